This is an optimization exercise on Yosys and OpenROAD, whose aim is a short achievable clock period and few clock cycles per item, not a production implementation. At most, simulation tests tie the RTL to the original design; equivalence was not proved. Runs are listed by start time; runs that overlapped did not see each other's results, and the first one shown may already differ from the original design. Not every run is shown, and edits may drop behaviour that the tests do not exercise. Function not checked in runs 1 and 3: the RTL went through the layout flow alone. Power figures rest on the tool's default switching activity, not on a simulated workload.

`design/flow/config.mk`:
```
export PLATFORM = sky130hd
export DESIGN_NAME = snax_alu_shell_wrapper
export DESIGN_NICKNAME = snax_alu_shell_wrapper
export VERILOG_FILES = /design/flow/design.v
export SDC_FILE = /design/flow/constraint.sdc
export NUM_CORES = 4
export LEC_CHECK = 0
export CAP_MARGIN = 20
export CORE_MARGIN = 2
export CORE_UTILIZATION = 40
export SLEW_MARGIN = 20
```
`design/flow/design.v`:
```
module snax_alu_csr #(
  parameter int unsigned RegRWCount   = 3,
  parameter int unsigned RegROCount   = 2,
  parameter int unsigned RegDataWidth = 32
)(
  input  logic                                    clk_i,
  input  logic                                    rst_ni,
  input  logic [RegRWCount-1:0][RegDataWidth-1:0] csr_reg_set_i,
  input  logic                                    csr_reg_set_valid_i,
  output logic                                    csr_reg_set_ready_o,
  output logic [RegROCount-1:0][RegDataWidth-1:0] csr_reg_ro_set_o,
  input  logic                                    acc_output_success_i,
  output logic                                    acc_ready_o,
  output logic               [1:0]                csr_alu_config_o
);
  logic [RegRWCount-1:0][RegDataWidth-1:0] csr_reg_rw_set;
  logic [RegDataWidth-1:0] csr_reg_rw_len;
  logic                    csr_reg_set_req_success;
  logic                    reg_ro_busy;
  logic [RegDataWidth-1:0] reg_ro_perf_counter;
  logic [RegDataWidth-1:0] len_counter;
  logic                    len_counter_finish;
  assign csr_reg_set_ready_o = 1'b1;
  assign csr_reg_set_req_success = csr_reg_set_valid_i && csr_reg_set_ready_o;
  always_ff @ (posedge clk_i or negedge rst_ni) begin
    if(!rst_ni) begin
      for( int i = 0; i < RegRWCount; i++) begin
        csr_reg_rw_set[i] <= {RegDataWidth{1'b0}};
      end
    end else begin
      if(csr_reg_set_req_success) begin
        csr_reg_rw_set <= csr_reg_set_i;
      end else begin
        csr_reg_rw_set <= csr_reg_rw_set;
      end
    end
  end
  assign csr_alu_config_o = csr_reg_rw_set[0][1:0];
  assign csr_reg_rw_len = csr_reg_rw_set[1];
  assign acc_ready_o = reg_ro_busy;
  assign len_counter_finish = (len_counter == (csr_reg_rw_len - 1));
  always_ff @(posedge clk_i or negedge rst_ni) begin
    if(!rst_ni) begin
      len_counter         <= {RegDataWidth{1'b0}};
      reg_ro_busy         <= 1'b0;
      reg_ro_perf_counter <= {RegDataWidth{1'b0}};
    end else begin
      if (len_counter_finish && acc_output_success_i) begin
        reg_ro_busy <= 1'b0;
      end else if (csr_reg_set_req_success) begin
        reg_ro_busy <= 1'b1;
      end else begin
        reg_ro_busy <= reg_ro_busy;
      end
      if (csr_reg_set_req_success) begin
        reg_ro_perf_counter <= 1;
      end else if (reg_ro_busy && !len_counter_finish) begin
        reg_ro_perf_counter <= reg_ro_perf_counter + 1;
      end else begin
        reg_ro_perf_counter <= reg_ro_perf_counter;
      end
      if (len_counter_finish && acc_output_success_i) begin
        len_counter <= {RegDataWidth{1'b0}};
      end else if (acc_output_success_i) begin
        len_counter <= len_counter + 1;
      end else begin
        len_counter <= len_counter;
      end
    end
  end
  assign csr_reg_ro_set_o[0] = {{(RegDataWidth-1){1'b0}},reg_ro_busy};
  assign csr_reg_ro_set_o[1] = reg_ro_perf_counter;
endmodule
module snax_alu_pe #(
  parameter int unsigned DataWidth = 64
)(
  input  logic                   clk_i,
  input  logic                   rst_ni,
  input  logic [  DataWidth-1:0] a_i,
  input  logic                   a_valid_i,
  output logic                   a_ready_o,
  input  logic [  DataWidth-1:0] b_i,
  input  logic                   b_valid_i,
  output logic                   b_ready_o,
  output logic [2*DataWidth-1:0] c_o,
  output logic                   c_valid_o,
  input  logic                   c_ready_i,
  input  logic                   acc_ready_i,
  input  logic [            1:0] alu_config_i
);
  localparam int unsigned CsrAddrAdd = 0;
  localparam int unsigned CsrAddrSub = 1;
  localparam int unsigned CsrAddrMul = 2;
  localparam int unsigned CsrAddrXor = 3;
  logic [2*DataWidth-1:0] result_wide;
  logic input_success;
  logic result_success;
  logic result_valid;
  assign input_success  = (a_valid_i && a_ready_o) && (b_valid_i && b_ready_o);
  always_comb begin
    case(alu_config_i)
      default: result_wide = a_i + b_i;
      CsrAddrSub: result_wide = a_i - b_i;
      CsrAddrMul: result_wide = a_i * b_i;
      CsrAddrXor: result_wide = a_i ^ b_i;
    endcase
  end
  assign a_ready_o = acc_ready_i && c_ready_i;
  assign b_ready_o = acc_ready_i && c_ready_i;
  assign c_valid_o = input_success;
  assign c_o       = result_wide;
endmodule
module snax_alu_shell_wrapper #(
  parameter int unsigned RegRWCount   = 3,
  parameter int unsigned RegROCount   = 2,
  parameter int unsigned NumPE        = 2,
  parameter int unsigned DataWidth    = 32,
  parameter int unsigned OutDataWidth = DataWidth*2,
  parameter int unsigned RegDataWidth = 32,
  parameter int unsigned RegAddrWidth = 32
)(
  input  logic clk_i,
  input  logic rst_ni,
  output logic [(NumPE*OutDataWidth)-1:0] acc2stream_0_data_o,
  output logic acc2stream_0_valid_o,
  input  logic acc2stream_0_ready_i,
  input  logic [(NumPE*DataWidth)-1:0] stream2acc_0_data_i,
  input  logic stream2acc_0_valid_i,
  output logic stream2acc_0_ready_o,
  input  logic [(NumPE*DataWidth)-1:0] stream2acc_1_data_i,
  input  logic stream2acc_1_valid_i,
  output logic stream2acc_1_ready_o,
  input  logic [RegRWCount*RegDataWidth-1:0]      csr_reg_set_i,
  input  logic                                    csr_reg_set_valid_i,
  output logic                                    csr_reg_set_ready_o,
  output logic [RegROCount*RegDataWidth-1:0]      csr_reg_ro_set_o
);
  logic [NumPE-1:0][DataWidth-1   :0] a_split;
  logic [NumPE-1:0][DataWidth-1   :0] b_split;
  logic [NumPE-1:0][OutDataWidth-1:0] c_split;
  logic [NumPE-1:0] a_ready;
  logic [NumPE-1:0] b_ready;
  logic [NumPE-1:0] result_valid;
  logic       acc_output_success;
  logic       acc_ready;
  logic [1:0] csr_alu_config;
  logic [RegROCount-1:0][RegDataWidth-1:0] csr_reg_ro_set;
  always_comb begin
    for (int i = 0; i < NumPE; i++) begin
      a_split[i] = stream2acc_0_data_i[i*DataWidth+:DataWidth];
      b_split[i] = stream2acc_1_data_i[i*DataWidth+:DataWidth];
      acc2stream_0_data_o[i*OutDataWidth+:OutDataWidth] = c_split[i];
    end
    stream2acc_0_ready_o = &a_ready;
    stream2acc_1_ready_o = &b_ready;
    acc2stream_0_valid_o = &result_valid;
  end
  assign acc_output_success = acc2stream_0_valid_o && acc2stream_0_ready_i;
  snax_alu_csr #(
    .RegDataWidth         ( RegDataWidth        )
  ) i_simple_alu_csr (
    .clk_i                ( clk_i               ),
    .rst_ni               ( rst_ni              ),
    .csr_reg_set_i        ( csr_reg_set_i       ),
    .csr_reg_set_valid_i  ( csr_reg_set_valid_i ),
    .csr_reg_set_ready_o  ( csr_reg_set_ready_o ),
    .csr_reg_ro_set_o     ( csr_reg_ro_set_o    ),
    .acc_output_success_i ( acc_output_success  ),
    .acc_ready_o          ( acc_ready           ),
    .csr_alu_config_o     ( csr_alu_config      )
  );
  for (genvar i = 0; i < NumPE; i ++) begin: gen_muls
    snax_alu_pe #(
      .DataWidth      ( DataWidth            )
    ) i_snax_alu_pe (
      .clk_i          ( clk_i                ),
      .rst_ni         ( rst_ni               ),
      .a_i            ( a_split[i]           ),
      .a_valid_i      ( stream2acc_0_valid_i ),
      .a_ready_o      ( a_ready[i]           ),
      .b_i            ( b_split[i]           ),
      .b_valid_i      ( stream2acc_1_valid_i ),
      .b_ready_o      ( b_ready[i]           ),
      .c_o            ( c_split[i]           ),
      .c_valid_o      ( result_valid[i]      ),
      .c_ready_i      ( acc2stream_0_ready_i ),
      .acc_ready_i    ( acc_ready            ),
      .alu_config_i   ( csr_alu_config       )
    );
  end
endmodule
```
`design/flow/constraint.sdc`:
```
create_clock -name core_clock -period 15.0 [get_ports {clk_i}]
set_input_delay 3.0000 -clock core_clock [delete_from_list [all_inputs] [get_ports {clk_i}]]
set_output_delay 3.0000 -clock core_clock [all_outputs]
set_load 0.01 [all_outputs]
```
`design/flow/run.sh`:
```
#!/bin/bash
# synth_recipe.tcl (not shown) runs the flow's synth.tcl, then flattens the netlist and writes it again
# the make line also repeats each setting of config.mk as NAME=value (left out here)
make -C /OpenROAD-flow-scripts/flow DESIGN_CONFIG=/design/flow/config.mk WORK_HOME=/design/flow/orfs CLKGATE_MAP_FILE= SYNTH_SCRIPT=/design/flow/synth_recipe.tcl finish
```
==> key figures, run 1 <==
Status
  • Status: complete, no violations

Clock network
  • CTS max path bufs: 2
  • Clock Pin Slew Worst Setup and Hold Paths: 70 ps
  • CTS tree: built
  • Worst skew pair latency: 370 ps
  • Sink Count: 99
  • Root Buffer: clkbuf_16
  • Number of buffers created by CTS: 9
  • H-Tree Depth: 3
  • CTS Hold Bufs: 0

Timing
  • RSZ-0062 raised after global routing: true
  • Hold_ws: 532 ps
  • Achievable frequency: 68.1 MHz
  • Slew @ Worst Pin: around 1200 ps
  • Hold Vio Cnt, Final: 0
  • Period minus WS final: 14690 ps
  • Setup violations, final: 0
  • Worst relative slew slack: 20.3%
  • Clock skew: roughly 11 ps
  • Final worst path period share: a little over nine tenths
  • Final setup TNS: 0 ps
  • Final Slew Violations: 0

Worst setup path
  • Worst reg2reg path depth: 11
  • Reg2reg start: i_simple_alu_csr.csr_reg_rw_set[40]
  • Crit path depth: 30
  • CP max stage delay: 590 ps
  • Setup crit start: stream2acc_1_data_i[17]
  • CP top delay family: adder cells
  • Endpoint type of the worst setup path: output pin
  • CP endpoint: acc2stream_0_data_o[59]
  • CP dominant cell by count: fa_1
  • CP arrival: 11690 ps
  • Worst Setup Start Kind: input pin
  • CP bufs+invs: 9
  • Worst flop-to-flop path endpoint: i_simple_alu_csr.reg_ro_perf_counter[31]
  • Slowest cell on crit path: clkdlybuf4s50_1
  • CP Data Required Time: approximately 12000 ps
  • Max Fanout on Critical Path: 9
  • Critical path class: input pin to output pin
  • R2R setup slack: 10460 ps

GRT
  • Total GRT Usage: about a quarter
  • Vias in the first global route: 68000
  • Initial antenna violation count: 11
  • Busiest grt layer: met2
  • Largest net degree at the start of global routing: 86
  • Met1 Usage GRT: 34.2%
  • Grt met2 use: 42.4%
  • GRT overflow: 0
  • GR met3 Demand/Resource: approximately 3.2%
  • First-pass GRT wire length: 407 mm

Routing
  • Routed vias: 64100
  • WL/cell: approximately 21 um
  • Routed vias/inst: ~5.3
  • Remaining routing DRC violations: 0
  • Drt first-iter violations: 4211
  • Antenna Nets Post-Route: 0
  • 1st-pass router iterations: 6
  • Drt total wl: 260 mm

Floorplanning
  • Die height: 451 um
  • Row count: around 160
  • Core region area: 0.198 sq mm
  • Initial Utilization: 40.4%
  • Die width: 451 um
  • Top-level port count: approximately 430
  • Die Area: 0.203 sq mm

Logic synthesis
  • Top cells by count, synth: inv_1 (1858), fa_1 (1794), and2_1 (1079), nand2_1 (1044), ha_1 (661)
  • Cell Area, Synth: roughly 0.08 sq mm
  • Most common cell in the netlist: inv_1
  • Sequential area share after synthesis: 3.10%
  • Synth top area cells: fa_1 (45%), ha_1 (10%), inv_1 (8.7%), and2_1 (8.5%), nand2_1 (4.9%)
  • Ys flop type: dfrtp_1
  • Area fraction in compound gates after synthesis: approximately 8.0%
  • XOR/XNOR Fraction of Synth Area: 2.72%
  • Mapped Cells: 9227
  • Synth unique cells: 86
  • Syn. warnings: 3
  • Synthesized area per cell: 8.65 sq um
  • Adder-Cell Fraction of Synth Area: 55.4%
  • Ys async rst share: 100%
  • Yosys top cell by area: fa_1
  • Largest family of logic cells by synthesized area: adder cells
  • Flops & latches, synth: 99
  • Multiplexer share of the synthesized area: less than 1%
  • Simple-gate area share of the yosys netlist: between 10% and 20%
  • Synth top area share: 45.0%
  • Post-synth EDFFs: 0

Layout
  • Layout Nets: approximately 12000
  • Layout cells sized above 1: 5.60%
  • Filler cell count in the final layout: 19400
  • Core Util, Final: 44.9%
  • Layout area overhead: 11.3%

Placed design
  • Routability cong.: about 0.95
  • Number of port buffers: between 300 and 400
  • Half-perimeter wire length after placement: around 220 mm

Worst hold path
  • Hold Path Class: flip-flop to flip-flop
  • Hold Path Stages: 1

Run
  • Max_cap viols: 0
## per-layer routing
metal  share of wire (%)  routed length (um)
met2                  47              123000
met5              0.0050                  13
met1                  41              106000
met3                 6.1               16000
met4                 5.4               14100
## worst reg2reg max path: cells and delay by family, from the launching register on
kind / cells / cell delay (ps)
AND/OR/NAND/NOR: 9 / 3690
AO/OA/AOI/OAI: 2 / 360
flip-flops: 1 / 430
## how the worst min path moves through the flow
stage / start / endpoint / slack, ps
2_1_floorplan: i_simple_alu_csr.csr_reg_rw_set[63] / i_simple_alu_csr.csr_reg_rw_set[63] / 500
3_3_place_gp: i_simple_alu_csr.csr_reg_rw_set[63] / i_simple_alu_csr.csr_reg_rw_set[63] / 530
3_5_place_dp: i_simple_alu_csr.csr_reg_rw_set[63] / i_simple_alu_csr.csr_reg_rw_set[63] / 520
4_1_cts: i_simple_alu_csr.csr_reg_rw_set[63] / i_simple_alu_csr.csr_reg_rw_set[63] / 540
5_1_grt: i_simple_alu_csr.csr_reg_rw_set[63] / i_simple_alu_csr.csr_reg_rw_set[63] / 560
6_report: i_simple_alu_csr.csr_reg_rw_set[63] / i_simple_alu_csr.csr_reg_rw_set[63] / 530
## timing repair
| action | in CTS | in global routing |
|---|---|---|
| endpoints found under the setup margin | 8 | 21 |
| setup buffers | 1 | 2 |
| gates resized for setup | 9 | 39 |
| pin swaps | 2 | 3 |
| cloned | 0 | 0 |
## stage by stage
| step | cells | setup slack (ps) | instance area, sq um |
|---|---|---|---|
| floorplan | 9257 | 1920 | 79900 |
| global placement | 12100 | -373 | 88200 |
| detailed placement | 12100 | -373 | 88300 |
| CTS | 12100 | 0.101 | 88600 |
| global route | 12100 | -9.41 | 88800 |
| finish | 12100 | 306 | 88800 |
## cell families (layout without fill, tap and decap cells)
kind of cell	after synthesis	count (layout)
multiplexers	50	50
other	2	37
buffers and inverters	2430	2618
adder cells (fa/ha/maj)	2455	2455
AND/OR/NAND/NOR	2933	2933
AO/OA/AOI/OAI	1010	1010
XOR/XNOR	248	248
flip-flops	99	99
## registers in the layout, summed over array words and instances, names as in the netlist
| signal | cells |
|---|---|
| i_simple_alu_csr.reg_ro_busy | 1 |
| i_simple_alu_csr.len_counter | 32 |
| i_simple_alu_csr.csr_reg_rw_set | 34 |
| i_simple_alu_csr.reg_ro_perf_counter | 32 |
## layout by cell type (no fill, tap or decap), drive strengths merged, types with 99 or more instances in the layout
cell type / n
nand2: 1044
inv: 1859
dfrtp: 99
ha: 661
a21oi: 292
a21o: 132
buf: 415
fa: 1794
xnor2: 151
o21ai: 241
clkdlybuf4s50: 319
and2: 1081
nor2: 388
## cell type report
type	instances	area [sq um]	area share [%]
multi-input combinational	6728	68400	77.0
clock inverter	5	110	0.124
antenna	5	12.5	0.0141
inverter	1861	6990	7.87
timing repair buffer	742	7310	8.23
tap	2640	3300	3.72
sequential	99	2480	2.80
clock buffer	10	239	0.269
Power of run 1 is not shown: default switching activity piles up to over one toggle a cycle in this logic, so the estimate is an artifact.
--- run 2: outline of the changes from run 1 ---
design/flow/design.v: 191 -> 4189 lines; modules unchanged: 1
  snax_alu_pe: edited, 39 -> 4008 lines, shown in part
  snax_alu_shell_wrapper: edited, 79 -> 108 lines
==> module snax_alu_pe, changes in run 2, first 67 of 4043 lines <==
@@ -1,39 +1,4008 @@
-module snax_alu_pe #(
-  parameter int unsigned DataWidth = 64
-)(
-  input  logic                   clk_i,
-  input  logic                   rst_ni,
-  input  logic [  DataWidth-1:0] a_i,
-  input  logic                   a_valid_i,
-  output logic                   a_ready_o,
-  input  logic [  DataWidth-1:0] b_i,
-  input  logic                   b_valid_i,
-  output logic                   b_ready_o,
-  output logic [2*DataWidth-1:0] c_o,
-  output logic                   c_valid_o,
-  input  logic                   c_ready_i,
-  input  logic                   acc_ready_i,
-  input  logic [            1:0] alu_config_i
+module snax_alu_pe (
+  input  logic        clk_i,
+  input  logic [31:0] a_i,
+  input  logic [31:0] b_i,
+  input  logic [ 1:0] mode_i,
+  output logic [63:0] c_o
 );
-  localparam int unsigned CsrAddrAdd = 0;
-  localparam int unsigned CsrAddrSub = 1;
-  localparam int unsigned CsrAddrMul = 2;
-  localparam int unsigned CsrAddrXor = 3;
-  logic [2*DataWidth-1:0] result_wide;
-  logic input_success;
-  logic result_success;
-  logic result_valid;
-  assign input_success  = (a_valid_i && a_ready_o) && (b_valid_i && b_ready_o);
+  logic [31:0] a_q, b_q;
+  logic [ 1:0] mode_q;
+  always_ff @(posedge clk_i) begin
+    a_q    <= a_i;
+    b_q    <= b_i;
+    mode_q <= mode_i;
+  end
+  logic [31:0][31:0] pp;
+  always_comb begin
+    for (int i = 0; i < 32; i++)
+      for (int j = 0; j < 32; j++)
+        pp[i][j] = a_q[i] & b_q[j];
+  end
+  logic s1;
+  logic c2;
+  logic s3;
+  logic c4;
+  logic s5;
+  logic c6;
+  logic s7;
+  logic c8;
+  logic s9;
+  logic c10;
+  logic s11;
+  logic c12;
+  logic s13;
+  logic c14;
+  logic s15;
+  logic c16;
+  logic s17;
+  logic c18;
+  logic s19;
+  logic c20;
+  logic s21;
==> module snax_alu_shell_wrapper as of run 2 <==
module snax_alu_shell_wrapper #(
  parameter int unsigned RegRWCount   = 3,
  parameter int unsigned RegROCount   = 2,
  parameter int unsigned NumPE        = 2,
  parameter int unsigned DataWidth    = 32,
  parameter int unsigned OutDataWidth = DataWidth*2,
  parameter int unsigned RegDataWidth = 32,
  parameter int unsigned RegAddrWidth = 32
)(
  input  logic clk_i,
  input  logic rst_ni,
  output logic [(NumPE*OutDataWidth)-1:0] acc2stream_0_data_o,
  output logic acc2stream_0_valid_o,
  input  logic acc2stream_0_ready_i,
  input  logic [(NumPE*DataWidth)-1:0] stream2acc_0_data_i,
  input  logic stream2acc_0_valid_i,
  output logic stream2acc_0_ready_o,
  input  logic [(NumPE*DataWidth)-1:0] stream2acc_1_data_i,
  input  logic stream2acc_1_valid_i,
  output logic stream2acc_1_ready_o,
  input  logic [RegRWCount*RegDataWidth-1:0]      csr_reg_set_i,
  input  logic                                    csr_reg_set_valid_i,
  output logic                                    csr_reg_set_ready_o,
  output logic [RegROCount*RegDataWidth-1:0]      csr_reg_ro_set_o
);
  localparam int unsigned Width   = NumPE*OutDataWidth;
  localparam int unsigned Latency = 3;
  localparam int unsigned QDepth  = Latency;
  localparam int unsigned Cap     = QDepth + 1;
  logic       acc_output_success;
  logic       acc_ready;
  logic [1:0] csr_alu_config;
  logic [1:0] alu_mode;
  logic       in_ready_q;
  logic       take;
  logic [1:0] valid_q;
  logic       res_valid;
  logic [Width-1:0] res;
  logic             out_valid_q;
  logic [Width-1:0] out_data_q;
  logic [QDepth-1:0][Width-1:0] q_data;
  logic [1:0] q_wr, q_rd;
  logic [2:0] q_cnt;
  logic [2:0] occ_q;
  snax_alu_csr #(
    .RegDataWidth         ( RegDataWidth        )
  ) i_simple_alu_csr (
    .clk_i                ( clk_i               ),
    .rst_ni               ( rst_ni              ),
    .csr_reg_set_i        ( csr_reg_set_i       ),
    .csr_reg_set_valid_i  ( csr_reg_set_valid_i ),
    .csr_reg_set_ready_o  ( csr_reg_set_ready_o ),
    .csr_reg_ro_set_o     ( csr_reg_ro_set_o    ),
    .acc_output_success_i ( acc_output_success  ),
    .acc_ready_o          ( acc_ready           ),
    .csr_alu_config_o     ( csr_alu_config      )
  );
  assign alu_mode = csr_reg_set_valid_i ? csr_reg_set_i[1:0] : csr_alu_config;
  assign stream2acc_0_ready_o = in_ready_q;
  assign stream2acc_1_ready_o = in_ready_q;
  assign take = stream2acc_0_valid_i && stream2acc_1_valid_i && in_ready_q;
  assign acc2stream_0_valid_o = out_valid_q;
  assign acc2stream_0_data_o  = out_data_q;
  assign acc_output_success   = out_valid_q && acc2stream_0_ready_i;
  for (genvar i = 0; i < NumPE; i ++) begin: gen_pes
    snax_alu_pe i_snax_alu_pe (
      .clk_i  ( clk_i                                           ),
      .a_i    ( stream2acc_0_data_i[i*DataWidth+:DataWidth]     ),
      .b_i    ( stream2acc_1_data_i[i*DataWidth+:DataWidth]     ),
      .mode_i ( alu_mode                                        ),
      .c_o    ( res[i*OutDataWidth+:OutDataWidth]               )
    );
  end
  always_ff @(posedge clk_i or negedge rst_ni) begin
    if (!rst_ni) begin
      valid_q <= '0;
    end else begin
      valid_q <= {valid_q[0], take};
    end
  end
  assign res_valid = valid_q[1];
  logic out_free;
  logic q_push, q_pop;
  assign out_free = !out_valid_q || acc2stream_0_ready_i;
  assign q_pop    = out_free && (q_cnt != 0);
  assign q_push   = res_valid && !(out_free && (q_cnt == 0));
  always_ff @(posedge clk_i or negedge rst_ni) begin
    if (!rst_ni) begin
      out_valid_q <= 1'b0;
      q_wr        <= '0;
      q_rd        <= '0;
      q_cnt       <= '0;
      occ_q       <= '0;
      in_ready_q  <= 1'b1;
    end else begin
      if (out_free) out_valid_q <= (q_cnt != 0) || res_valid;
      if (q_push) q_wr <= (q_wr == QDepth-1) ? '0 : q_wr + 1;
      if (q_pop)  q_rd <= (q_rd == QDepth-1) ? '0 : q_rd + 1;
      q_cnt <= q_cnt + 3'(q_push) - 3'(q_pop);
      occ_q <= occ_q + 3'(take) - 3'(acc_output_success);
      in_ready_q <= (occ_q + 3'(take) - 3'(acc_output_success)) < Cap;
    end
  end
  always_ff @(posedge clk_i) begin
    if (out_free) out_data_q <= (q_cnt != 0) ? q_data[q_rd] : res;
    if (res_valid) q_data[q_wr] <= res;
  end
endmodule
==> run 2 against run 1 <==
Flip-flop and latch count up 1206. Non-clock buffer count down 230. Register-to-register slack worse by 1400 ps. Synthesized cell count up 18%. Fmax up 150%. Routed wire length up 44%. Sequential share of layout area up 23 points. Setup slack better by 8700 ps.
==> key figures, run 2 <==
Status
  • Status: complete, no violations

Layout
  • Most frequent cells in the layout: fa_1 (1804), and2_1 (1507), inv_1 (1497)
  • Biggest regs: gen_pes.i_snax_alu_pe.tree_q x482, q_data x384, out_data_q x128
  • Most flop-heavy register: gen_pes.i_snax_alu_pe.tree_q
  • Layout area overhead: 10.8%
  • Max reg flops: 482 (+1300%)
  • Layout cells sized above 1: 4.95% (-0.65 points)
  • Commonest non-fill, non-tap cell in the layout: fa_1
  • Layout Nets: 13200 (+9.1%)
  • Filler cell count in the final layout: 26200 (+35%)

Logic synthesis
  • Ys async rst share: 8.66% (-91 points)
  • Synth top area cells: fa_1 (32%), edfxtp_1 (14%), dfxtp_1 (12%), and2_1 (8.4%), inv_1 (5.0%)
  • Synthesized area per cell: 10.3 sq um (+19%)
  • Synth unique cells: 89 (+3.5%)
  • Syn. warnings: 3 (unchanged)
  • Sequential area share after synthesis: 28.3% (+25 points)
  • Cell Area, Synth: 0.112 sq mm (+41%)
  • Top cells by count, synth: fa_1 (1804), and2_1 (1510), inv_1 (1500), nand2_1 (742), dfxtp_1 (680)
  • Flops & latches, synth: 1305 (+1200%)
  • Mapped Cells: 10900 (+18%)
  • Most common cell in the netlist: fa_1
  • Yosys top cell by area: fa_1
  • Post-synth EDFFs: 512 (+512)
  • Synth top area share: 32.1% (-13 points)
  • Ys flop type: dfxtp_1

Run
  • Max_cap viols: 0 (unchanged)

Routing
  • Remaining routing DRC violations: 0 (unchanged)
  • Antenna Nets Post-Route: 0 (unchanged)
  • Drt first-iter violations: 8063 (+91%)
  • 1st-pass router iterations: 6 (unchanged)
  • Drt total wl: 374 mm (+44%)
  • WL/cell: 25.4 um (+18%)
  • Routed vias/inst: 5.60 (+5.8%)
  • Routed vias: 82500 (+29%)

Clock network
  • Postcts setup bufs: 0 (-1)
  • H-Tree Depth: 4 (+1)
  • CTS tree: built
  • Clock Pin Slew Worst Setup and Hold Paths: 60 ps (about the same)
  • Worst skew pair latency: 870 ps (+500 ps)
  • Sink Count: 1305 (+1200%)
  • CTS Hold Bufs: 0 (unchanged)
  • CTS max path bufs: 4 (+2)
  • Root Buffer: clkbuf_16
  • Number of buffers created by CTS: 162 (+153)
  • Post-cts resize count: 0 (-9)

Worst setup path
  • Endpoint type of the worst setup path: flip-flop
  • R2R setup slack: 9030 ps (-1430 ps)
  • CP Data Required Time: 15690 ps (+3690 ps)
  • CP endpoint: gen_pes[1].i_snax_alu_pe.oth_q[31]
  • Worst Setup Start Kind: flip-flop
  • Setup crit start: gen_pes[1].i_snax_alu_pe.b_q[3]
  • Max Fanout on Critical Path: 19 (+10)
  • Critical path class: flip-flop to flip-flop
  • CP arrival: 6660 ps (-5030 ps)
  • Worst reg2reg path depth: 18 (+7)
  • Reg2reg start: gen_pes[1].i_snax_alu_pe.b_q[3]
  • Worst flop-to-flop path endpoint: gen_pes[1].i_snax_alu_pe.oth_q[31]

Timing
  • Period minus WS final: 5970 ps (-8720 ps)
  • Achievable frequency: 168 MHz (+150%)
  • Final worst path period share: 39.8% (-58 points)
  • Final Slew Violations: 0 (unchanged)
  • Clock skew: 76.0 ps (+65.2 ps)
  • Slew @ Worst Pin: 1160 ps (-18.3 ps)
  • Worst relative slew slack: 22.7% (+2.5 points)
  • Hold Vio Cnt, Final: 0 (unchanged)
  • RSZ-0062 raised after global routing: false
  • Final setup TNS: 0 ps (unchanged)
  • Setup violations, final: 0 (unchanged)

Floorplanning
  • Die height: 534 um (+18%)
  • Top-level port count: 426 (unchanged)
  • Initial Utilization: 40.2% (-0.12 points)
  • Row count: 194 (+19%)
  • Core region area: 0.279 sq mm (+41%)
  • Die Area: 0.285 sq mm (+40%)
  • Die width: 534 um (+18%)

Placed design
  • Half-perimeter wire length after placement: 246 mm (+13%)
  • Routability cong.: 0.931 (-2.2%)
  • Number of port buffers: 331 (unchanged)

GRT
  • First-pass GRT wire length: 562 mm (+38%)
  • Total GRT Usage: 26.1% (+0.31 points)
  • Largest net degree at the start of global routing: 201 (+130%)
  • Initial antenna violation count: 32 (+21)
  • Vias in the first global route: 87800 (+29%)
  • GRT overflow: 0 (unchanged)

Worst hold path
  • Hold Path Class: flip-flop to flip-flop
## run 2: cell count changes in the layout (fill, tap and decap cells not counted), moves of 305 or more
| cell | before | now |
|---|---|---|
| and2_1 | 1079 | 1507 |
| dfxtp_1 | 0 | 673 |
| edfxtp_1 | 0 | 512 |
| ha_1 | 659 | 332 |
| inv_1 | 1855 | 1497 |
| nand2_1 | 1043 | 738 |
## run 2: logic make-up (layout without fill, tap and decap cells)
logic type      Yosys count  in the layout  synth area share, %
simple gates           3065           3065                 14.6
flops                  1305           1305                 28.3
fa+ha+maj              2136           2136                 35.8
compound gates         1647           1647                 9.55
buf+inv                2231           2305                 7.61
mux                     171            171                 1.56
xor+xnor                329            329                 2.56
other cells               2             43              0.00668
## run 2: worst min-delay path by stage
stage                     depth (start not counted)    endpoint  startpoint  slack, ps
after global routing                              0  valid_q[1]  valid_q[0]        370
after floorplan                                   0  valid_q[1]  valid_q[0]        330
after detailed placement                          0  valid_q[1]  valid_q[0]        340
after CTS                                         0  valid_q[1]  valid_q[0]        360
after global placement                            0  valid_q[1]  valid_q[0]        340
final                                             0  valid_q[1]  valid_q[0]        350
## run 2: cell type report
class                   count  area (sq um)  area share [%]
diodes                     11          27.5          0.0221
inverters                1501          5650            4.53
clock inverters            90           992           0.797
repair buffers            512          4690            3.76
flip-flops and latches   1305         31800            25.6
well taps                3724          4660            3.74
multi-input cells        7380         72200            58.0
clock buffers             202          4480            3.60
## run 2: layer usage
metal,GRT usage [%],vias to the layer above,share of wire (%)
li1,-,34600,-
met1,37.1,42700,43
met2,39.3,4375,43
met3,6.54,834,11
met4,8.02,6,3.3
met5,0,-,0.0091
## run 2: worst max-delay path: stages (launching register included)
cell,delay [ps]
dfxtp_1,300
buf_4,250
or4_1,740
or4_1,510
or2_2,310
nor3_1,530
a21oi_1,170
xnor2_1,180
ha_1,400
nand2_1,120
nor2_1,160
nand3_1,160
or3b_2,490
a21oi_1,370
o41ai_1,260
o31ai_1,440
a41oi_1,180
xor2_1,170
o21ai_0,100
## run 2: stage by stage
stage / utilization [%] / setup WS, ps / hold slack (ps) / instances / area (sq um)
floorplan: - / 3310 / 331 / 10900 / 113000
global placement: 42.6 / 9130 / 341 / 14400 / 119000
detailed placement: 42.6 / 9030 / 343 / 14400 / 119000
CTS: 44.6 / 9180 / 357 / 14700 / 125000
global route: 44.6 / 8760 / 367 / 14700 / 125000
finish: 44.6 / 9030 / 352 / 14700 / 125000
Testbench counts for the RTL of run 2, summed over its fixed seeds: cycles 12,742, items 12,166.
Power of run 2 is not shown: the default activity estimate is doubtful for this run.
==> run 3: changes to the inputs <==
--- a/design/flow/design.v
+++ b/design/flow/design.v
@@ -71,12 +71,15 @@
   assign csr_reg_ro_set_o[0] = {{(RegDataWidth-1){1'b0}},reg_ro_busy};
   assign csr_reg_ro_set_o[1] = reg_ro_perf_counter;
 endmodule
-module snax_alu_pe (
+module snax_alu_pe #(
+  parameter int unsigned FastLat = 1
+) (
   input  logic        clk_i,
   input  logic [31:0] a_i,
   input  logic [31:0] b_i,
   input  logic [ 1:0] mode_i,
-  output logic [63:0] c_o
+  output logic [63:0] fast_o,
+  output logic [63:0] prod_o
 );
   logic [31:0] a_q, b_q;
   logic [ 1:0] mode_q;
@@ -85,6 +88,26 @@
     b_q    <= b_i;
     mode_q <= mode_i;
   end
+  logic [31:0] fa, fb;
+  logic [ 1:0] fm;
+  logic [32:0] oth;
+  if (FastLat == 1) begin : gen_fast_in
+    assign fa = a_i;
+    assign fb = b_i;
+    assign fm = mode_i;
+  end else begin : gen_fast_reg
+    assign fa = a_q;
+    assign fb = b_q;
+    assign fm = mode_q;
+  end
+  always_comb begin
+    case (fm)
+      2'd1:    oth = {1'b0, fa} - {1'b0, fb};
+      2'd3:    oth = {1'b0, fa ^ fb};
+      default: oth = {1'b0, fa} + {1'b0, fb};
+    endcase
+  end
+  assign fast_o = (fm == 2'd1) ? {{31{oth[32]}}, oth} : {31'b0, oth};
   logic [31:0][31:0] pp;
   always_comb begin
     for (int i = 0; i < 32; i++)
@@ -3339,17 +3362,7 @@
   assign c1622 = (pp[29][29] & pp[30][28]) | (pp[29][29] & pp[31][27]) | (pp[30][28] & pp[31][27]);
   assign s1623 = pp[28][31] ^ pp[29][30] ^ pp[30][29];
   assign c1624 = (pp[28][31] & pp[29][30]) | (pp[28][31] & pp[30][29]) | (pp[29][30] & pp[30][29]);
-  logic [32:0] oth;
-  always_comb begin
-    case (mode_q)
-      2'd1:    oth = {1'b0, a_q} - {1'b0, b_q};
-      2'd3:    oth = {1'b0, a_q ^ b_q};
-      default: oth = {1'b0, a_q} + {1'b0, b_q};
-    endcase
-  end
   logic [240:0] tree_q;
-  logic [32:0] oth_q;
-  logic [ 1:0] mode_q2;
   always_ff @(posedge clk_i) begin
       tree_q[0] <= pp[0][0];
       tree_q[1] <= pp[0][1];
@@ -3592,8 +3605,6 @@
       tree_q[238] <= pp[30][31];
       tree_q[239] <= pp[31][30];
       tree_q[240] <= pp[31][31];
-      oth_q   <= oth;
-      mode_q2 <= mode_q;
   end
   logic s1625;
   logic c1626;
@@ -4067,17 +4078,10 @@
   assign c1858 = (c1738 & s1739) | (c1738 & tree_q[237]) | (s1739 & tree_q[237]);
   assign s1859 = c1740 ^ tree_q[238] ^ tree_q[239];
   assign c1860 = (c1740 & tree_q[238]) | (c1740 & tree_q[239]) | (tree_q[238] & tree_q[239]);
-  logic [63:0] row0, row1, prod;
+  logic [63:0] row0, row1;
   assign row0 = {1'b0, c1860, c1858, c1856, c1854, c1852, c1850, c1848, c1846, c1844, c1842, c1840, c1838, c1836, c1834, c1832, c1830, c1828, c1826, c1824, c1822, c1820, c1818, c1816, c1814, c1812, c1810, c1808, c1806, c1804, c1802, c1800, c1798, c1796, c1794, c1792, c1790, c1788, c1786, c1784, c1782, c1780, c1778, c1776, c1774, c1772, c1770, c1768, c1766, c1764, c1762, c1760, c1758, c1756, c1754, c1752, c1750, c1748, c1746, c1744, c1742, s1741, tree_q[1], tree_q[0]};
   assign row1 = {1'b0, tree_q[240], s1859, s1857, s1855, s1853, s1851, s1849, s1847, s1845, s1843, s1841, s1839, s1837, s1835, s1833, s1831, s1829, s1827, s1825, s1823, s1821, s1819, s1817, s1815, s1813, s1811, s1809, s1807, s1805, s1803, s1801, s1799, s1797, s1795, s1793, s1791, s1789, s1787, s1785, s1783, s1781, s1779, s1777, s1775, s1773, s1771, s1769, s1767, s1765, s1763, s1761, s1759, s1757, s1755, s1753, s1751, s1749, s1747, s1745, s1743, tree_q[5], tree_q[2], 1'b0};
-  assign prod = row0 + row1;
-  always_comb begin
-    case (mode_q2)
-      2'd2:    c_o = prod;
-      2'd1:    c_o = {{31{oth_q[32]}}, oth_q};
-      default: c_o = {31'b0, oth_q};
-    endcase
-  end
+  assign prod_o = row0 + row1;
 endmodule
 module snax_alu_shell_wrapper #(
   parameter int unsigned RegRWCount   = 3,
@@ -4105,18 +4109,20 @@
   output logic [RegROCount*RegDataWidth-1:0]      csr_reg_ro_set_o
 );
   localparam int unsigned Width   = NumPE*OutDataWidth;
-  localparam int unsigned Latency = 3;
-  localparam int unsigned QDepth  = Latency;
+  localparam int unsigned FastLat = 1;
+  localparam int unsigned QDepth  = 3;
   localparam int unsigned Cap     = QDepth + 1;
   logic       acc_output_success;
   logic       acc_ready;
   logic [1:0] csr_alu_config;
   logic [1:0] alu_mode;
+  logic       is_mul;
   logic       in_ready_q;
   logic       take;
-  logic [1:0] valid_q;
-  logic       res_valid;
-  logic [Width-1:0] res;
+  logic       take_q;
+  logic       mul_q0, mul_q1;
+  logic       fast_valid, arr_valid;
+  logic [Width-1:0] fast_res, prod_res, arr_data;
   logic             out_valid_q;
   logic [Width-1:0] out_data_q;
   logic [QDepth-1:0][Width-1:0] q_data;
@@ -4144,27 +4150,41 @@
   assign acc2stream_0_data_o  = out_data_q;
   assign acc_output_success   = out_valid_q && acc2stream_0_ready_i;
   for (genvar i = 0; i < NumPE; i ++) begin: gen_pes
-    snax_alu_pe i_snax_alu_pe (
+    snax_alu_pe #(
+      .FastLat ( FastLat )
+    ) i_snax_alu_pe (
       .clk_i  ( clk_i                                           ),
       .a_i    ( stream2acc_0_data_i[i*DataWidth+:DataWidth]     ),
       .b_i    ( stream2acc_1_data_i[i*DataWidth+:DataWidth]     ),
       .mode_i ( alu_mode                                        ),
-      .c_o    ( res[i*OutDataWidth+:OutDataWidth]               )
+      .fast_o ( fast_res[i*OutDataWidth+:OutDataWidth]          ),
+      .prod_o ( prod_res[i*OutDataWidth+:OutDataWidth]          )
     );
   end
+  assign is_mul = (alu_mode == 2'd2);
   always_ff @(posedge clk_i or negedge rst_ni) begin
     if (!rst_ni) begin
-      valid_q <= '0;
+      take_q <= 1'b0;
+      mul_q0 <= 1'b0;
+      mul_q1 <= 1'b0;
     end else begin
-      valid_q <= {valid_q[0], take};
+      take_q <= take;
+      mul_q0 <= take && is_mul;
+      mul_q1 <= mul_q0;
     end
   end
-  assign res_valid = valid_q[1];
+  if (FastLat == 1) begin : gen_fast1
+    assign fast_valid = take && !is_mul;
+  end else begin : gen_fast2
+    assign fast_valid = take_q && !mul_q0;
+  end
+  assign arr_valid = fast_valid || mul_q1;
+  assign arr_data  = mul_q1 ? prod_res : fast_res;
   logic out_free;
   logic q_push, q_pop;
   assign out_free = !out_valid_q || acc2stream_0_ready_i;
   assign q_pop    = out_free && (q_cnt != 0);
-  assign q_push   = res_valid && !(out_free && (q_cnt == 0));
+  assign q_push   = arr_valid && !(out_free && (q_cnt == 0));
   always_ff @(posedge clk_i or negedge rst_ni) begin
     if (!rst_ni) begin
       out_valid_q <= 1'b0;
@@ -4174,7 +4194,7 @@
       occ_q       <= '0;
       in_ready_q  <= 1'b1;
     end else begin
-      if (out_free) out_valid_q <= (q_cnt != 0) || res_valid;
+      if (out_free) out_valid_q <= (q_cnt != 0) || arr_valid;
       if (q_push) q_wr <= (q_wr == QDepth-1) ? '0 : q_wr + 1;
       if (q_pop)  q_rd <= (q_rd == QDepth-1) ? '0 : q_rd + 1;
       q_cnt <= q_cnt + 3'(q_push) - 3'(q_pop);
@@ -4183,7 +4203,7 @@
     end
   end
   always_ff @(posedge clk_i) begin
-    if (out_free) out_data_q <= (q_cnt != 0) ? q_data[q_rd] : res;
-    if (res_valid) q_data[q_wr] <= res;
+    if (out_free) out_data_q <= (q_cnt != 0) ? q_data[q_rd] : arr_data;
+    if (arr_valid) q_data[q_wr] <= arr_data;
   end
 endmodule
==> run 3 against run 2 <==
Still clean. Critical path depth is 1 higher. Count of clock-buffer cells in the layout down 8. First-iteration DRC count grew 2.0%. Synthesized cell count increased by 0.76%. Sequential share of layout area shrank 0.75 points. Utilization shrank 0.13 points. Worst hold slack lost 18 ps. Flip-flop and latch count down 70. Clock skew up 11 ps. Setup slack worse by 3300 ps. Die area decreased by 0.68%. Non-clock buffer count shrank 17. Critical endpoint is now q_data[58]. Largest cell class unchanged. Highest routed layer unchanged.
==> key figures, run 3 <==
Status
  • Status: complete, no violations

Timing
  • Achievable frequency: 108 MHz (-36%)
  • Setup violations, final: 0 (unchanged)
  • Period minus WS final: 9260 ps (+3300 ps)
  • Worst relative slew slack: 12.2% (-11 points)
  • Final setup TNS: 0 ps (unchanged)
  • Final Slew Violations: 0 (unchanged)
  • Clock skew: 87.3 ps (+11.2 ps)
  • Hold Vio Cnt, Final: 0 (unchanged)
  • Final worst path period share: 61.8% (+22 points)
  • Slew @ Worst Pin: 1320 ps (+158 ps)
  • RSZ-0062 raised after global routing: false

Layout
  • Filler cell count in the final layout: 26100 (-0.61%)
  • Biggest regs: gen_pes.i_snax_alu_pe.tree_q x482, q_data x384, out_data_q x128
  • Layout area overhead: 10.3%
  • Layout Nets: 13200 (+0.16%)
  • Most flop-heavy register: gen_pes.i_snax_alu_pe.tree_q
  • Most frequent cells in the layout: fa_1 (1804), and2_1 (1564), inv_1 (1546)
  • Commonest non-fill, non-tap cell in the layout: fa_1
  • Core Util, Final: 44.5% (-0.13 points)
  • Layout cells sized above 1: 5.16% (+0.21 points)
  • Max reg flops: 482 (unchanged)

Worst setup path
  • CP arrival: 9830 ps (+3170 ps)
  • Crit path cell chain: buf_2 -> buf_4 -> mux2i_1 -> inv_1 -> nand2_2 -> nor2_1 -> a21o_1 -> fa_1 -> nand2b_1 -> a21oi_1 -> o2111a_1 -> o211ai_1 -> a31o_2 -> o31ai_1 -> o21ai_1 -> nand2_1 -> buf_4 -> a22o_1 -> a31oi_1
  • CP top delay family: compound AO/OA/AOI/OAI gates
  • Critical path class: input pin to flip-flop
  • Slowest cell on crit path: mux2i_1
  • Max Fanout on Critical Path: 83 (+64)
  • Endpoint type of the worst setup path: flip-flop
  • CP max stage delay: 880 ps (+140 ps)
  • Worst Setup Start Kind: input pin
  • CP Data Required Time: 15560 ps (-130 ps)
  • CP bufs+invs: 4 (+3)
  • CP dominant cell by count: buf_4

Clock network
  • Sink Count: 1235 (-5.4%)
  • Root Buffer: clkbuf_16
  • CTS max path bufs: 4 (unchanged)
  • Worst skew pair latency: 870 ps (about the same)
  • H-Tree Depth: 4 (unchanged)
  • Number of buffers created by CTS: 145 (-10%)
  • Post-cts resize count: 0 (unchanged)
  • Clock Pin Slew Worst Setup and Hold Paths: 60 ps (about the same)
  • CTS Hold Bufs: 0 (unchanged)
  • Postcts setup bufs: 0 (unchanged)
  • CTS tree: built

Floorplanning
  • Top-level port count: 426 (unchanged)
  • Die height: 532 um (-0.34%)
  • Core region area: 0.277 sq mm (-0.86%)
  • Die Area: 0.283 sq mm (-0.68%)
  • Row count: 193 (-0.52%)
  • Initial Utilization: 40.3% (+0.073 points)
  • Die width: 532 um (-0.34%)

Logic synthesis
  • Most common cell in the netlist: fa_1
  • Top cells by count, synth: fa_1 (1804), and2_1 (1564), inv_1 (1548), nand2_1 (829), dfxtp_1 (610)
  • Post-synth EDFFs: 512 (unchanged)
  • Flops & latches, synth: 1235 (-5.4%)
  • Adder-Cell Fraction of Synth Area: 35.3% (-0.49 points)
  • Ys async rst share: 9.15% (+0.49 points)
  • XOR/XNOR Fraction of Synth Area: 2.57% (+0.0098 points)
  • Cell Area, Synth: 0.112 sq mm (-0.68%)
  • Synthesized area per cell: 10.2 sq um (-1.4%)
  • Yosys top cell by area: fa_1
  • Ys flop type: dfxtp_1
  • Simple-gate area share of the yosys netlist: 15.8% (+1.2 points)
  • Synth top area share: 32.4% (+0.22 points)
  • Area fraction in compound gates after synthesis: 9.68% (+0.13 points)
  • Synth top area cells: fa_1 (32%), edfxtp_1 (14%), dfxtp_1 (11%), and2_1 (8.8%), inv_1 (5.2%)
  • Largest family of logic cells by synthesized area: adder cells
  • Sequential area share after synthesis: 27.2% (-1.1 points)
  • Syn. warnings: 3 (unchanged)
  • Multiplexer share of the synthesized area: 1.66% (+0.10 points)
  • Mapped Cells: 11000 (+0.76%)
  • Synth unique cells: 91 (+2.2%)

Routing
  • Remaining routing DRC violations: 0 (unchanged)
  • Routed vias: 83600 (+1.3%)
  • Routed vias/inst: 5.65 (+0.89%)
  • WL/cell: 26.3 um (+3.4%)
  • Antenna Nets Post-Route: 0 (unchanged)
  • Drt total wl: 388 mm (+3.8%)
  • 1st-pass router iterations: 8 (+2)
  • Drt first-iter violations: 8227 (+2.0%)

Worst hold path
  • Hold Path Class: flip-flop to flip-flop

Run
  • Max_cap viols: 0 (unchanged)

GRT
  • First-pass GRT wire length: 578 mm (+2.8%)
  • Total GRT Usage: 27.3% (+1.1 points)
  • Largest net degree at the start of global routing: 191 (-5.0%)
  • GRT overflow: 0 (unchanged)
  • Initial antenna violation count: 54 (+69%)
  • Vias in the first global route: 88500 (+0.77%)

Placed design
  • Routability cong.: 0.937 (+0.68%)
  • Half-perimeter wire length after placement: 259 mm (+5.3%)
  • Number of port buffers: 331 (unchanged)
run 3: cell count changes in the layout (fill, tap and decap cells not counted), moves of 34 or more:
cell       before   now
dfxtp_1       673   517
o2bb2ai_1     229   345
o21ai_0       314   222
a22oi_1        99     8
a21oi_1       516   426
nand2_1       738   826
dfxtp_2         7    93
ha_1          332   266
and2_1       1507  1564
inv_1        1497  1546
nor2_1        377   415
xnor2_1       199   164
xor2_1        130   164
run 3: final timing paths:
check / from / to / slack, ps / depth (start not counted)
setup reg to reg: i_simple_alu_csr.csr_reg_rw_set[0] / q_data[58] / 8480 / 17
min in group asynchronous: rst_ni / i_simple_alu_csr.csr_reg_rw_set[43] / 2210 / 1
max in group asynchronous: rst_ni / q_rd[1] / 11410 / 2
hold / removal: mul_q0 / mul_q1 / 330 / 0
hold reg to reg: mul_q0 / mul_q1 / 330 / 0
setup / recovery: csr_reg_set_valid_i / q_data[58] / 5740 / 19
run 3: cell families after synthesis:
group,count (synthesis)
flip-flops,1235
AO/OA/AOI/OAI,1582
AND/OR/NAND/NOR,3328
adder cells (fa/ha/maj),2070
other,2
multiplexers,181
buffers and inverters,2243
XOR/XNOR,328
run 3: final cells by class:
| class | instances | area, sq um | area share, % |
|---|---|---|---|
| Antenna cell | 30 | 75.1 | 0.0610 |
| Clock buffer | 194 | 4080 | 3.31 |
| Clock inverter | 53 | 532 | 0.432 |
| Inverter | 1551 | 5840 | 4.74 |
| Multi-Input combinational cell | 7521 | 72900 | 59.2 |
| Sequential cell | 1235 | 30500 | 24.8 |
| Tap cell | 3705 | 4640 | 3.77 |
| Timing Repair Buffer | 495 | 4550 | 3.69 |
run 3: worst register-to-register path, cell delays in order, from the launching register on:
cell and delay (ps):
dfrtp_1 350, mux2i_1 710, inv_1 360, nand2_2 530, nor2_1 130, a21o_1 200
fa_1 380, nand2b_1 190, a21oi_1 400, o2111a_1 320, o211ai_1 190, a31o_2 350
o31ai_1 770, o21ai_1 540, nand2_1 170, buf_4 370, a22o_1 220, a31oi_1 40
run 3: per-stage QoR:
step	area (sq um)	std cells	hold slack, ps	setup slack [ps]
6_report	123000	14800	334	5740
5_1_grt	123000	14800	346	5540
4_1_cts	123000	14800	327	5770
3_5_place_dp	118000	14500	343	4900
3_3_place_gp	118000	14500	338	4990
2_1_floorplan	112000	11000	331	4020
run 3: per-layer routing:
| metal | GRT usage (%) | vias up | part of all wire (%) |
|---|---|---|---|
| li1 | - | 34900 | - |
| met1 | 36.6 | 43200 | 41 |
| met2 | 42.2 | 4409 | 44 |
| met3 | 5.49 | 972 | 9.5 |
| met4 | 12.9 | 8 | 5.3 |
| met5 | 0 | - | 0.026 |
Power of run 3 is not shown: the default activity estimate is doubtful for this run.
==> run 4: too many edits to list; what changed since run 3 <==
design/flow/design.v: 4209 -> 4327 lines; modules unchanged: 1
  snax_alu_pe: edited, 4012 -> 4123 lines, shown in part
  snax_alu_shell_wrapper: edited, 124 -> 131 lines
==> module snax_alu_pe, changes in run 4, first 87 of 1981 lines <==
@@ -17,7 +17,8 @@
   end
   logic [31:0] fa, fb;
   logic [ 1:0] fm;
-  logic [32:0] oth;
+  logic [32:0] f_add, f_sub;
+  logic [31:0] f_xor;
   if (FastLat == 1) begin : gen_fast_in
     assign fa = a_i;
     assign fb = b_i;
@@ -27,14 +28,16 @@
     assign fb = b_q;
     assign fm = mode_q;
   end
+  assign f_add = {1'b0, fa} + {1'b0, fb};
+  assign f_sub = {1'b0, fa} - {1'b0, fb};
+  assign f_xor = fa ^ fb;
   always_comb begin
     case (fm)
-      2'd1:    oth = {1'b0, fa} - {1'b0, fb};
-      2'd3:    oth = {1'b0, fa ^ fb};
-      default: oth = {1'b0, fa} + {1'b0, fb};
+      2'd1:    fast_o = {{31{f_sub[32]}}, f_sub};
+      2'd3:    fast_o = {32'b0, f_xor};
+      default: fast_o = {31'b0, f_add};
     endcase
   end
-  assign fast_o = (fm == 2'd1) ? {{31{oth[32]}}, oth} : {31'b0, oth};
   logic [31:0][31:0] pp;
   always_comb begin
     for (int i = 0; i < 32; i++)
@@ -1445,226 +1448,6 @@
   logic c1402;
   logic s1403;
   logic c1404;
-  logic s1405;
-  logic c1406;
-  logic s1407;
-  logic c1408;
-  logic s1409;
-  logic c1410;
-  logic s1411;
-  logic c1412;
-  logic s1413;
-  logic c1414;
-  logic s1415;
-  logic c1416;
-  logic s1417;
-  logic c1418;
-  logic s1419;
-  logic c1420;
-  logic s1421;
-  logic c1422;
-  logic s1423;
-  logic c1424;
-  logic s1425;
-  logic c1426;
-  logic s1427;
-  logic c1428;
-  logic s1429;
-  logic c1430;
-  logic s1431;
-  logic c1432;
-  logic s1433;
-  logic c1434;
-  logic s1435;
-  logic c1436;
-  logic s1437;
-  logic c1438;
-  logic s1439;
-  logic c1440;
-  logic s1441;
-  logic c1442;
-  logic s1443;
-  logic c1444;
-  logic s1445;
-  logic c1446;
-  logic s1447;
-  logic c1448;
-  logic s1449;
-  logic c1450;
-  logic s1451;
-  logic c1452;
-  logic s1453;
-  logic c1454;
-  logic s1455;
-  logic c1456;
==> module snax_alu_shell_wrapper, changes in run 4 <==
@@ -117,8 +117,15 @@
       in_ready_q <= (occ_q + 3'(take) - 3'(acc_output_success)) < Cap;
     end
   end
+  logic             sel_queue, sel_arr;
+  logic [Width-1:0] out_data_d;
+  assign sel_queue  = out_free && (q_cnt != 0);
+  assign sel_arr    = out_free && (q_cnt == 0);
+  assign out_data_d = ({Width{sel_queue}} & q_data[q_rd])
+                    | ({Width{sel_arr}}   & arr_data)
+                    | ({Width{!out_free}} & out_data_q);
   always_ff @(posedge clk_i) begin
-    if (out_free) out_data_q <= (q_cnt != 0) ? q_data[q_rd] : arr_data;
+    out_data_q <= out_data_d;
     if (arr_valid) q_data[q_wr] <= arr_data;
   end
 endmodule
removed: design/flow/run.sh
==> design/flow/flow/run.sh (new file) <==
#!/bin/bash
set -o pipefail
MARGIN=$(cat flow/margin.txt)
bash standard.sh synth > run_synth.log 2>&1 || exit 1
bash standard.sh SETUP_SLACK_MARGIN=$MARGIN finish > run_layout.log 2>&1 || exit 1
==> design/flow/flow/margin.txt (new file) <==
10.8
==> design/flow/standard.sh (new file) <==
#!/bin/bash
# synth_recipe.tcl (not shown) runs the flow's synth.tcl, then flattens the netlist and writes it again
# the make line also repeats each setting of config.mk as NAME=value (left out here)
make -C /OpenROAD-flow-scripts/flow DESIGN_CONFIG=/design/flow/config.mk WORK_HOME=/design/flow/orfs CLKGATE_MAP_FILE= SYNTH_SCRIPT=/design/flow/synth_recipe.tcl "${@:-finish}"
--- a/design/flow/config.mk
+++ b/design/flow/config.mk
@@ -5,6 +5,7 @@
 export SDC_FILE = /design/flow/constraint.sdc
 export NUM_CORES = 4
 export LEC_CHECK = 0
+export ABC_CLOCK_PERIOD_IN_PS = 4000
 export CAP_MARGIN = 20
 export CORE_MARGIN = 2
 export CORE_UTILIZATION = 40
==> run 4 against run 3 <==
Area after synthesis rose by 7.7%. Critical path type unchanged. Register-to-register slack improved by 1300 ps. Die area is 7.6% higher. Synthesized cell count is 14% higher.
==> key figures, run 4 <==
GRT
  • GR met3 Demand/Resource: 5.46% (-0.026 points)
  • Met1 Usage GRT: 37.1% (+0.46 points)
  • Initial antenna violation count: 29 (-46%)
  • GRT overflow: 0 (unchanged)
  • Largest net degree at the start of global routing: 74 (-61%)
  • First-pass GRT wire length: 624 mm (+8.0%)
  • Total GRT Usage: 27.3% (+0.095 points)
  • Busiest grt layer: met2
  • Grt met2 use: 42.0% (-0.19 points)
  • Vias in the first global route: 94500 (+6.8%)

Logic synthesis
  • Syn. warnings: 3 (unchanged)
  • Cell Area, Synth: 0.120 sq mm (+7.7%)
  • Most common cell in the netlist: inv_1
  • Top cells by count, synth: inv_1 (2570), fa_1 (1806), and2_1 (1500), dfxtp_1 (954), nand2_1 (945)
  • Yosys top cell by area: fa_1
  • Ys async rst share: 7.79% (-1.4 points)
  • Synth unique cells: 89 (-2.2%)
  • Sequential area share after synthesis: 27.8% (+0.59 points)
  • Ys flop type: dfxtp_1
  • Post-synth EDFFs: 384 (-25%)
  • Synthesized area per cell: 9.62 sq um (-5.5%)
  • Synth top area cells: fa_1 (30%), dfxtp_1 (16%), edfxtp_1 (9.6%), inv_1 (8.0%), and2_1 (7.8%)
  • Flops & latches, synth: 1451 (+17%)
  • Synth top area share: 30.1% (-2.3 points)
  • Mapped Cells: 12500 (+14%)

Floorplanning
  • Core region area: 0.300 sq mm (+8.1%)
  • Top-level port count: 426 (unchanged)
  • Row count: 201 (+4.1%)
  • Die Area: 0.305 sq mm (+7.6%)
  • Die height: 552 um (+3.7%)
  • Die width: 552 um (+3.7%)
  • Initial Utilization: 40.1% (-0.17 points)

Layout
  • Most frequent cells in the layout: inv_1 (2525), fa_1 (1800), and2_1 (1497)
  • Biggest regs: gen_pes.i_snax_alu_pe.tree_q x698, q_data x384, out_data_q x128
  • Layout area overhead: 22.6%
  • Most flop-heavy register: gen_pes.i_snax_alu_pe.tree_q
  • Commonest non-fill, non-tap cell in the layout: inv_1
  • Layout cells sized above 1: 19.5% (+14 points)
  • Core Util, Final: 49.2% (+4.7 points)
  • Max reg flops: 698 (+45%)
  • Layout Nets: 15300 (+16%)

Worst setup path
  • Reg2reg start: gen_pes[1].i_snax_alu_pe.tree_q[15]
  • CP top delay family: compound AO/OA/AOI/OAI gates
  • CP Data Required Time: 15690 ps (+130 ps)
  • CP arrival: 6160 ps (-3670 ps)
  • Max Fanout on Critical Path: 7 (-92%)
  • R2R setup slack: 9740 ps (+1260 ps)
  • Worst flop-to-flop path endpoint: out_data_q[117]
  • Crit path depth: 20 (+1)
  • Critical path class: input pin to flip-flop
  • CP dominant cell by count: buf_12
  • Worst Setup Start Kind: input pin
  • Crit path cell chain: buf_12 -> inv_12 -> ha_4 -> inv_2 -> fa_2 -> a211oi_4 -> o211ai_1 -> a211oi_2 -> buf_4 -> o31ai_4 -> a21oi_4 -> o41ai_4 -> buf_4 -> a211oi_4 -> buf_12 -> buf_6 -> o21ai_4 -> buf_12 -> buf_8 -> a211oi_2
  • Endpoint type of the worst setup path: flip-flop
  • Slowest cell on crit path: fa_2
  • Worst reg2reg path depth: 18 (+1)
  • CP max stage delay: 390 ps (-490 ps)
  • CP bufs+invs: 9 (+5)

Timing
  • Final Slew Violations: 0 (unchanged)
  • Achievable frequency: 183 MHz (+69%)
  • Final worst path period share: 36.5% (-25 points)
  • Setup violations, final: 0 (unchanged)
  • RSZ-0062 raised after global routing: true
  • Clock skew: 78.7 ps (-8.61 ps)
  • Final setup TNS: 0 ps (unchanged)
  • Slew @ Worst Pin: 1260 ps (-56.1 ps)
  • Period minus WS final: 5480 ps (-3790 ps)
  • Worst relative slew slack: 16.0% (+3.7 points)
  • Hold Vio Cnt, Final: 0 (unchanged)

Routing
  • Routed vias: 92700 (+11%)
  • WL/cell: 24.9 um (-5.1%)
  • 1st-pass router iterations: 6 (-2)
  • Antenna Nets Post-Route: 0 (unchanged)
  • Remaining routing DRC violations: 0 (unchanged)
  • Drt total wl: 425 mm (+9.6%)
  • Drt first-iter violations: 8676 (+5.5%)
  • Routed vias/inst: 5.43 (-3.9%)

Worst hold path
  • Hold Path Stages: 0 (unchanged)
  • Hold Path Class: flip-flop to flip-flop
  • Worst Hold End: mul_q1
  • Hold_sp: mul_q0

Clock network
  • CTS tree: built
  • Clock Pin Slew Worst Setup and Hold Paths: 70 ps (about the same)
  • Sink Count: 1451 (+17%)
  • Number of buffers created by CTS: 176 (+21%)
  • Root Buffer: clkbuf_16
  • Worst skew pair latency: 880 ps (about the same)
  • CTS max path bufs: 4 (unchanged)
  • H-Tree Depth: 4 (unchanged)

Status
  • Status: complete, no violations

Placed design
  • Routability cong.: 0.937 (about the same)
  • Half-perimeter wire length after placement: 270 mm (+4.5%)
  • Number of port buffers: 331 (unchanged)

Run
  • Max_cap viols: 0 (unchanged)
run 4: worst reg2reg max path, stage by stage, from the launching register on:
cell       delay, ps
dfxtp_1          310
inv_1             50
fa_1             530
inv_1             50
fa_1             530
fa_1             420
ha_1             400
o211ai_1         150
a21oi_2          220
o211ai_1         150
a2111o_1         570
a2111oi_4        430
buf_6            200
o21a_2           230
a31oi_2          140
mux2i_4          250
buf_4            170
o311ai_4         260
nand2_1           80
run 4: worst max-delay path by stage:
stage	from	end	slack (ps)
after floorplan	csr_reg_set_valid_i	q_cnt[1]	8060
after global placement	stream2acc_1_data_i[35]	q_data[252]	7230
after detailed placement	csr_reg_set_valid_i	out_data_q[73]	7260
after CTS	stream2acc_0_data_i[32]	q_data[124]	9630
after global routing	stream2acc_0_data_i[32]	q_data[124]	9450
final	stream2acc_0_data_i[32]	q_data[124]	9520
run 4: routing by layer:
metal	up-vias	part of all wire (%)
met2	4654	44
met1	47300	41
li1	39800	-
met5	-	0
met4	0	5.6
met3	992	9.8
run 4: layout make-up:
cell class                 instances  area, sq um
inverter                        2576         9820
clock inverter                    66          778
multi-input combinational       7759        82400
clock buffer                     241         4970
antenna                           13         32.5
sequential                      1451        33900
timing repair buffer             999        10500
fill                           27100       152000
tap                             3958         4950
run 4: kinds of logic (layout without fill, tap and decap cells):
kind of cell / count (synthesis) / after routing / synth area share, %
muxes: 199 / 199 / 1.70
other: 2 / 45 / 0.00625
buffers and inverters: 3326 / 3882 / 10.5
and+or+nand+nor: 3286 / 3298 / 14.3
adders and majority gates: 2134 / 2134 / 33.5
xor gates and xnor gates: 219 / 219 / 1.60
AOI/OAI and AO/OA: 1877 / 1877 / 10.6
DFF: 1451 / 1451 / 27.8
run 4: repair_timing:
action                                  in CTS  in global routing
endpoints found under the hold margin        0                  0
endpoints found under the setup margin    1121               1039
gates resized for setup                   2702                469
setup buffers                              363                107
gates cloned                                34                 24
pin swaps                                  401                260
hold buffers                                 0                  0
run 4: stage by stage:
step | hold slack [ps] | cells | setup WS, ps | instance area, sq um
after floorplan | 331 | 12500 | 8060 | 122000
after global placement | 333 | 16200 | 7230 | 128000
after detailed placement | 345 | 16200 | 7260 | 128000
after CTS | 360 | 16900 | 9630 | 143000
after global routing | 369 | 17100 | 9450 | 147000
final | 361 | 17100 | 9520 | 147000
Testbench counts for the RTL of run 4, summed over its fixed seeds: cycles 12,462, items 12,166.
Power of run 4 is left out: the tool's default activity adds up to more than one toggle a clock period on the data nets, which glitch-free logic cannot reach.
## Run 5: large edit since run 4, in outline
design/flow/design.v: 4327 -> 4613 lines; modules unchanged: 1
  snax_alu_pe: edited, 4123 -> 4400 lines, shown in part
  snax_alu_shell_wrapper: edited, 131 -> 140 lines
==> module snax_alu_pe as of run 5, first 94 of 4400 lines <==
module snax_alu_pe #(
  parameter int unsigned FastLat = 1
) (
  input  logic        clk_i,
  input  logic [31:0] a_i,
  input  logic [31:0] b_i,
  input  logic [ 1:0] mode_i,
  output logic [63:0] xor_o,
  output logic [63:0] fast_o,
  output logic [63:0] prod_o
);
  logic [31:0] a_q, b_q;
  logic [ 1:0] mode_q;
  always_ff @(posedge clk_i) begin
    a_q    <= a_i;
    b_q    <= b_i;
    mode_q <= mode_i;
  end
  assign xor_o = {32'b0, a_i ^ b_i};
  logic [31:0] fa, fb;
  logic [ 1:0] fm;
  logic [32:0] f_add, f_sub;
  logic [31:0] f_xor;
  if (FastLat == 1) begin : gen_fast_in
    assign fa = a_i;
    assign fb = b_i;
    assign fm = mode_i;
  end else begin : gen_fast_reg
    assign fa = a_q;
    assign fb = b_q;
    assign fm = mode_q;
  end
  assign f_add = {1'b0, fa} + {1'b0, fb};
  assign f_sub = {1'b0, fa} - {1'b0, fb};
  assign f_xor = fa ^ fb;
  always_comb begin
    case (fm)
      2'd1:    fast_o = {{31{f_sub[32]}}, f_sub};
      2'd3:    fast_o = {32'b0, f_xor};
      default: fast_o = {31'b0, f_add};
    endcase
  end
  logic [31:0][31:0] pp;
  always_comb begin
    for (int i = 0; i < 32; i++)
      for (int j = 0; j < 32; j++)
        pp[i][j] = a_q[i] & b_q[j];
  end
  logic s1;
  logic c2;
  logic s3;
  logic c4;
  logic s5;
  logic c6;
  logic s7;
  logic c8;
  logic s9;
  logic c10;
  logic s11;
  logic c12;
  logic s13;
  logic c14;
  logic s15;
  logic c16;
  logic s17;
  logic c18;
  logic s19;
  logic c20;
  logic s21;
  logic c22;
  logic s23;
  logic c24;
  logic s25;
  logic c26;
  logic s27;
  logic c28;
  logic s29;
  logic c30;
  logic s31;
  logic c32;
  logic s33;
  logic c34;
  logic s35;
  logic c36;
  logic s37;
  logic c38;
  logic s39;
  logic c40;
  logic s41;
  logic c42;
  logic s43;
  logic c44;
  logic s45;
  logic c46;
==> module snax_alu_shell_wrapper as of run 5 <==
module snax_alu_shell_wrapper #(
  parameter int unsigned RegRWCount   = 3,
  parameter int unsigned RegROCount   = 2,
  parameter int unsigned NumPE        = 2,
  parameter int unsigned DataWidth    = 32,
  parameter int unsigned OutDataWidth = DataWidth*2,
  parameter int unsigned RegDataWidth = 32,
  parameter int unsigned RegAddrWidth = 32
)(
  input  logic clk_i,
  input  logic rst_ni,
  output logic [(NumPE*OutDataWidth)-1:0] acc2stream_0_data_o,
  output logic acc2stream_0_valid_o,
  input  logic acc2stream_0_ready_i,
  input  logic [(NumPE*DataWidth)-1:0] stream2acc_0_data_i,
  input  logic stream2acc_0_valid_i,
  output logic stream2acc_0_ready_o,
  input  logic [(NumPE*DataWidth)-1:0] stream2acc_1_data_i,
  input  logic stream2acc_1_valid_i,
  output logic stream2acc_1_ready_o,
  input  logic [RegRWCount*RegDataWidth-1:0]      csr_reg_set_i,
  input  logic                                    csr_reg_set_valid_i,
  output logic                                    csr_reg_set_ready_o,
  output logic [RegROCount*RegDataWidth-1:0]      csr_reg_ro_set_o
);
  localparam int unsigned Width   = NumPE*OutDataWidth;
  localparam int unsigned FastLat = 2;
  localparam int unsigned MulLat  = 4;
  localparam int unsigned QDepth  = MulLat;
  localparam int unsigned Cap     = QDepth + 1;
  logic       acc_output_success;
  logic       acc_ready;
  logic [1:0] csr_alu_config;
  logic [1:0] alu_mode;
  logic       is_mul, is_xor;
  logic       in_full_q, in_ready_q;
  logic       take;
  logic       addsub_q;
  logic [MulLat-2:0] mul_q;
  logic       xor_valid, fast_valid, arr_valid;
  logic [Width-1:0] xor_res, fast_res, prod_res, arr_data;
  logic             out_valid_q, out_empty_q;
  logic [Width-1:0] out_data_q;
  logic [QDepth-1:0][Width-1:0] q_data;
  logic [1:0] q_wr, q_rd;   
  logic [2:0] q_cnt;
  logic [2:0] occ_q;
  snax_alu_csr #(
    .RegDataWidth         ( RegDataWidth        )
  ) i_simple_alu_csr (
    .clk_i                ( clk_i               ),
    .rst_ni               ( rst_ni              ),
    .csr_reg_set_i        ( csr_reg_set_i       ),
    .csr_reg_set_valid_i  ( csr_reg_set_valid_i ),
    .csr_reg_set_ready_o  ( csr_reg_set_ready_o ),
    .csr_reg_ro_set_o     ( csr_reg_ro_set_o    ),
    .acc_output_success_i ( acc_output_success  ),
    .acc_ready_o          ( acc_ready           ),
    .csr_alu_config_o     ( csr_alu_config      )
  );
  assign alu_mode = csr_reg_set_valid_i ? csr_reg_set_i[1:0] : csr_alu_config;
  assign stream2acc_0_ready_o = !in_full_q;
  assign stream2acc_1_ready_o = !in_full_q;
  assign take = stream2acc_0_valid_i && stream2acc_1_valid_i && in_ready_q;
  assign acc2stream_0_valid_o = out_valid_q;
  assign acc2stream_0_data_o  = out_data_q;
  assign acc_output_success   = !out_empty_q && acc2stream_0_ready_i;
  for (genvar i = 0; i < NumPE; i ++) begin: gen_pes
    snax_alu_pe #(
      .FastLat ( FastLat )
    ) i_snax_alu_pe (
      .clk_i  ( clk_i                                           ),
      .a_i    ( stream2acc_0_data_i[i*DataWidth+:DataWidth]     ),
      .b_i    ( stream2acc_1_data_i[i*DataWidth+:DataWidth]     ),
      .mode_i ( alu_mode                                        ),
      .xor_o  ( xor_res[i*OutDataWidth+:OutDataWidth]           ),
      .fast_o ( fast_res[i*OutDataWidth+:OutDataWidth]          ),
      .prod_o ( prod_res[i*OutDataWidth+:OutDataWidth]          )
    );
  end
  assign is_mul = (alu_mode == 2'd2);
  assign is_xor = (alu_mode == 2'd3);
  always_ff @(posedge clk_i or negedge rst_ni) begin
    if (!rst_ni) begin
      addsub_q <= 1'b0;
      mul_q    <= '0;
    end else begin
      addsub_q <= take && !is_mul && !is_xor;
      mul_q    <= {mul_q[MulLat-3:0], take && is_mul};
    end
  end
  assign xor_valid = take && is_xor;
  if (FastLat == 1) begin : gen_fast1
    assign fast_valid = take && !is_mul && !is_xor;
  end else begin : gen_fast2
    assign fast_valid = addsub_q;
  end
  assign arr_valid = xor_valid || fast_valid || mul_q[MulLat-2];
  assign arr_data  = mul_q[MulLat-2] ? prod_res :
                     fast_valid      ? fast_res : xor_res;
  logic out_free;
  logic q_push, q_pop;
  assign out_free = out_empty_q || acc2stream_0_ready_i;
  assign q_pop    = out_free && (q_cnt != 0);
  assign q_push   = arr_valid && !(out_free && (q_cnt == 0));
  always_ff @(posedge clk_i or negedge rst_ni) begin
    if (!rst_ni) begin
      out_valid_q <= 1'b0;
      out_empty_q <= 1'b1;
      q_wr        <= '0;
      q_rd        <= '0;
      q_cnt       <= '0;
      occ_q       <= '0;
      in_full_q   <= 1'b0;
      in_ready_q  <= 1'b1;
    end else begin
      if (out_free) begin
        out_valid_q <=  ((q_cnt != 0) || arr_valid);
        out_empty_q <= !((q_cnt != 0) || arr_valid);
      end
      if (q_push) q_wr <= (q_wr == QDepth-1) ? '0 : q_wr + 1;
      if (q_pop)  q_rd <= (q_rd == QDepth-1) ? '0 : q_rd + 1;
      q_cnt <= q_cnt + 3'(q_push) - 3'(q_pop);
      occ_q <= occ_q + 3'(take) - 3'(acc_output_success);
      in_full_q  <= (occ_q + 3'(take) - 3'(acc_output_success)) >= Cap;
      in_ready_q <= (occ_q + 3'(take) - 3'(acc_output_success)) <  Cap;
    end
  end
  logic             sel_queue, sel_arr;
  logic [Width-1:0] out_data_d;
  assign sel_queue  = out_free && (q_cnt != 0);
  assign sel_arr    = out_free && (q_cnt == 0);
  assign out_data_d = ({Width{sel_queue}} & q_data[q_rd])
                    | ({Width{sel_arr}}   & arr_data)
                    | ({Width{!out_free}} & out_data_q);
  always_ff @(posedge clk_i) begin
    out_data_q <= out_data_d;
    if (arr_valid) q_data[q_wr] <= arr_data;
  end
endmodule
==> design/flow/flow/run.sh (replaced) <==
#!/bin/bash
set -o pipefail
MARGIN=$(cat flow/margin.txt)
bash standard.sh synth > run_synth.log 2>&1 || exit 1
bash standard.sh SETUP_SLACK_MARGIN=$MARGIN MATCH_CELL_FOOTPRINT=0 \
  "BUFFER_PORTS_ARGS=-buffer_cell sky130_fd_sc_hd__buf_8" finish > run_layout.log 2>&1 || exit 1
==> design/flow/flow/margin.txt (replaced) <==
10.75
--- a/design/flow/config.mk
+++ b/design/flow/config.mk
@@ -5,8 +5,10 @@
 export SDC_FILE = /design/flow/constraint.sdc
 export NUM_CORES = 4
 export LEC_CHECK = 0
-export ABC_CLOCK_PERIOD_IN_PS = 4000
+export ABC_CLOCK_PERIOD_IN_PS = 1500
 export CAP_MARGIN = 20
 export CORE_MARGIN = 2
 export CORE_UTILIZATION = 40
+export CTS_CLUSTER_DIAMETER = 150
+export CTS_CLUSTER_SIZE = 20
 export SLEW_MARGIN = 20
==> run 5 against run 4 <==
Routed wire length grew 5.1%. Flip-flop and latch count increased by 678. Sequential share of layout area is 9.5 points higher. Area after synthesis is 12% higher. Setup slack better by 1000 ps. Utilization down 4.3 points. Critical path depth shrank 19. Register-to-register slack better by 1000 ps.
==> key figures, run 5 <==
Logic synthesis
  • Sequential area share after synthesis: 36.0% (+8.1 points)
  • Yosys top cell by area: fa_1
  • Most common cell in the netlist: inv_1
  • Synth unique cells: 96 (+7.9%)
  • Area fraction in compound gates after synthesis: 8.68% (-1.9 points)
  • Adder-Cell Fraction of Synth Area: 30.0% (-3.5 points)
  • Synth top area cells: fa_1 (27%), dfxtp_1 (22%), edfxtp_1 (11%), and2_1 (6.6%), inv_1 (6.5%)
  • Ys async rst share: 5.50% (-2.3 points)
  • Mapped Cells: 12700 (+1.9%)
  • Multiplexer share of the synthesized area: 2.50% (+0.80 points)
  • Syn. warnings: 3 (unchanged)
  • Top cells by count, synth: inv_1 (2313), fa_1 (1806), dfxtp_1 (1500), and2_1 (1416), nand2_1 (780)
  • Cell Area, Synth: 0.134 sq mm (+12%)
  • Post-synth EDFFs: 512 (+33%)
  • Largest family of logic cells by synthesized area: adder cells
  • XOR/XNOR Fraction of Synth Area: 2.08% (+0.48 points)
  • Simple-gate area share of the yosys netlist: 12.0% (-2.3 points)
  • Flops & latches, synth: 2129 (+47%)
  • Synth top area share: 26.9% (-3.2 points)
  • Synthesized area per cell: 10.5 sq um (+9.6%)
  • Ys flop type: dfxtp_1

GRT
  • GRT overflow: 0 (unchanged)
  • Vias in the first global route: 95600 (+1.1%)
  • Initial antenna violation count: 55 (+90%)
  • Total GRT Usage: 26.1% (-1.3 points)
  • Largest net degree at the start of global routing: 179 (+140%)
  • First-pass GRT wire length: 652 mm (+4.5%)

Worst setup path
  • Worst flop-to-flop path endpoint: q_data[149]
  • CP max stage delay: 460 ps (+70 ps)
  • CP bufs+invs: 1 (-8)
  • CP top delay family: flip-flops
  • Worst reg2reg path depth: 14 (-4)
  • CP Data Required Time: 12000 ps (-3690 ps)
  • Slowest cell on crit path: dfxtp_4
  • Reg2reg start: gen_pes[0].i_snax_alu_pe.a_q[6]
  • Max Fanout on Critical Path: 2 (-5)
  • Critical path class: flip-flop to output pin
  • Endpoint type of the worst setup path: output pin
  • CP arrival: 1440 ps (-4720 ps)
  • R2R setup slack: 10780 ps (+1040 ps)
  • Worst Setup Start Kind: flip-flop
  • Crit path cell chain: buf_8

Timing
  • Clock skew: 46.9 ps (-31.8 ps)
  • Hold Vio Cnt, Final: 0 (unchanged)
  • Slew @ Worst Pin: 1160 ps (-103 ps)
  • Hold_ws: 332 ps (-29.5 ps)
  • Period minus WS final: 4440 ps (-1040 ps)
  • Final Slew Violations: 0 (unchanged)
  • Setup violations, final: 0 (unchanged)
  • Worst relative slew slack: 22.8% (+6.9 points)
  • Achievable frequency: 225 MHz (+23%)
  • Final worst slack: 10560 ps (+1040 ps)
  • RSZ-0062 raised after global routing: true
  • Final setup TNS: 0 ps (unchanged)
  • Final worst path period share: 29.6% (-6.9 points)

Layout
  • Most frequent cells in the layout: inv_1 (2309), fa_1 (1804), and2_1 (1415)
  • Layout Nets: 15100 (-1.2%)
  • Core Util, Final: 44.9% (-4.3 points)
  • Max reg flops: 992 (+42%)
  • Layout area overhead: 11.7%
  • Most flop-heavy register: gen_pes.i_snax_alu_pe.tree1_q
  • Layout cells sized above 1: 10.5% (-9.0 points)
  • Post-Layout Cell Count: 17200 (+1.0%)
  • Commonest non-fill, non-tap cell in the layout: inv_1
  • Biggest regs: gen_pes.i_snax_alu_pe.tree1_q x992, q_data x512, gen_pes.i_snax_alu_pe.tree2_q x250

Routing
  • Drt total wl: 447 mm (+5.1%)
  • Drt first-iter violations: 9956 (+15%)
  • Routed vias: 93400 (+0.76%)
  • Antenna Nets Post-Route: 0 (unchanged)
  • Remaining routing DRC violations: 0 (unchanged)
  • Routed vias/inst: 5.42 (-0.25%)
  • 1st-pass router iterations: 8 (+2)
  • WL/cell: 25.9 um (+4.1%)

Clock network
  • Clock Pin Slew Worst Setup and Hold Paths: 90 ps (+20 ps)
  • CTS max path bufs: 3 (-1)
  • Number of buffers created by CTS: 117 (-34%)
  • Root Buffer: clkbuf_16
  • H-Tree Depth: 3 (-1)
  • Sink Count: 2129 (+47%)
  • Worst skew pair latency: 860 ps (-20 ps)
  • CTS Hold Bufs: 0 (unchanged)
  • CTS tree: built

Floorplanning
  • Initial Utilization: 40.2% (+0.10 points)
  • Core region area: 0.334 sq mm (+11%)
  • Die width: 584 um (+5.7%)
  • Row count: 212 (+5.5%)
  • Top-level port count: 426 (unchanged)
  • Die height: 584 um (+5.7%)
  • Die Area: 0.341 sq mm (+12%)

Power
  • LEAKAGE: around 0.067 uW
  • Peak VDD IR: 0.159 mV
  • Combinational power share: 54.2%
  • PD cells: between 150 and 200 mW/mm^2
  • Sw frac: 44.5%
  • Internal power: 14600 uW
  • Sw power: 11700 uW
  • Reg power frac: 32.5%
  • Clock power frac: 13.3%

Placed design
  • Number of port buffers: 331 (unchanged)
  • Dpl ws: 7780 ps (+525 ps)
  • Routability cong.: 0.973 (+3.8%)
  • Half-perimeter wire length after placement: 294 mm (+8.9%)
  • Placed Cells incl. Taps: 16900 (+4.4%)

Worst hold path
  • Hold Path Stages: 0 (unchanged)
  • Hold Path Class: flip-flop to flip-flop
  • Hold_sp: gen_pes[0].i_snax_alu_pe.tree1_q[5]
  • Worst Hold End: gen_pes[0].i_snax_alu_pe.tree2_q[4]

Status
  • Status: complete, no violations

Run
  • Max_cap viols: 0 (unchanged)
## run 5: cell count changes after synthesis, sizes merged, moves of 128 or more
cell and change:
inv -257, mux4 +128, dfxtp +546, edfxtp +128, mux2i -140, o22ai +470, nand2 -165, o2bb2ai -340
## run 5: logic make-up after synthesis
| group | count (synthesis) |
|---|---|
| other | 2 |
| AND/OR/NAND/NOR | 3061 |
| XOR/XNOR | 319 |
| adder cells (fa/ha/maj) | 2137 |
| multiplexers | 172 |
| AO/OA/AOI/OAI | 1832 |
| flip-flops | 2129 |
| buffers and inverters | 3084 |
## run 5: worst reg2reg max path, delay by kind of cell (launching register included)
| kind | cells | cell delay, ps |
|---|---|---|
| AND/OR/NAND/NOR | 2 | 410 |
| flip-flops | 1 | 330 |
| buffers and inverters | 2 | 640 |
| adder cells (fa/ha/maj) | 1 | 490 |
| AO/OA/AOI/OAI | 8 | 1880 |
| XOR/XNOR | 1 | 190 |
## run 5: area by class of cell
class                      instances  area, sq um
inverter                        2320         8720
fill                           31200       184000
multi-input combinational       7562        75500
tap                             4387         5490
clock inverter                     9          216
clock buffer                     160         3110
sequential                      2129        48700
antenna                           23         57.6
timing repair buffer             646         8150
## run 5: stage by stage
step	cell area, sq um	power (uW)
5_1_grt	150000	28200
3_5_place_dp	144000	22300
2_1_floorplan	135000	16700
3_3_place_gp	144000	22100
4_1_cts	149000	26100
6_report	150000	26300
## run 5: routing by layer
layer / vias to the layer above / GRT usage, % / wire length, um
met3: 830 / 5.68 / 46500
met4: 12 / 11.0 / 21500
li1: 40200 / - / -
met1: 47700 / 35.9 / 184000
met5: - / 0 / 103
met2: 4751 / 39.6 / 195000
## run 5: worst max-delay path by stage
stage | startpoint | to | depth (start not counted)
2_1_floorplan | csr_reg_set_valid_i | q_cnt[1] | 11
3_3_place_gp | csr_reg_set_valid_i | q_data[369] | 7
3_5_place_dp | csr_reg_set_valid_i | q_data[369] | 7
4_1_cts | i_simple_alu_csr.reg_ro_perf_counter[7] | csr_reg_ro_set_o[39] | 1
5_1_grt | i_simple_alu_csr.reg_ro_perf_counter[7] | csr_reg_ro_set_o[39] | 1
6_report | out_data_q[7] | acc2stream_0_data_o[7] | 1
## run 5: repair_timing
item | 4_1_cts | 5_1_grt
endpoints found under the setup margin | 1170 | 620
buffers inserted | 48 | 48
hold endpoints to repair | 0 | 0
pin swaps | 14 | 23
gates cloned | 13 | 6
resized for setup | 403 | 182
## run 5: power by group through the flow
stage	Combinational, uW	Sequential (uW)	Clock, uW
floorplan	8500	8200	0
global route	15800	8640	3730
global placement	13500	8560	0
detailed placement	13800	8580	0
finish	14200	8530	3500
CTS	14000	8520	3550
Testbench counts for the RTL of run 5, summed over its fixed seeds: cycles 12,607, items 12,166.
==> run 6: changes to the inputs <==
--- a/design/flow/design.v
+++ b/design/flow/design.v
@@ -4499,8 +4499,8 @@
   localparam int unsigned Width   = NumPE*OutDataWidth;
   localparam int unsigned FastLat = 2;
   localparam int unsigned MulLat  = 4;
-  localparam int unsigned QDepth  = MulLat;
-  localparam int unsigned Cap     = QDepth + 1;
+  localparam int unsigned QDepth  = MulLat + 1;
+  localparam int unsigned Cap     = QDepth;
   logic       acc_output_success;
   logic       acc_ready;
   logic [1:0] csr_alu_config;
@@ -4515,7 +4515,7 @@
   logic             out_valid_q, out_empty_q;
   logic [Width-1:0] out_data_q;
   logic [QDepth-1:0][Width-1:0] q_data;
-  logic [1:0] q_wr, q_rd;   
+  logic [2:0] q_wr, q_rd, q_rd1;   
   logic [2:0] q_cnt;
   logic [2:0] occ_q;
   snax_alu_csr #(
@@ -4571,41 +4571,44 @@
   assign arr_valid = xor_valid || fast_valid || mul_q[MulLat-2];
   assign arr_data  = mul_q[MulLat-2] ? prod_res :
                      fast_valid      ? fast_res : xor_res;
-  logic out_free;
-  logic q_push, q_pop;
-  assign out_free = out_empty_q || acc2stream_0_ready_i;
-  assign q_pop    = out_free && (q_cnt != 0);
-  assign q_push   = arr_valid && !(out_free && (q_cnt == 0));
+  logic       out_go;
+  logic       cnt_ge1, cnt_ge2;
+  logic       sel_next, sel_head, sel_arr;
+  logic [Width-1:0] out_data_d;
+  assign out_go   = acc_output_success;
+  assign cnt_ge1  = (q_cnt != 0);
+  assign cnt_ge2  = (q_cnt > 1);
+  assign sel_next = out_go && cnt_ge2;
+  assign sel_head = !out_go && cnt_ge1;
+  assign sel_arr  = !sel_next && !sel_head;
+  assign out_data_d = ({Width{sel_next}} & q_data[q_rd1])
+                    | ({Width{sel_head}} & q_data[q_rd])
+                    | ({Width{sel_arr}}  & arr_data);
   always_ff @(posedge clk_i or negedge rst_ni) begin
     if (!rst_ni) begin
       out_valid_q <= 1'b0;
       out_empty_q <= 1'b1;
       q_wr        <= '0;
       q_rd        <= '0;
+      q_rd1       <= 3'd1;
       q_cnt       <= '0;
       occ_q       <= '0;
       in_full_q   <= 1'b0;
       in_ready_q  <= 1'b1;
     end else begin
-      if (out_free) begin
-        out_valid_q <=  ((q_cnt != 0) || arr_valid);
-        out_empty_q <= !((q_cnt != 0) || arr_valid);
+      out_valid_q <=  (arr_valid || cnt_ge2 || (cnt_ge1 && !out_go));
+      out_empty_q <= !(arr_valid || cnt_ge2 || (cnt_ge1 && !out_go));
+      if (arr_valid) q_wr <= (q_wr == QDepth-1) ? '0 : q_wr + 3'd1;
+      if (out_go) begin
+        q_rd  <= q_rd1;
+        q_rd1 <= (q_rd1 == QDepth-1) ? '0 : q_rd1 + 3'd1;
       end
-      if (q_push) q_wr <= (q_wr == QDepth-1) ? '0 : q_wr + 1;
-      if (q_pop)  q_rd <= (q_rd == QDepth-1) ? '0 : q_rd + 1;
-      q_cnt <= q_cnt + 3'(q_push) - 3'(q_pop);
+      q_cnt <= q_cnt + 3'(arr_valid) - 3'(out_go);
       occ_q <= occ_q + 3'(take) - 3'(acc_output_success);
       in_full_q  <= (occ_q + 3'(take) - 3'(acc_output_success)) >= Cap;
       in_ready_q <= (occ_q + 3'(take) - 3'(acc_output_success)) <  Cap;
     end
   end
-  logic             sel_queue, sel_arr;
-  logic [Width-1:0] out_data_d;
-  assign sel_queue  = out_free && (q_cnt != 0);
-  assign sel_arr    = out_free && (q_cnt == 0);
-  assign out_data_d = ({Width{sel_queue}} & q_data[q_rd])
-                    | ({Width{sel_arr}}   & arr_data)
-                    | ({Width{!out_free}} & out_data_q);
   always_ff @(posedge clk_i) begin
     out_data_q <= out_data_d;
     if (arr_valid) q_data[q_wr] <= arr_data;
--- a/design/flow/config.mk
+++ b/design/flow/config.mk
@@ -8,7 +8,8 @@
 export ABC_CLOCK_PERIOD_IN_PS = 1500
 export CAP_MARGIN = 20
 export CORE_MARGIN = 2
-export CORE_UTILIZATION = 40
-export CTS_CLUSTER_DIAMETER = 150
-export CTS_CLUSTER_SIZE = 20
+export CORE_UTILIZATION = 60
+export CTS_CLUSTER_DIAMETER = 100
+export CTS_CLUSTER_SIZE = 30
+export PLACE_DENSITY = 0.7
 export SLEW_MARGIN = 20
==> run 6 against run 5 <==
Clock skew grew 5.6 ps. Flip-flop and latch count grew 133. Still clean on timing, DRC and antenna. Combinational power grew 19%. Critical endpoint is now csr_reg_ro_set_o[34].
==> key figures, run 6 <==
Logic synthesis
  • Ys flop type: dfxtp_1
  • Simple-gate area share of the yosys netlist: 12.6% (+0.53 points)
  • Syn. warnings: 3 (unchanged)
  • Ys async rst share: 5.39% (-0.10 points)
  • Largest family of logic cells by synthesized area: adder cells
  • Synth unique cells: 97 (+1.0%)
  • Synth top area share: 24.9% (-2.0 points)
  • Synthesized area per cell: 10.8 sq um (+2.0%)
  • Adder-Cell Fraction of Synth Area: 27.9% (-2.1 points)
  • Multiplexer share of the synthesized area: 4.34% (+1.8 points)
  • Post-synth EDFFs: 640 (+25%)
  • Cell Area, Synth: 0.145 sq mm (+7.9%)
  • Top cells by count, synth: inv_1 (1810), fa_1 (1806), dfxtp_1 (1500), and2_1 (1430), nand2_1 (1189)
  • Flops & latches, synth: 2262 (+6.2%)
  • Yosys top cell by area: fa_1
  • Most common cell in the netlist: inv_1
  • Synth top area cells: fa_1 (25%), dfxtp_1 (21%), edfxtp_1 (13%), and2_1 (6.2%), inv_1 (4.7%)
  • Sequential area share after synthesis: 36.1% (+0.12 points)
  • Mapped Cells: 13500 (+5.8%)
  • XOR/XNOR Fraction of Synth Area: 1.90% (-0.18 points)
  • Area fraction in compound gates after synthesis: 10.1% (+1.4 points)

Power
  • Total Power: 29700 uW (+13%)
  • LEAKAGE: 0.0705 uW (+5.2%)
  • PD cells: 186 mW/mm^2 (+6.5%)
  • Peak VDD IR: 0.187 mV (+18%)

Routing
  • Drt first-iter violations: 13200 (+33%)
  • 1st-pass router iterations: 8 (unchanged)
  • Antenna Nets Post-Route: 0 (unchanged)
  • WL/cell: 30.0 um (+16%)
  • Remaining routing DRC violations: 0 (unchanged)
  • Routed vias/inst: 6.40 (+18%)
  • Drt total wl: 502 mm (+12%)
  • Routed vias: 107000 (+14%)

Floorplanning
  • Top-level port count: 426 (unchanged)
  • Row count: 180 (-15%)
  • Core region area: 0.240 sq mm (-28%)
  • Initial Utilization: 60.3% (+20 points)
  • Die height: 495 um (-15%)
  • Die width: 495 um (-15%)
  • Die Area: 0.245 sq mm (-28%)

Layout
  • Filler cell count in the final layout: 18300 (-41%)
  • Max reg flops: 992 (unchanged)
  • Layout Nets: 15800 (+4.2%)
  • Most frequent cells in the layout: inv_1 (1805), fa_1 (1803), and2_1 (1423)
  • Layout cells sized above 1: 11.6% (+1.1 points)
  • Layout area overhead: 10.1%
  • Biggest regs: gen_pes.i_snax_alu_pe.tree1_q x992, q_data x640, gen_pes.i_snax_alu_pe.tree2_q x250
  • Commonest non-fill, non-tap cell in the layout: inv_1
  • Most flop-heavy register: gen_pes.i_snax_alu_pe.tree1_q

Worst setup path
  • CP top delay family: flip-flops
  • CP Data Required Time: 12000 ps (about the same)
  • Reg2reg start: gen_pes[0].i_snax_alu_pe.b_q[8]
  • Critical path class: flip-flop to output pin
  • Max Fanout on Critical Path: 2 (unchanged)
  • CP max stage delay: 530 ps (+70 ps)
  • Crit path cell chain: buf_8
  • CP arrival: 1460 ps (+20 ps)
  • Worst Setup Start Kind: flip-flop
  • Slowest cell on crit path: dfrtp_4
  • Endpoint type of the worst setup path: output pin
  • Setup crit start: i_simple_alu_csr.reg_ro_perf_counter[2]
  • CP bufs+invs: 1 (unchanged)

Timing
  • Clock skew: 52.5 ps (+5.57 ps)
  • Worst relative slew slack: 18.3% (-4.5 points)
  • Achievable frequency: 224 MHz (-0.56%)
  • Hold Vio Cnt, Final: 0 (unchanged)
  • Hold_ws: 339 ps (+7.19 ps)
  • RSZ-0062 raised after global routing: true
  • Period minus WS final: 4460 ps (+24.8 ps)
  • Final setup TNS: 0 ps (unchanged)
  • Setup violations, final: 0 (unchanged)
  • Slew @ Worst Pin: 1220 ps (+65.0 ps)
  • Final worst path period share: 29.8% (+0.17 points)
  • Final Slew Violations: 0 (unchanged)

Clock network
  • Number of buffers created by CTS: 103 (-12%)
  • Clock Pin Slew Worst Setup and Hold Paths: 110 ps (+20 ps)
  • Worst skew pair latency: 830 ps (-30 ps)
  • CTS Hold Bufs: 0 (unchanged)
  • Root Buffer: clkbuf_16
  • H-Tree Depth: 3 (unchanged)
  • CTS max path bufs: 3 (unchanged)
  • CTS tree: built
  • Sink Count: 2262 (+6.2%)

GRT
  • Largest net degree at the start of global routing: 123 (-31%)
  • Vias in the first global route: 111000 (+16%)
  • Initial antenna violation count: 39 (-29%)
  • GRT overflow: 0 (unchanged)
  • First-pass GRT wire length: 729 mm (+12%)
  • Total GRT Usage: 40.9% (+15 points)

Run
  • Max_cap viols: 0 (unchanged)

Worst hold path
  • Hold Path Class: flip-flop to flip-flop
  • Hold_sp: gen_pes[0].i_snax_alu_pe.tree1_q[5]

Placed design
  • Half-perimeter wire length after placement: 328 mm (+11%)
  • Routability cong.: 1.04 (+7.2%)
  • Number of port buffers: 331 (unchanged)

Status
  • Status: complete, no violations
-- run 6: final timing paths --
kind                                                                end  slack, ps  depth (start not counted)
worst max-delay path                               csr_reg_ro_set_o[34]      10540                          1
worst min-delay path                gen_pes[0].i_snax_alu_pe.tree2_q[4]        340                          0
worst max register to register                              q_data[146]      10770                         12
worst min register to register      gen_pes[0].i_snax_alu_pe.tree2_q[4]        340                          0
max in group asynchronous       i_simple_alu_csr.reg_ro_perf_counter[2]      11990                          1
min in group asynchronous              i_simple_alu_csr.len_counter[21]       2290                          1
-- run 6: layout make-up --
cell class	instances	area (sq um)	share of cell area [%]
multi-input cells	8552	84000	52.7
flip-flops and latches	2262	52700	33.0
repair buffers	667	8340	5.23
inverters	1815	6830	4.28
well taps	3185	3990	2.50
clock buffers	123	2770	1.74
clock inverters	60	868	0.544
diodes	37	92.6	0.0580
-- run 6: stage by stage --
step           instance area (sq um)  std cells  util [%]  setup slack, ps
6_report                      160000      16700      66.4            10540
5_1_grt                       159000      16700      66.4            10500
4_1_cts                       159000      16600      66.0            10490
3_3_place_gp                  153000      16400      63.5             8070
2_1_floorplan                 145000      13500         -             7950
3_5_place_dp                  153000      16400      63.6             7950
-- run 6: metal layers --
layer / GRT usage (%) / up-vias / part of all wire (%)
met2: 60.7 / 7324 / 44
met3: 12.7 / 1537 / 14
li1: - / 43600 / -
met5: 0 / - / 0.035
met4: 20.0 / 16 / 5.5
met1: 54.7 / 54300 / 37
-- run 6: kinds of logic after synthesis --
family | count (synthesis)
xor gates and xnor gates | 315
adders and majority gates | 2144
and+or+nand+nor | 3564
muxes | 303
other | 2
buffers and inverters | 2697
AOI/OAI and AO/OA | 2184
DFF | 2262
-- run 6: repair_timing --
item | CTS | global route
cloned | 18 | 3
pin swaps | 18 | 25
setup endpoints to repair | 1503 | 1226
hold endpoints to repair | 0 | 0
buffers inserted | 58 | 19
resized for setup | 421 | 175
-- run 6: power breakdown --
part | switching [uW] | leakage, uW | internal (uW)
Clock | 2230 | 0.00175 | 1520
Combinational | 10500 | 0.0488 | 6420
Sequential | 1040 | 0.0200 | 8050
Testbench counts for the RTL of run 6, summed over its fixed seeds: cycles 12,607, items 12,166.
==> run 7: changes to the inputs <==
==> design/flow/design.v: back to that of run 5 <==
==> run 7 against run 6 <==
Register-to-register slack hardly changed. Highest routed layer unchanged. Utilization is 0.34 points higher. Largest power group unchanged. Area after synthesis is 7.3% lower. Die area is 7.2% lower. Clock skew is 6.3 ps lower. Largest cell class unchanged. Critical path type unchanged.
==> key figures, run 7 <==
Status
  • Status: complete, no violations

Clock network
  • Clock Pin Slew Worst Setup and Hold Paths: 110 ps (about the same)
  • CTS Hold Bufs: 0 (unchanged)
  • Worst skew pair latency: 840 ps (about the same)
  • Root Buffer: clkbuf_16
  • H-Tree Depth: 3 (unchanged)
  • Sink Count: 2129 (-5.9%)
  • CTS max path bufs: 3 (unchanged)
  • CTS tree: built
  • Number of buffers created by CTS: 94 (-8.7%)

Worst setup path
  • Crit path cell chain: buf_8
  • CP max stage delay: 470 ps (-60 ps)
  • Endpoint type of the worst setup path: output pin
  • R2R setup slack: 10780 ps (about the same)
  • Slowest cell on crit path: dfxtp_4
  • CP arrival: 1440 ps (-20 ps)
  • CP Data Required Time: 12000 ps (about the same)
  • CP bufs+invs: 1 (unchanged)
  • Critical path class: flip-flop to output pin
  • CP top delay family: flip-flops
  • Max Fanout on Critical Path: 2 (unchanged)
  • Worst Setup Start Kind: flip-flop

Floorplanning
  • Top-level port count: 426 (unchanged)
  • Row count: 173 (-3.9%)
  • Die width: 477 um (-3.7%)
  • Core region area: 0.223 sq mm (-7.4%)
  • Die Area: 0.228 sq mm (-7.2%)
  • Initial Utilization: 60.4% (+0.071 points)
  • Die height: 477 um (-3.7%)

GRT
  • Largest net degree at the start of global routing: 118 (-4.1%)
  • GRT overflow: 0 (unchanged)
  • Total GRT Usage: 38.8% (-2.1 points)
  • Vias in the first global route: 101000 (-9.0%)
  • Initial antenna violation count: 46 (+18%)
  • First-pass GRT wire length: 651 mm (-11%)

Placed design
  • Dpl ws: 7470 ps (-481 ps)
  • Half-perimeter wire length after placement: 288 mm (-12%)
  • Number of port buffers: 331 (unchanged)
  • Routability cong.: 1.01 (-3.0%)

Routing
  • Routed vias: 96700 (-9.5%)
  • WL/cell: 27.9 um (-7.2%)
  • Routed vias/inst: 6.11 (-4.5%)
  • Remaining routing DRC violations: 0 (unchanged)
  • 1st-pass router iterations: 7 (-1)
  • Drt total wl: 441 mm (-12%)
  • Drt first-iter violations: 11700 (-12%)
  • Antenna Nets Post-Route: 0 (unchanged)

Layout
  • Layout Nets: 15100 (-4.2%)
  • Layout cells sized above 1: 10.8% (-0.83 points)
  • Commonest non-fill, non-tap cell in the layout: inv_1
  • Most flop-heavy register: gen_pes.i_snax_alu_pe.tree1_q
  • Max reg flops: 992 (unchanged)
  • Filler cell count in the final layout: 17100 (-6.7%)
  • Most frequent cells in the layout: inv_1 (2309), fa_1 (1804), and2_1 (1414)
  • Layout area overhead: 10.5%
  • Biggest regs: gen_pes.i_snax_alu_pe.tree1_q x992, q_data x512, gen_pes.i_snax_alu_pe.tree2_q x250

Logic synthesis
  • Cell Area, Synth: 0.134 sq mm (-7.3%)
  • Synth top area cells: fa_1 (27%), dfxtp_1 (22%), edfxtp_1 (11%), and2_1 (6.6%), inv_1 (6.5%)
  • Synthesized area per cell: 10.5 sq um (-1.9%)
  • Mapped Cells: 12700 (-5.5%)
  • Sequential area share after synthesis: 36.0% (-0.12 points)
  • Top cells by count, synth: inv_1 (2313), fa_1 (1806), dfxtp_1 (1500), and2_1 (1416), nand2_1 (780)
  • Most common cell in the netlist: inv_1
  • Ys async rst share: 5.50% (+0.10 points)
  • Yosys top cell by area: fa_1
  • Synth unique cells: 96 (-1.0%)
  • Ys flop type: dfxtp_1
  • Flops & latches, synth: 2129 (-5.9%)
  • Syn. warnings: 3 (unchanged)
  • Synth top area share: 26.9% (+2.0 points)
  • Post-synth EDFFs: 512 (-20%)

Timing
  • Final setup TNS: 0 ps (unchanged)
  • Achievable frequency: 225 MHz (+0.58%)
  • Final Slew Violations: 0 (unchanged)
  • Setup violations, final: 0 (unchanged)
  • Worst relative slew slack: 21.6% (+3.3 points)
  • Final worst slack: 10560 ps (+25.8 ps)
  • Final worst path period share: 29.6% (-0.17 points)
  • Clock skew: 46.2 ps (-6.29 ps)
  • Period minus WS final: 4440 ps (-25.8 ps)
  • Slew @ Worst Pin: 1170 ps (-48.2 ps)
  • Hold Vio Cnt, Final: 0 (unchanged)
  • RSZ-0062 raised after global routing: true

Worst hold path
  • Hold Path Class: flip-flop to flip-flop

Run
  • Max_cap viols: 0 (unchanged)

Power
  • PD cells: 178 mW/mm^2 (-4.3%)
  • LEAKAGE: 0.0670 uW (-5.0%)
  • Peak VDD IR: 0.196 mV (+4.4%)
[run 7: cell types whose count changed in the layout (fill, tap and decap cells not counted), sizes merged, moves of 27 or more]
cell	before	now
mux4	256	128
nand2	1196	784
o21ai	599	312
o22ai	104	520
buf	650	623
inv	1838	2336
a221o	35	6
a22o	227	0
a21oi	316	378
o21bai	118	39
edfxtp	640	512
o21a	28	61
a22oi	264	79
[run 7: timing repair]
| action | 4_1_cts | 5_1_grt |
|---|---|---|
| pin swaps | 18 | 27 |
| cloned | 18 | 6 |
| endpoints found under the setup margin | 1159 | 699 |
| gates resized for setup | 448 | 201 |
| buffers inserted | 65 | 40 |
[run 7: final cells by class]
cell class	count	area, sq um	share of cell area [%]
antenna	35	87.6	0.0590
clock buffer	118	2490	1.68
clock inverter	44	596	0.401
inverter	2320	8730	5.88
multi-input combinational	7563	75900	51.1
sequential	2129	48700	32.8
tap	2975	3720	2.51
timing repair buffer	641	8320	5.60
[run 7: path summary, 6_finish.rpt]
check | end | cells after the start | from
worst min-delay path | gen_pes[1].i_snax_alu_pe.tree2_q[4] | 0 | gen_pes[1].i_snax_alu_pe.tree1_q[5]
min in group asynchronous | i_simple_alu_csr.len_counter[29] | 1 | rst_ni
max in group asynchronous | q_rd[1] | 1 | rst_ni
worst min register to register | gen_pes[1].i_snax_alu_pe.tree2_q[4] | 0 | gen_pes[1].i_snax_alu_pe.tree1_q[5]
worst max-delay path | acc2stream_0_data_o[12] | 1 | out_data_q[12]
worst max register to register | q_data[405] | 14 | gen_pes[0].i_snax_alu_pe.a_q[4]
[run 7: through the flow]
step | hold slack [ps] | utilization, % | total power [uW] | area, sq um | instances
2_1_floorplan | 310 | - | 16700 | 135000 | 12800
3_3_place_gp | 310 | 63.7 | 22000 | 142000 | 15500
3_5_place_dp | 312 | 63.7 | 22400 | 142000 | 15500
4_1_cts | 327 | 66.1 | 26000 | 147000 | 15700
5_1_grt | 332 | 66.7 | 28200 | 148000 | 15800
6_report | 334 | 66.7 | 26500 | 148000 | 15800
[run 7: cell families after synthesis]
group / synth area share, %
buffers and inverters: 8.74
and+or+nand+nor: 12.0
adders and majority gates: 30.0
DFF: 36.0
AOI/OAI and AO/OA: 8.68
xor gates and xnor gates: 2.08
muxes: 2.50
other: 0.00559
[run 7: where the power goes]
group | internal (uW) | switching, uW | leakage (uW)
clock network | 1280 | 2040 | 0.00148
logic | 5640 | 9020 | 0.0467
registers | 7570 | 936 | 0.0188
[run 7: metal layers]
metal / GRT usage [%] / wire, um / up-vias
li1: - / - / 40100
met1: 53.3 / 170000 / 49200
met2: 57.2 / 191000 / 6289
met3: 11.2 / 57100 / 1134
met4: 17.8 / 22800 / 2
met5: 0.0840 / 10 / -
Testbench counts for the RTL of run 7, summed over its fixed seeds: cycles 12,607, items 12,166.

-- static timing again, ports no longer ideal --
The flow's constraints put no driver on any port. The routed layouts listed below were extracted and timed again, unchanged, in two steps.
Step 1: set_driving_cell puts a clkbuf_16 on clk_i and a buf_2 on each other input, an assumption about the parent block.
Step 2 adds t to the input delays and takes it off the output delays; t is the mean of the earliest and latest rising clock arrival at the registers after step 1. Input paths then give back, and output paths get back, about the clock's delay inside the block.
a / b / c = no drivers / after step 1 / after step 2; a / b = the first two.
| run | t, ns | setup slack, ns | worst setup path at the end | clock arrival spread, ns |
|---|---|---|---|---|
| run 1 | 0.410 | 0.306 / 0.278 / 0.278 | input to output | 0.011 / 0.010 |
| run 2 | 0.925 | 9.031 / 9.031 / 8.958 | input to register | 0.082 / 0.082 |
| run 3 | 0.932 | 5.735 / 5.823 / 4.890 | input to register | 0.091 / 0.091 |
| run 4 | 0.962 | 9.525 / 9.419 / 8.456 | input to register | 0.101 / 0.101 |
| run 5 | 0.937 | 10.561 / 10.456 / 9.782 | input to register | 0.052 / 0.052 |
| run 6 | 0.899 | 10.536 / 10.443 / 9.885 | input to register | 0.061 / 0.061 |
| run 7 | 0.903 | 10.562 / 10.474 / 9.785 | input to register | 0.051 / 0.051 |
After both steps setup and hold are still met in every run listed. For run 4, which loses most, drivers alone change the setup slack by -0.106 ns; drivers and shift together by -1.069 ns.
